Background: an optimization exercise with open tools, aiming at small area and a short achievable clock period. Do not read the settings as production practice. Only simulation tests tie the RTL to the original design; equivalence was not proved. Order is by start time. A run may have started before the one above it ended, and the first run may already hold edits. Not every run is shown, and edits may drop behaviour that the tests do not exercise. Power and IR drop assume default switching activity.

**flow/design.v**
```verilog
   module B_regFile(Clk, SrcRegA, SrcRegB, DestReg, WriteData, WE, DataA, DataB);
   input Clk;
   input [5-1:0] SrcRegA, SrcRegB;
   input [5-1:0] DestReg;
   input [32-1:0] WriteData;
   input WE;
   output [32-1:0] DataA, DataB;
   reg [32-1:0]    REG_FILE [0:32-1];   
   integer 			i,j;
always @(negedge Clk)
       begin 
	if (WE) 
    	  REG_FILE[DestReg] <=  WriteData;
        end
   assign   DataA = REG_FILE[SrcRegA];
   assign   DataB = REG_FILE[SrcRegB];
endmodule
```
**flow/constraint.sdc**
```tcl
create_clock -name core_clock -period 11.0 [get_ports {Clk}]
set_input_delay 2.2000 -clock core_clock [delete_from_list [all_inputs] [get_ports {Clk}]]
set_output_delay 2.2000 -clock core_clock [all_outputs]
set_load 0.01 [all_outputs]
```
**flow/config.mk**
```make
export PLATFORM = sky130hd
export DESIGN_NAME = B_regFile
export DESIGN_NICKNAME = B_regFile
export VERILOG_FILES = /design/flow/design.v
export SDC_FILE = /design/flow/constraint.sdc
export NUM_CORES = 4
export LEC_CHECK = 0
export CAP_MARGIN = 20
export CORE_MARGIN = 2
export CORE_UTILIZATION = 40
export SLEW_MARGIN = 20
```
**flow/run.sh**
```bash
#!/bin/bash
# synth_recipe.tcl (not shown) runs the flow's synth.tcl, then flattens the netlist and writes it again
# the make line also repeats each setting of config.mk as NAME=value (left out here)
make -C /OpenROAD-flow-scripts/flow DESIGN_CONFIG=/design/flow/config.mk WORK_HOME=/design/flow/orfs CLKGATE_MAP_FILE= SYNTH_SCRIPT=/design/flow/synth_recipe.tcl finish
```
==> run notes, run 1 <==
Clock Tree Root sky130_fd_sc_hd__clkbuf_16; Boundary Pins 113; number of iterations in the first detailed-routing pass 6; TritonCTS buffer count approximately 110; setup TNS after final layout 0 ns; global-route wire length before repair 222200 um; GRT Overall Usage 23.98%; biggest regs REG_FILE x1024; via count of the first global-routing pass roughly 37000; utilization after layout 49.07%; distinct cell type count of the synthesized netlist 24; run status complete, no violations; count of final hold-check violations 0; setup repair bufs after CTS 0; mean cell area of the mapped netlist 14.40 sq um; IO Port Bufs 112; number of synthesized flops with an enable pin around 1000; synthesis-stage register bit count 1024; number of warnings issued by yosys 1; sequential-to-total area share from yosys stat 63.06%; worst path bufs/invs 1; number of max-slew violations in the final report 0; area enclosed by the die boundary 0.1247 sq mm; Worst-Margin Slew 1.100 ns; layout cell share with drive strength beyond 1 7.694%; placed wire-length estimate 79680 um; Crit. End Element primary output; number of antenna violations at the first check in global routing 10; largest net degree at the start of global routing 114; Synth area leaders sky130_fd_sc_hd__edfxtp_1 (63%), sky130_fd_sc_hd__mux2i_1 (21%), sky130_fd_sc_hd__a22oi_1 (3.0%); slowest cell delay on critical path ~0.58 ns; number of gates on the worst path with buffers counted 6; vias after detailed routing 35070; area used by sequential logic in the layout 0.03075 sq mm; post-synth net total ~3400; MaxCap Viol Count 0; Synth Area in Compound Gates 8.046%; sinks on the clock net 1024; adder-cell share of the synthesized area 0%; post-detailed-routing wire length 154000 um; area added between synthesis and finish 22.15%; Max H-tree Level 3; post_cts resized 0; family with the most delay on the worst path compound AO/OA/AOI/OAI gates; Initial Utilization 40.17%; area of the mapped netlist 0.04876 sq mm; number of flip-flops under the largest register name 1024; class of the most critical hold timing path in -> out; nets 4526; tightest slew margin relative to the limit 26.69%; register with the most flip-flops REG_FILE; highest fanout seen on the critical path 2; cells after synthesis 3387; Cell Chain, Critical Path mux2i_1 > a22o_1 > nor3_1 > a31oi_1 > nand3_1 > clkdlybuf4s50_1; mux share of post-synthesis cell area 21.02%; startpoint type of the worst setup path flip-flop; setup repair after global routing missed its margin no; floorplan die height 353.2 um; Die X roughly 350 um; leading register cell type out of synthesis sky130_fd_sc_hd__edfxtp_1; routed wire length per instance 24.83 um; count of nets left with antenna violations after detail routing 0; library cell with the largest summed area after synthesis sky130_fd_sc_hd__edfxtp_1; last weighted congestion value of the routability-driven placer about 0.77; number of buffers inserted for hold repair after clock tree synthesis 0; buffer depth of the longest clock path 3; fraction of synthesized cell area in xor and xnor cells 0%; combinational family with the most area after synthesis multiplexers; hold path depth 6; worst path arrival time 8.32 ns; Slowest cell on crit path sky130_fd_sc_hd__a31oi_1; Site Rows 128; TritonCTS clock tree built; residual DRC count 0; via count normalized by instance count 5.652; fraction of the mapped netlist area in simple logic gates 4.716%; Post-synth ARST share 0%; drt initial violations 3240; total area of multi-input combinational cells 0.01678 sq mm; power density relative to cell area roughly 180 mW/mm^2; core area 0.1214 sq mm; reported leakage power ~0.026 uW; count of filler cells inserted in the layout 10840; total gr overflow 0; Req. time, crit path 8.80 ns; critical path start-end classification reg -> out; final number of setup-violating endpoints 0; Hold WS about 5.8 ns; CTS clk-pin slew, worst paths around 0.030 ns; maximum vdd ir drop 0.1297 mV; fraction of post-synthesis cell area in the top cell type by area a little over three fifths
## cells in the mapped netlist (3+ instances only)
cell type,count
sky130_fd_sc_hd__nand3_1,194
sky130_fd_sc_hd__clkbuf_4,4
sky130_fd_sc_hd__buf_4,52
sky130_fd_sc_hd__buf_1,7
sky130_fd_sc_hd__nor2b_1,4
sky130_fd_sc_hd__a31oi_1,64
sky130_fd_sc_hd__buf_6,37
sky130_fd_sc_hd__clkbuf_1,73
sky130_fd_sc_hd__nand2_1,195
sky130_fd_sc_hd__edfxtp_1,1024
sky130_fd_sc_hd__a22oi_1,192
sky130_fd_sc_hd__or3b_2,3
sky130_fd_sc_hd__nor2_1,35
sky130_fd_sc_hd__nor3_1,64
sky130_fd_sc_hd__mux2i_1,1024
sky130_fd_sc_hd__nand2b_1,4
sky130_fd_sc_hd__nand3b_1,5
sky130_fd_sc_hd__buf_2,80
sky130_fd_sc_hd__a22o_1,128
sky130_fd_sc_hd__a21oi_1,192
## worst min-delay path: cells and delay by family
kind          cells  cell delay, ns
buf+inv           2            0.81
mux               1            0.27
simple gates      3            0.23
## routing by layer
layer	up-vias	global-route usage, %	routed length (um)
met5	-	0	106
met4	16	12.48	5233
met3	303	6.770	12060
met2	1528	38.07	73580
met1	17640	29.86	63030
li1	15580	-	-
## final timing paths
path,from,end
min,SrcRegA[1],DataA[16]
max,REG_FILE[5][7],DataA[7]
## power by group
part | switching, uW | internal (uW)
sequential | 19.9 | 4380
clock | 2570 | 2900
combinational | 523 | 296
total | 3110 | 7580
## logic make-up after synthesis
group                  Yosys count
flip-flops                    1024
multiplexers                  1024
AO/OA/AOI/OAI                  576
AND/OR/NAND/NOR                509
buffers and inverters          254
## metrics by stage
step | worst slack (ns) | instance area (sq um) | cells | total power, uW
2_1_floorplan | 0.8659 | 48760 | 3387 | 5462
3_3_place_gp | 0.8008 | 51830 | 4964 | 5804
3_5_place_dp | 0.7867 | 51840 | 4965 | 5810
4_1_cts | 0.4885 | 59620 | 6200 | 10810
5_1_grt | 0.4242 | 59550 | 6200 | 11290
6_report | 0.4835 | 59560 | 6204 | 10690
## cells in the final DEF (no fill, tap or decap), types with 3 or more instances in the layout
cell type	n
sky130_fd_sc_hd__inv_1	1048
sky130_fd_sc_hd__buf_4	58
sky130_fd_sc_hd__clkinvlp_2	31
sky130_fd_sc_hd__bufinv_16	22
sky130_fd_sc_hd__or3b_2	3
sky130_fd_sc_hd__nand3b_1	5
sky130_fd_sc_hd__clkbuf_16	114
sky130_fd_sc_hd__nand2b_2	4
sky130_fd_sc_hd__nor3_1	64
sky130_fd_sc_hd__a22oi_1	192
sky130_fd_sc_hd__inv_6	3
sky130_fd_sc_hd__inv_4	11
sky130_fd_sc_hd__buf_12	36
sky130_fd_sc_hd__nand2_1	193
sky130_fd_sc_hd__clkdlybuf4s50_1	93
sky130_fd_sc_hd__a21oi_1	192
sky130_fd_sc_hd__nor2b_4	4
sky130_fd_sc_hd__mux2i_1	1024
sky130_fd_sc_hd__nand3_1	194
sky130_fd_sc_hd__edfxtp_1	1024
sky130_fd_sc_hd__a22o_1	128
sky130_fd_sc_hd__nor2_4	34
sky130_fd_sc_hd__clkinv_4	3
sky130_fd_sc_hd__a31oi_1	64
sky130_fd_sc_hd__buf_2	17
sky130_fd_sc_hd__diode_2	4
## final cells by class
class / instances / share of cell area, %
Antenna cell: 4 / 0.01680
Clock buffer: 114 / 4.789
Clock inverter: 1122 / 8.291
Multi-Input combinational cell: 2109 / 28.17
Sequential cell: 1024 / 51.62
Tap cell: 1625 / 3.413
Timing Repair Buffer: 206 / 3.697
==> inputs of run 2 (changes only) <==
==> flow/design.v (replaced) <==
module B_aoi222(a1, a2, b1, b2, c1, c2, y);
   input a1, a2, b1, b2, c1, c2;
   output y;
   assign y = ~((a1 & a2) | (b1 & b2) | (c1 & c2));
endmodule
module B_rdbit(sel, d, y);
   input [32:0] sel;
   input [32:0] d;
   output y;
   wire [10:0] n;
   genvar g;
   generate
      for (g = 0; g < 11; g = g + 1) begin : g_aoi
         B_aoi222 u (.a1(sel[3*g]), .a2(d[3*g]), .b1(sel[3*g+1]), .b2(d[3*g+1]),
                     .c1(sel[3*g+2]), .c2(d[3*g+2]), .y(n[g]));
      end
   endgenerate
   assign y = ~(&n);
endmodule
module B_regFile(Clk, SrcRegA, SrcRegB, DestReg, WriteData, WE, DataA, DataB);
   input Clk;
   input [4:0] SrcRegA, SrcRegB;
   input [4:0] DestReg;
   input [31:0] WriteData;
   input WE;
   output [31:0] DataA, DataB;
   reg [31:0] REG_FILE [0:31];
   wire [31:0] wen = WE ? (32'd1 << DestReg) : 32'd0;
   always @(posedge Clk)
      if (WE) REG_FILE[DestReg] <= WriteData;
   genvar k, b;
   wire [31:0] decA = 32'd1 << SrcRegA;
   wire [31:0] decB = 32'd1 << SrcRegB;
   wire [32:0] selA = {WE & (SrcRegA == DestReg), decA & ~wen};
   wire [32:0] selB = {WE & (SrcRegB == DestReg), decB & ~wen};
   generate
      for (b = 0; b < 32; b = b + 1) begin : g_bit
         wire [32:0] col;
         for (k = 0; k < 32; k = k + 1) begin : g_col
            wire [31:0] word = REG_FILE[k];
            assign col[k] = word[b];
         end
         assign col[32] = WriteData[b];
         B_rdbit ua (.sel(selA), .d(col), .y(DataA[b]));
         B_rdbit ub (.sel(selB), .d(col), .y(DataB[b]));
      end
   endgenerate
endmodule
--- a/flow/config.mk
+++ b/flow/config.mk
@@ -11 +11,2 @@
 export SLEW_MARGIN = 20
+export SYNTH_HIERARCHICAL = 1
==> run 2 against run 1 <==
  * Critical path depth grew 3
  * Wire length shrank 3.6%
  * First-iteration DRC count grew to 2.6 times the previous value
  * Final cell count shrank 38%
  * Sequential share of layout area grew 13 points
  * Hold slack lost 3.7 ns
  * Global-route usage grew 3.9 points
  * Still clean on timing, DRC and antenna
  * Sequential cell count is the same
  * Cell area shrank 20%
  * Core utilization shrank 1.2 points
  * Clock power shrank 37%
==> run notes, run 2 <==
Die X 321.6 um; area used by sequential logic in the layout 0.03075 sq mm; number of max-slew violations in the final report 0; setup repair bufs after CTS 0; timing-limited maximum frequency 110.4 MHz; final number of setup-violating endpoints 0; number of synthesized flops with an enable pin approximately 1000; synthesis-stage register bit count between 1000 and 1500; class of the most critical hold timing path in -> reg; TritonCTS clock tree built; Boundary Pins 113; routed wire length per instance 38.39 um; cell repeated most along the worst path sky130_fd_sc_hd__clkdlybuf4s50_1; number of buffers inserted for hold repair after clock tree synthesis 0; Cell Chain, Critical Path clkdlybuf4s50_1 > nand4b_1 > nor2_4 > nor4_2 > buf_4 > a222oi_1 > nand4_1 > or3_1 > clkdlybuf4s50_1; setup repair after global routing missed its margin no; nets around 2500; worst path bufs/invs 3; Slowest cell on crit path sky130_fd_sc_hd__clkdlybuf4s50_1; Initial Utilization 40.36%; power density relative to cell area between 150 and 200 mW/mm^2; area enclosed by the die boundary 0.1034 sq mm; largest net degree at the start of global routing 35; share of power burned in combinational logic ~6.5%; sequential power share between 50% and 60%; Min Clock Period, post-route 9.055 ns; setup TNS after final layout 0 ns; count of filler cells inserted in the layout approximately 8200; Final Power 8335 uW; maximum vdd ir drop 0.1117 mV; floorplan die height 321.6 um; Crit. End Element primary output; slowest cell delay on critical path 0.99 ns; biggest regs REG_FILE x1024; number of flip-flops under the largest register name 1024; library cell with the largest summed area after synthesis sky130_fd_sc_hd__edfxtp_1; cell-internal power 6518 uW; IO Port Bufs between 100 and 150; sinks on the clock net just over 1000; worst path arrival time 6.86 ns; commonest cells after routing, fill and taps aside sky130_fd_sc_hd__edfxtp_1 (1024), sky130_fd_sc_hd__a222oi_1 (704), sky130_fd_sc_hd__buf_4 (135); CTS clk-pin slew, worst paths 0.06 ns; vias after detailed routing 29740; via count of the first global-routing pass 29320; Synth area leaders sky130_fd_sc_hd__edfxtp_1 (76%), sky130_fd_sc_hd__a222oi_1 (17%), sky130_fd_sc_hd__nand4_1 (2.0%); family with the most delay on the worst path simple AND/OR/NAND/NOR gates; residual DRC count 0; number of iterations in the first detailed-routing pass 13; share of the clock period used by the worst path 82.32%; clock network power share about two fifths; total gr overflow 0; count of nets left with antenna violations after detail routing 0; startpoint type of the worst setup path input port; placed wire-length estimate 85030 um; register with the most flip-flops REG_FILE; reported leakage power around 0.014 uW; global-route wire length before repair 207600 um; buffer depth of the longest clock path 3; drt initial violations ~8400; most common cell after layout, fill and taps aside sky130_fd_sc_hd__edfxtp_1; area added between synthesis and finish 18.61%; diodes inserted 0; GRT Overall Usage 27.92%; Clock Tree Root sky130_fd_sc_hd__clkbuf_16; MaxCap Viol Count 0; mean cell area of the mapped netlist about 19 sq um; number of warnings issued by yosys 7; Net Sw Power approximately 1800 uW; distinct cell type count of the synthesized netlist 27; cells after synthesis 2155; count leader, synth sky130_fd_sc_hd__edfxtp_1; leading register cell type out of synthesis sky130_fd_sc_hd__edfxtp_1; fraction of post-synthesis cell area in the top cell type by area approximately three quarters; Max H-tree Level 3; Worst-Margin Slew 1.187 ns; switching power share of the total 21.80%; highest fanout seen on the critical path 32; run status complete, no violations; Req. time, crit path 8.80 ns; synth cell count leaders sky130_fd_sc_hd__edfxtp_1 (1024), sky130_fd_sc_hd__a222oi_1 (704), sky130_fd_sc_hd__nand4_1 (129), sky130_fd_sc_hd__nand3_1 (66), sky130_fd_sc_hd__or3_1 (66); core area 0.1000 sq mm; post-synth net total between 2000 and 2500; tightest slew margin relative to the limit 20.41%; via count normalized by instance count around 7.7; last weighted congestion value of the routability-driven placer 0.9505; critical path start-end classification in -> out; count of final hold-check violations 0; TritonCTS buffer count 100; layout cell share with drive strength beyond 1 14.88%; Site Rows 116; area of the mapped netlist 0.04036 sq mm; post-detailed-routing wire length 148400 um; post_cts resized 0; sequential-to-total area share from yosys stat 76.19%; number of antenna violations at the first check in global routing 7; total area of multi-input combinational cells 0.01011 sq mm; Post-synth ARST share 0%
==> run 2: cell type report <==
cell class                 instances  area share, %
clock inverter                    54          1.127
tap                             1298          3.393
timing repair buffer             247          4.449
clock buffer                     129          5.677
sequential                      1024          64.24
multi-input combinational       1114          21.12
==> run 2: worst paths after layout <==
check                    startpoint               end  slack, ns  depth (start not counted)
worst min-delay path  WriteData[28]  REG_FILE[21][28]       2.09                          1
worst max-delay path     DestReg[3]          DataA[4]       1.94                          9
==> run 2: Yosys stat by module (local to each module, per instance) <==
module | copies in the design | cells | area (sq um)
B_rdbit | 64 | 4 | 23.77
B_regFile | 1 | 1195 | 31790
B_aoi222 | 704 | 1 | 10.01
==> run 2: power by group through the flow <==
stage	sequential, uW	clock [uW]	combinational [uW]
after floorplan	4440	0	188
after global placement	4440	0	518
after detailed placement	4440	0	524
after CTS	4360	3460	527
after global routing	4370	3600	555
final	4360	3430	542
==> run 2: kinds of logic after synthesis <==
family | count (synthesis) | share of synthesized area (%)
DFF | 1024 | 76.19
buffers and inverters | 17 | 0.2325
xor gates and xnor gates | 10 | 0.2170
and+or+nand+nor | 400 | 5.897
AOI/OAI and AO/OA | 704 | 17.46
==> run 2: metal layers <==
metal	GRT usage (%)	vias up	wire, um
met4	14.43	12	8217
li1	-	11610	-
met3	7.275	473	24000
met1	37.08	14700	50060
met5	0.3310	-	108
met2	42.30	2947	66020
==> run 2: stage by stage <==
step                util, %  cells  worst slack, ns  hold WS, ns  instance area [sq um]
detailed placement    44.59   3682            2.011        3.070                  44600
global route          47.87   3866            1.830        2.083                  47870
finish                47.87   3866            1.945        2.090                  47870
floorplan                 -   2155            2.183        2.299                  40360
global placement      44.59   3682            2.103        3.057                  44600
CTS                   47.85   3865            2.004        2.360                  47850
==> inputs of run 3 (changes only) <==
--- a/flow/config.mk
+++ b/flow/config.mk
@@ -10,2 +10,3 @@
 export CORE_UTILIZATION = 40
+export SETUP_SLACK_MARGIN = 5
 export SLEW_MARGIN = 20
==> run 3 against run 2 <==
  * Sequential power hardly changed
  * Hold slack better by 0.14 ns
  * Sequential cell count stayed put
  * Final cell count is 5.2% higher
  * Synthesized cell count stayed put
  * Non-clock buffer count is 203 higher
  * Via count is 6.3% higher
  * Fmax is 22% higher
  * Die area stayed put
  * Highest routed layer unchanged
==> run notes, run 3 <==
Cell Chain, Critical Path buf_16 > or4b_4 > buf_6 > nor2_4 > buf_12 > buf_12 > nor3_4 > clkbuf_16 > a222oi_1 > nand4_1 > or3_4 > buf_6; area added between synthesis and finish 27.34%; Min Clock Period, post-route 7.405 ns; area of the mapped netlist 0.04036 sq mm; CTS clk-pin slew, worst paths 0.06 ns; number of flip-flops under the largest register name 1024; Max H-tree Level 3; via count of the first global-routing pass 30230; count of final hold-check violations 0; TritonCTS buffer count 100; hold path depth 4; number of max-slew violations in the final report 0; setup TNS after final layout 0 ns; sequential-to-total area share from yosys stat 76.19%; number of warnings issued by yosys 7; residual DRC count 0; met1 layer usage reported by global route 41.25%; count leader, synth sky130_fd_sc_hd__edfxtp_1; library cell with the largest summed area after synthesis sky130_fd_sc_hd__edfxtp_1; most common cell after layout, fill and taps aside sky130_fd_sc_hd__edfxtp_1; Synth area leaders sky130_fd_sc_hd__edfxtp_1 (76%), sky130_fd_sc_hd__a222oi_1 (17%), sky130_fd_sc_hd__nand4_1 (2.0%); Initial Utilization 40.36%; run status complete, no violations; slowest cell delay on critical path 0.59 ns; number of buffers inserted for hold repair after clock tree synthesis 0; core area between 0.1 and 0.15 sq mm; share of the clock period used by the worst path 67.32%; sinks on the clock net 1024; cells after synthesis 2155; post-synth net total 2204; GRT Overall Usage 30.64%; final number of setup-violating endpoints 0; tightest slew margin relative to the limit 31.94%; MaxCap Viol Count 0; IO Port Bufs 112; sequential power share a little over half; synth cell count leaders sky130_fd_sc_hd__edfxtp_1 (1024), sky130_fd_sc_hd__a222oi_1 (704), sky130_fd_sc_hd__nand4_1 (129), sky130_fd_sc_hd__nand3_1 (66), sky130_fd_sc_hd__or3_1 (66); met2 track utilization from global routing 45.01%; Clock Tree Root sky130_fd_sc_hd__clkbuf_16; busiest metal layer after global routing met2; count of nets left with antenna violations after detail routing 0; fraction of post-synthesis cell area in the top cell type by area 76.19%; worst path arrival time 5.21 ns; number of placed instances with taps included 3686; post-detailed-routing wire length approximately 170000 um; met3 GRT Util just under 9%; Crit. End Element primary output; largest net degree at the start of global routing 35; cell-internal power 6427 uW; drt initial violations around 9200; setup repair after global routing missed its margin yes; total gr overflow 0; Site Rows 116; commonest cells after routing, fill and taps aside sky130_fd_sc_hd__edfxtp_1 (1024), sky130_fd_sc_hd__a222oi_1 (704), sky130_fd_sc_hd__buf_4 (203); number of synthesized flops with an enable pin 1024; nets 2740; synthesis-stage register bit count 1024; Post-synth ARST share 0%; number of antenna violations at the first check in global routing 1; layout cell share with drive strength beyond 1 26.40%; Slowest cell on crit path sky130_fd_sc_hd__or4b_4; maximum vdd ir drop 0.1151 mV; placed wire-length estimate 85100 um; Die X 321.6 um; diodes inserted 0; mean cell area of the mapped netlist 18.73 sq um; last weighted congestion value of the routability-driven placer 0.9089; Net Sw Power 1891 uW; number of gates on the worst path with buffers counted 12; Boundary Pins 113; share of power burned in combinational logic 7.6%; biggest regs REG_FILE x1024; area enclosed by the die boundary 0.1034 sq mm; register with the most flip-flops REG_FILE; vias after detailed routing 31620; leading register cell type out of synthesis sky130_fd_sc_hd__edfxtp_1; Hold WS 2.230 ns; routed wire length per instance 40.72 um; family with the most delay on the worst path simple AND/OR/NAND/NOR gates; timing-limited maximum frequency 135.0 MHz; critical path start-end classification in -> out; switching power share of the total between 20% and 30%; utilization after layout 51.39%; count of filler cells inserted in the layout 7853; class of the most critical hold timing path in -> reg; reported leakage power 0.01613 uW; startpoint type of the worst setup path input port; distinct cell type count of the synthesized netlist 27; power density relative to cell area 161.9 mW/mm^2; via count normalized by instance count about 8; Req. time, crit path 8.80 ns; number of iterations in the first detailed-routing pass 14; Final Instance Count excl. Fillers 4067; clock network power share between 30% and 40%; highest fanout seen on the critical path 8; Worst-Margin Slew between 1 and 1.5 ns; global-route wire length before repair 224600 um; worst path bufs/invs 6; buffer depth of the longest clock path 3; TritonCTS clock tree built; floorplan die height between 300 and 400 um
run 3: kinds of logic after synthesis:
logic type      share of synthesized area (%)
compound gates                          17.46
flops                                   76.19
buf+inv                                0.2325
simple gates                            5.897
xor+xnor                               0.2170
run 3: worst paths after layout:
check / start / end
hold / removal: DestReg[1] / REG_FILE[26][1]
setup / recovery: DestReg[3] / DataA[14]
run 3: final cells by class:
class                           instances  area, sq um  share of cell area [%]
Tap cell                             1298         1624                   3.160
Timing Repair Buffer                  450         5223                   10.16
Clock buffer                          124         2656                   5.169
Sequential cell                      1024        30750                   59.83
Clock inverter                         56        432.9                  0.8424
Multi-Input combinational cell       1115        10710                   20.83
run 3: per-module statistics from Yosys (local to each module, per instance):
module | area, sq um | copies in the design
B_aoi222 | 10.01 | 704
B_rdbit | 23.77 | 64
B_regFile | 31790 | 1
run 3: metrics by stage:
stage / total power (uW) / setup WS, ns / cell area [sq um]
4_1_cts: 8283 / 3.752 / 50880
3_5_place_dp: 4994 / 1.850 / 44920
3_3_place_gp: 4985 / 1.880 / 44920
5_1_grt: 8477 / 3.605 / 51390
6_report: 8318 / 3.595 / 51390
2_1_floorplan: 4651 / 3.076 / 40730
run 3: repair_timing:
item / 4_1_cts / 5_1_grt
setup buffers: 124 / 34
setup endpoints to repair: 64 / 64
pin swaps: 271 / 147
gates cloned: 38 / 5
gates resized for setup: 574 / 60
run 3: layer usage:
| layer | up-vias | routed length, um |
|---|---|---|
| li1 | 12040 | - |
| met1 | 15640 | 55690 |
| met2 | 3356 | 70850 |
| met3 | 576 | 28790 |
| met4 | 2 | 10250 |
| met5 | - | 13 |
run 3: power by group through the flow:
stage	Sequential [uW]	Combinational, uW	Clock (uW)
floorplan	4440	211	0
detailed placement	4440	549	0
finish	4360	636	3320
global placement	4440	544	0
global route	4370	645	3470
CTS	4360	603	3320
==> inputs of run 4 (changes only) <==
==> flow/design.v (replaced) <==
module B_aoi222(a1, a2, b1, b2, c1, c2, y);
   input a1, a2, b1, b2, c1, c2;
   output y;
   assign y = ~((a1 & a2) | (b1 & b2) | (c1 & c2));
endmodule
module B_rdbit(sel, d, hit, hitn, wd, y);
   input [31:0] sel;
   input [31:0] d;
   input hit, hitn, wd;
   output y;
   wire [10:0] n;
   genvar g;
   generate
      for (g = 0; g < 10; g = g + 1) begin : g_aoi
         B_aoi222 u (.a1(sel[3*g]), .a2(d[3*g]), .b1(sel[3*g+1]), .b2(d[3*g+1]),
                     .c1(sel[3*g+2]), .c2(d[3*g+2]), .y(n[g]));
      end
   endgenerate
   B_aoi222 u10 (.a1(sel[30]), .a2(d[30]), .b1(sel[31]), .b2(d[31]),
                 .c1(hit), .c2(wd), .y(n[10]));
   wire p0 = ~(&n[3:0]);
   wire p1 = ~(&n[7:4]);
   wire p2 = ~(&n[10:8]);
   assign y = (p0 | p1 | p2) & (hitn | wd);
endmodule
module B_regFile(Clk, SrcRegA, SrcRegB, DestReg, WriteData, WE, DataA, DataB);
   input Clk;
   input [4:0] SrcRegA, SrcRegB;
   input [4:0] DestReg;
   input [31:0] WriteData;
   input WE;
   output [31:0] DataA, DataB;
   reg [31:0] REG_FILE [0:31];
   always @(posedge Clk)
      if (WE) REG_FILE[DestReg] <= WriteData;
   wire [31:0] selA = 32'd1 << SrcRegA;
   wire [31:0] selB = 32'd1 << SrcRegB;
   wire hitA = WE & (SrcRegA == DestReg);
   wire hitB = WE & (SrcRegB == DestReg);
   genvar k, b;
   generate
      for (b = 0; b < 32; b = b + 1) begin : g_bit
         wire [31:0] col;
         for (k = 0; k < 32; k = k + 1) begin : g_col
            wire [31:0] word = REG_FILE[k];
            assign col[k] = word[b];
         end
         B_rdbit ua (.sel(selA), .d(col), .hit(hitA), .hitn(~hitA), .wd(WriteData[b]), .y(DataA[b]));
         B_rdbit ub (.sel(selB), .d(col), .hit(hitB), .hitn(~hitB), .wd(WriteData[b]), .y(DataB[b]));
      end
   endgenerate
endmodule
--- a/flow/config.mk
+++ b/flow/config.mk
@@ -10,2 +10,3 @@
 export CORE_UTILIZATION = 40
+export CTS_BUF_LIST = sky130_fd_sc_hd__clkbuf_4 sky130_fd_sc_hd__clkbuf_8
 export SETUP_SLACK_MARGIN = 5
==> run 4 against run 3 <==
  * Still clean on timing, DRC and antenna
  * Sequential power barely moved
  * Synthesized cell count barely moved
  * Sequential cell count did not move
  * Via count rose by 8.6%
  * Final cell count rose by 4.5%
  * Highest routed layer unchanged
==> run notes, run 4 <==
worst path setup slack after routing roughly 4.3 ns; TritonCTS clock tree built; total gr overflow 0; layout cell share with drive strength beyond 1 29.90%; TritonCTS buffer count 163; area enclosed by the die boundary 0.1036 sq mm; number of warnings issued by yosys 7; GRT Overall Usage between 30% and 40%; nets 2870; maximum vdd ir drop 0.1103 mV; mean cell area of the mapped netlist 18.77 sq um; post-synth net total about 2200; Worst Setup Slack post-DPL approximately 2.8 ns; Req. time, crit path roughly 9 ns; class of the most critical hold timing path in -> reg; core area between 0.1 and 0.15 sq mm; floorplan die height 321.9 um; Slowest cell on crit path sky130_fd_sc_hd__a222oi_1; setup repair after global routing missed its margin yes; number of buffers inserted for hold repair after clock tree synthesis 0; highest fanout seen on the critical path 32; final number of setup-violating endpoints 0; timing-limited maximum frequency 148.2 MHz; run status complete, no violations; critical path start-end classification in -> out; Initial Utilization ~40%; tightest slew margin relative to the limit 27.38%; placed wire-length estimate 93260 um; hold path depth 1; number of antenna violations at the first check in global routing 10; global-route wire length before repair 251000 um; Synth area leaders sky130_fd_sc_hd__edfxtp_1 (76%), sky130_fd_sc_hd__a222oi_1 (17%), sky130_fd_sc_hd__nand4_1 (2.0%); distinct cell type count of the synthesized netlist 21; post-detailed-routing wire length roughly 190000 um; count of nets left with antenna violations after detail routing 0; synthesis-stage register bit count 1024; number of synthesized flops with an enable pin 1024; via count normalized by instance count between 8 and 9; vias after detailed routing 34330; slowest cell delay on critical path 0.53 ns; residual DRC count 0; cells after synthesis approximately 2200; CTS clk-pin slew, worst paths 0.07 ns; Worst-Margin Slew 1.087 ns; Crit. End Element primary output; Hold WS 1.895 ns; area of the mapped netlist 0.04042 sq mm; leading register cell type out of synthesis sky130_fd_sc_hd__edfxtp_1; Min Clock Period, post-route 6.749 ns; IO Port Bufs 112; biggest regs REG_FILE x1024; largest net degree at the start of global routing 37; Site Rows around 120; last weighted congestion value of the routability-driven placer 0.9101; number of max-slew violations in the final report 0; MaxCap Viol Count 0; count of final hold-check violations 0; sinks on the clock net slightly above 1000; buffer depth of the longest clock path 3; Clock Tree Root sky130_fd_sc_hd__clkbuf_8; count leader, synth sky130_fd_sc_hd__edfxtp_1; reported leakage power 0.01669 uW; library cell with the largest summed area after synthesis sky130_fd_sc_hd__edfxtp_1; Post-synth ARST share 0%; via count of the first global-routing pass about 32000; Die X 321.9 um; share of the clock period used by the worst path 61.36%; Max H-tree Level 4; synth cell count leaders sky130_fd_sc_hd__edfxtp_1 (1024), sky130_fd_sc_hd__a222oi_1 (704), sky130_fd_sc_hd__nand4_1 (128), sky130_fd_sc_hd__nor2_1 (98), sky130_fd_sc_hd__nand3_1 (70); fraction of post-synthesis cell area in the top cell type by area 76.07%; power density relative to cell area 156.7 mW/mm^2; most common cell after layout, fill and taps aside sky130_fd_sc_hd__edfxtp_1; number of flip-flops under the largest register name 1024; routed wire length per instance 45.59 um; setup TNS after final layout 0 ns; number of iterations in the first detailed-routing pass 15; Cell Chain, Critical Path buf_12 > buf_4 > nand2b_4 > buf_4 > nor2_4 > buf_8 > a222oi_1 > nand4_1 > o32a_1 > buf_2; startpoint type of the worst setup path input port; worst path arrival time between 4 and 5 ns; cell repeated most along the worst path sky130_fd_sc_hd__buf_4; register with the most flip-flops REG_FILE; drt initial violations 9803; commonest cells after routing, fill and taps aside sky130_fd_sc_hd__edfxtp_1 (1024), sky130_fd_sc_hd__a222oi_1 (704), sky130_fd_sc_hd__buf_4 (172); area added between synthesis and finish 30.09%; utilization after layout 52.51%; sequential-to-total area share from yosys stat between 70% and 80%; Boundary Pins 113
run 4: changes by cell type in the layout (fill, tap and decap cells not counted), sizes merged, moves of 9 or more:
cell	change
buf	+93
o32a	+64
clkdlybuf4s50	-9
nor3	-45
or3	-63
nor4	-21
nor2	+70
bufbuf	-18
clkbuf	+98
run 4: power by group:
| part | switching [uW] | internal (uW) |
|---|---|---|
| sequential | 22.6 | 4340 |
| clock | 1560 | 1650 |
| combinational | 418 | 241 |
| total | 2000 | 6240 |
run 4: stage by stage:
stage,area [sq um],power [uW],instances
floorplan,40890,4657,2154
global placement,44690,4978,3666
detailed placement,44690,4987,3666
CTS,51250,8153,4141
global route,52570,8403,4245
finish,52580,8240,4249
run 4: timing repair:
action | CTS | global route
endpoints found under the setup margin | 64 | 64
buffers inserted | 152 | 85
gates cloned | 36 | 15
resized for setup | 641 | 83
hold endpoints to repair | 0 | 0
pin swaps | 429 | 203
run 4: routing by layer:
layer / global-route usage [%] / vias to the layer above / share of wire, %
li1: - / 12370 / -
met1: 41.98 / 16630 / 31
met2: 50.24 / 4117 / 41
met3: 15.81 / 1188 / 18
met4: 25.47 / 18 / 9.5
met5: 0.2364 / - / 0.15
run 4: per-module statistics from Yosys (local to each module, per instance):
module	cell area, sq um	flops+latches	copies in the design
B_regFile	31610	1024	1
B_rdbit	27.53	0	64
B_aoi222	10.01	0	704
run 4: layout make-up:
cell class,count,area [sq um]
repair buffers,518,6457
clock inverters,69,445.4
flip-flops and latches,1024,30750
clock buffers,218,2669
diodes,8,20.02
multi-input cells,1114,10620
well taps,1298,1624
fillers,7781,47560
run 4: path summary, 6_finish.rpt:
path,startpoint,slack (ns),end
max,SrcRegB[3],4.25,DataB[28]
min,WriteData[25],1.90,REG_FILE[23][25]
run 4: worst max-delay path, delay by kind of cell:
kind	cells	cell delay (ns)
AOI/OAI and AO/OA	2	1.00
and+or+nand+nor	3	0.52
buffers and inverters	5	0.81
run 4: cells by family (layout without fill, tap and decap cells):
kind of cell / Yosys count / in the layout / synth area share (%)
buffers and inverters: 19 / 805 / 0.2848
flip-flops: 1024 / 1024 / 76.07
XOR/XNOR: 10 / 10 / 0.2167
other: 0 / 8 / 0
AND/OR/NAND/NOR: 333 / 336 / 4.408
AO/OA/AOI/OAI: 768 / 768 / 19.02
==> inputs of run 5 (changes only) <==
==> flow/flow/run.sh (new file) <==
#!/bin/bash
# Own layout flow: the standard ORFS flow (standard.sh, unchanged
# synthesis, floorplan, power grid and routing) with three changes:
#  - ports are buffered with buf_2 rather than the resizer's default pick
#  - CTS inserts no dummy loads
#  - CTS uses the buffers from CTS_BUF_LIST in config.mk
set -euo pipefail
cd "$(dirname "$0")/.."
export BUFFER_PORTS_ARGS="-buffer_cell sky130_fd_sc_hd__buf_2"
export CTS_ARGS="-sink_clustering_enable -repair_clock_nets -dont_use_dummy_load -buf_list {sky130_fd_sc_hd__clkbuf_4 sky130_fd_sc_hd__clkbuf_8}"
bash standard.sh finish > flow_make.log 2>&1
==> flow/standard.sh (new file) <==
#!/bin/bash
# synth_recipe.tcl (not shown) runs the flow's synth.tcl, then flattens the netlist and writes it again
# the make line also repeats each setting of config.mk as NAME=value (left out here)
make -C /OpenROAD-flow-scripts/flow DESIGN_CONFIG=/design/flow/config.mk WORK_HOME=/design/flow/orfs CLKGATE_MAP_FILE= SYNTH_SCRIPT=/design/flow/synth_recipe.tcl "${@:-finish}"
removed: flow/run.sh
==> run 5 against run 4 <==
  * Still clean
  * Global-route usage fell by 1.1 points
  * Wire length fell by 3.7%
  * Fmax barely moved
  * Synthesized area did not move
  * Via count fell by 3.1%
  * Sequential power barely moved
  * Count of clock-buffer cells in the layout fell by 55
  * First-iteration DRC count fell by 1.4%
  * Total power fell by 7.1%
  * Critical endpoint is now DataA[3]
==> run notes, run 5 <==
share of the clock period used by the worst path between 60 and 70%; switching power share of the total 23.32%; area added between synthesis and finish 26.20%; MaxCap Viol Count 0; Synth area leaders sky130_fd_sc_hd__edfxtp_1 (76%), sky130_fd_sc_hd__a222oi_1 (17%), sky130_fd_sc_hd__nand4_1 (2.0%); critical path start-end classification in -> out; mux share of post-synthesis cell area 0%; Min Clock Period, post-route around 6.8 ns; via count of the first global-routing pass 31290; power density relative to cell area between 150 and 200 mW/mm^2; Clock Tree Root sky130_fd_sc_hd__clkbuf_8; library cell with the largest summed area after synthesis sky130_fd_sc_hd__edfxtp_1; tightest slew margin relative to the limit 30.53%; post-synth net total about 2200; placed wire-length estimate roughly 97000 um; count of filler cells inserted in the layout 7862; Initial Utilization 40.36%; area of the mapped netlist 0.04042 sq mm; area enclosed by the die boundary around 0.10 sq mm; cell repeated most along the worst path sky130_fd_sc_hd__buf_12; Slowest cell on crit path sky130_fd_sc_hd__a222oi_1; count of final hold-check violations 0; worst path arrival time 4.55 ns; distinct cell type count of the synthesized netlist 21; cells after synthesis 2154; Worst-Margin Slew 1.040 ns; Die X about 320 um; CTS clk-pin slew, worst paths 0.06 ns; number of flip-flops under the largest register name 1024; synth cell count leaders sky130_fd_sc_hd__edfxtp_1 (1024), sky130_fd_sc_hd__a222oi_1 (704), sky130_fd_sc_hd__nand4_1 (128), sky130_fd_sc_hd__nor2_1 (98), sky130_fd_sc_hd__nand3_1 (70); core area 0.1001 sq mm; worst path bufs/invs 4; family with the most delay on the worst path compound AO/OA/AOI/OAI gates; mean cell area of the mapped netlist around 19 sq um; share of power burned in combinational logic between 8 and 9%; timing-limited maximum frequency 148.1 MHz; count of nets left with antenna violations after detail routing 0; fraction of post-synthesis cell area in the top cell type by area 76.07%; slowest cell delay on critical path ~0.64 ns; sequential power share 57.1%; class of the most critical hold timing path in -> reg; sinks on the clock net 1024; count leader, synth sky130_fd_sc_hd__edfxtp_1; reported leakage power between 0.015 and 0.02 uW; Cell Chain, Critical Path buf_12 > nand3b_1 > buf_6 > nor2_4 > buf_12 > a222oi_1 > nand4_1 > o32a_1 > buf_2; adder-cell share of the synthesized area 0%; number of max-slew violations in the final report 0; Req. time, crit path approximately 8.8 ns; setup TNS after final layout 0 ns; highest fanout seen on the critical path 5; Site Rows between 100 and 150; via count normalized by instance count 8.107; cell-internal power 5872 uW; setup repair after global routing missed its margin yes; final number of setup-violating endpoints 0; layout cell share with drive strength beyond 1 28.20%; TritonCTS clock tree built; synthesis-stage register bit count 1024; global-route wire length before repair 243700 um; TritonCTS buffer count 163; fraction of synthesized cell area in xor and xnor cells 0.2167%; Max H-tree Level 4; residual DRC count 0; Worst Setup Slack post-DPL roughly 3.6 ns; Post-synth ARST share 0%; Boundary Pins between 100 and 150; post-detailed-routing wire length 186600 um; last weighted congestion value of the routability-driven placer 0.9135; leading register cell type out of synthesis sky130_fd_sc_hd__edfxtp_1; Synth Area in Compound Gates 19.02%; number of iterations in the first detailed-routing pass 14; total gr overflow 0; commonest cells after routing, fill and taps aside sky130_fd_sc_hd__edfxtp_1 (1024), sky130_fd_sc_hd__a222oi_1 (704), sky130_fd_sc_hd__buf_4 (177); worst path setup slack after routing 4.247 ns; IO Port Bufs 112; fraction of the mapped netlist area in simple logic gates 4.408%; GRT Overall Usage approximately a third; register with the most flip-flops REG_FILE; number of antenna violations at the first check in global routing 12; sequential-to-total area share from yosys stat 76.07%; floorplan die height 321.9 um; buffer depth of the longest clock path 3; drt initial violations 9665; routed wire length per instance between 40 and 50 um; vias after detailed routing 33260; Net Sw Power approximately 1800 uW; combinational family with the most area after synthesis compound AO/OA/AOI/OAI gates; run status complete, no violations; number of synthesized flops with an enable pin 1024; most common cell after layout, fill and taps aside sky130_fd_sc_hd__edfxtp_1; clock network power share 34.8%; Crit. End Element primary output; maximum vdd ir drop 0.1319 mV; number of warnings issued by yosys 7; biggest regs REG_FILE x1024; startpoint type of the worst setup path input port; nets 2845; largest net degree at the start of global routing 37
## run 5: cell counts after synthesis
Identical to the previous run, type by type.
## run 5: kinds of logic after synthesis
kind of cell / after synthesis
AOI/OAI and AO/OA: 768
xor gates and xnor gates: 10
buffers and inverters: 19
DFF: 1024
and+or+nand+nor: 333
## run 5: final cells by class
cell class              instances  area [sq um]  share of cell area, %
diodes                         11         27.53                0.05396
clock buffers                 163          2243                  4.398
multi-input cells            1112         10560                  20.69
flip-flops and latches       1024         30750                  60.28
well taps                    1298          1624                  3.184
repair buffers                495          5812                  11.39
## run 5: power groups by stage
stage / clock network [uW] / registers (uW) / logic, uW
after CTS: 2640 / 4370 / 555
after global routing: 2820 / 4370 / 626
after floorplan: 0 / 4440 / 216
final: 2670 / 4370 / 621
after detailed placement: 0 / 4450 / 478
after global placement: 0 / 4440 / 467
## run 5: timing repair
action                     in CTS  in global routing
cloned                         21                 11
setup buffers                 177                 75
setup endpoints to repair      64                 64
pin swaps                     329                198
hold buffers                    0                  0
gates resized for setup       269                 91
## run 5: layer usage
layer	wire length (um)	track usage [%]	vias to the layer above
met4	15770	21.74	16
met3	34160	12.95	856
met2	77800	49.57	3924
li1	-	-	12180
met5	332	1.324	-
met1	58530	42.67	16290
## run 5: metrics by stage
step	hold slack [ns]	total power, uW	instances	utilization [%]	cell area (sq um)
5_1_grt	1.890	7813	4096	50.92	51000
2_1_floorplan	2.299	4657	2154	-	40890
4_1_cts	1.842	7562	4006	49.56	49630
3_3_place_gp	2.707	4909	3641	43.88	43940
6_report	1.883	7658	4103	50.94	51010
3_5_place_dp	2.731	4924	3645	43.99	44050
## run 5: worst paths after layout
check,start,end,slack [ns],cells after the start
hold / removal,WriteData[1],REG_FILE[21][1],1.88,1
setup / recovery,SrcRegA[2],DataA[3],4.25,9
## run 5: modules after synthesis, one instance, submodules excluded
| module | area, sq um | flops+latches |
|---|---|---|
| B_regFile | 31610 | 1024 |
| B_rdbit | 27.53 | 0 |
| B_aoi222 | 10.01 | 0 |
==> inputs of run 6 (changes only) <==
--- a/flow/config.mk
+++ b/flow/config.mk
@@ -8,2 +8,3 @@
 export CAP_MARGIN = 20
+export CELL_PAD_IN_SITES_DETAIL_PLACEMENT = 1
 export CORE_MARGIN = 2
@@ -11,3 +12,3 @@
 export CTS_BUF_LIST = sky130_fd_sc_hd__clkbuf_4 sky130_fd_sc_hd__clkbuf_8
-export SETUP_SLACK_MARGIN = 5
+export SETUP_SLACK_MARGIN = 4.45
 export SLEW_MARGIN = 20
==> run 6 against run 5 <==
  * Wire length rose by 8.4%
  * Sequential cell count did not move
  * Synthesized area did not move
  * Final cell count fell by 2.5%
  * Combinational power fell by 2%
  * Synthesized cell count did not move
  * Total power rose by 0.28%
  * Core utilization fell by 1.5 points
  * Global-route usage rose by 0.36 points
  * Critical path depth did not move
  * Sequential share of layout area rose by 1.8 points
  * Largest cell class unchanged
  * Highest routed layer unchanged
==> run notes, run 6 <==
adder-cell share of the synthesized area 0%; vias after detailed routing 33750; switching power share of the total roughly 24%; run status complete, no violations; area used by sequential logic in the layout 0.03075 sq mm; mean cell area of the mapped netlist 18.77 sq um; power density relative to cell area roughly 150 mW/mm^2; worst setup path startpoint SrcRegA[2]; worst path arrival time 4.55 ns; global-route wire length before repair 248900 um; post-detailed-routing wire length just over 200000 um; tightest slew margin relative to the limit 28.49%; number of max-slew violations in the final report 0; class of the most critical hold timing path in -> reg; TritonCTS buffer count approximately 160; area added between synthesis and finish 22.56%; worst path setup slack after routing roughly 4.3 ns; Boundary Pins 113; Min Clock Period, post-route 6.748 ns; setup repair after global routing missed its margin yes; DP Area 0.04404 sq mm; fraction of post-synthesis cell area in the top cell type by area between 70% and 80%; cell-internal power 5815 uW; sequential power share 56.9%; Final Instance Count excl. Fillers about 4000; synthesis-stage register bit count 1024; area enclosed by the die boundary between 0.1 and 0.15 sq mm; Worst-Margin Slew 1.070 ns; post-synth net total about 2200; reported leakage power 0.01526 uW; buffer depth of the longest clock path 3; routed wire length per instance 50.53 um; library cell with the largest summed area after synthesis sky130_fd_sc_hd__edfxtp_1; nets 2743; fraction of synthesized cell area in xor and xnor cells less than 1%; most common cell after layout, fill and taps aside sky130_fd_sc_hd__edfxtp_1; Clock Tree Root sky130_fd_sc_hd__clkbuf_8; Site Rows 116; total area of multi-input combinational cells 0.01045 sq mm; share of power burned in combinational logic 7.9%; leading register cell type out of synthesis sky130_fd_sc_hd__edfxtp_1; mux share of post-synthesis cell area 0%; via count of the first global-routing pass 32760; layout cell share with drive strength beyond 1 roughly a quarter; number of warnings issued by yosys 7; biggest regs REG_FILE x1024; critical path start-end classification in -> out; count of nets left with antenna violations after detail routing 0; placed wire-length estimate 97540 um; fraction of the mapped netlist area in simple logic gates 4.408%; floorplan die height 321.9 um; distinct cell type count of the synthesized netlist 21; utilization after layout 49.47%; count of final hold-check violations 0; via count normalized by instance count around 8.4; maximum vdd ir drop 0.1077 mV; number of placed instances with taps included 3647; Worst Setup Slack post-DPL 3.748 ns; last weighted congestion value of the routability-driven placer 0.8821; total gr overflow 0; sequential-to-total area share from yosys stat approximately three quarters; Die X roughly 320 um; sinks on the clock net 1024; Post-synth ARST share 0%; Max H-tree Level 4; highest fanout seen on the critical path 32; synth cell count leaders sky130_fd_sc_hd__edfxtp_1 (1024), sky130_fd_sc_hd__a222oi_1 (704), sky130_fd_sc_hd__nand4_1 (128), sky130_fd_sc_hd__nor2_1 (98), sky130_fd_sc_hd__nand3_1 (70); IO Port Bufs 112; startpoint type of the worst setup path input port; Req. time, crit path 8.80 ns; drt initial violations around 10000; Synth Area in Compound Gates about a fifth; MaxCap Viol Count 0; Net Sw Power 1864 uW; residual DRC count 0; CTS clk-pin slew, worst paths ~0.060 ns; cells after synthesis 2154; Crit. End Element primary output; core area 0.1001 sq mm; Initial Utilization 40.36%; share of the clock period used by the worst path between 60 and 70%; largest net degree at the start of global routing 37; number of synthesized flops with an enable pin 1024; number of flip-flops under the largest register name 1024; TritonCTS clock tree built; setup TNS after final layout 0 ns; Synth area leaders sky130_fd_sc_hd__edfxtp_1 (76%), sky130_fd_sc_hd__a222oi_1 (17%), sky130_fd_sc_hd__nand4_1 (2.0%); number of antenna violations at the first check in global routing 17; commonest cells after routing, fill and taps aside sky130_fd_sc_hd__edfxtp_1 (1024), sky130_fd_sc_hd__a222oi_1 (704), sky130_fd_sc_hd__clkbuf_8 (159); count leader, synth sky130_fd_sc_hd__edfxtp_1; area of all placed cells without fillers slightly below 0.05 sq mm; timing-limited maximum frequency roughly 150 MHz; area of the mapped netlist 0.04042 sq mm; final number of setup-violating endpoints 0; register with the most flip-flops REG_FILE; GRT Overall Usage 34.48%; termination of the worst setup path DataA[24]; number of iterations in the first detailed-routing pass 13; combinational family with the most area after synthesis compound AO/OA/AOI/OAI gates; count of filler cells inserted in the layout around 9300; clock network power share 35.2%
==> run 6: how the worst min path moves through the flow <==
stage	start	to	slack [ns]	depth (start not counted)
after global placement	WriteData[28]	REG_FILE[10][28]	2.72	1
after detailed placement	WriteData[20]	REG_FILE[30][20]	2.74	1
after floorplan	WriteData[0]	REG_FILE[0][0]	2.30	0
after CTS	WriteData[16]	REG_FILE[16][16]	1.83	1
after global routing	WriteData[16]	REG_FILE[0][16]	1.85	1
final	WriteData[16]	REG_FILE[24][16]	1.88	1
==> run 6: metrics by stage <==
step,power [uW],hold slack (ns)
floorplan,4646,2.299
global placement,4916,2.721
detailed placement,4936,2.740
CTS,7526,1.832
global route,7800,1.851
finish,7679,1.875
==> run 6: Yosys stat by module (local to each module, per instance) <==
module | cell area [sq um] | flip-flops and latches | cells
B_aoi222 | 10.01 | 0 | 1
B_regFile | 31610 | 1024 | 1194
B_rdbit | 27.53 | 0 | 4
==> run 6: power groups by stage <==
stage,registers [uW],logic (uW),clock network (uW)
finish,4370,608,2700
CTS,4370,519,2640
global placement,4440,474,0
detailed placement,4450,488,0
floorplan,4440,205,0
global route,4370,609,2820
==> run 6: timing repair <==
item                                    in CTS  in global routing
hold buffers                                 0                  0
setup buffers                               50                100
endpoints found under the setup margin      64                 63
endpoints found under the hold margin        0                  0
gates cloned                                 5                 29
pin swaps                                   69                138
resized for setup                          128                111
==> run 6: layout make-up <==
cell class,instances,share of cell area [%]
multi-input combinational,1112,21.10
tap,1298,3.278
clock buffer,159,4.417
antenna,11,0.05556
sequential,1024,62.07
timing repair buffer,397,9.082
==> run 6: cells by family (layout without fill, tap and decap cells) <==
family                 count (synthesis)  count (layout)
other                                  0              11
AO/OA/AOI/OAI                        768             768
AND/OR/NAND/NOR                      333             334
flip-flops                          1024            1024
XOR/XNOR                              10              10
buffers and inverters                 19             556
==> run 6: critical path, stage by stage <==
cell	delay, ns
sky130_fd_sc_hd__clkbuf_16	0.13
sky130_fd_sc_hd__or3b_4	0.45
sky130_fd_sc_hd__buf_4	0.17
sky130_fd_sc_hd__nor2_4	0.08
sky130_fd_sc_hd__buf_6	0.44
sky130_fd_sc_hd__a222oi_1	0.22
sky130_fd_sc_hd__nand3_1	0.18
sky130_fd_sc_hd__o32a_1	0.31
sky130_fd_sc_hd__buf_2	0.21
==> run 6: per-layer routing <==
layer | vias to the layer above | GRT usage, % | share of wire, %
li1 | 11970 | - | -
met1 | 16550 | 41.91 | 31
met2 | 4121 | 50.65 | 42
met3 | 1101 | 13.00 | 18
met4 | 8 | 24.17 | 9.2
met5 | - | 0 | 0.051
==> inputs of run 7 (changes only) <==
==> flow/flow/run.sh (replaced) <==
#!/bin/bash
# Own layout flow: the standard ORFS flow (standard.sh, unchanged
# synthesis, floorplan, power grid and routing) with three changes:
#  - ports are buffered with buf_2 rather than the resizer's default pick
#  - CTS inserts no dummy loads
#  - CTS uses clkbuf_8/clkbuf_16 and clusters up to 24 flip-flops per leaf buffer
set -euo pipefail
cd "$(dirname "$0")/.."
export BUFFER_PORTS_ARGS="-buffer_cell sky130_fd_sc_hd__buf_2"
export CTS_ARGS="-sink_clustering_enable -repair_clock_nets -dont_use_dummy_load -buf_list {sky130_fd_sc_hd__clkbuf_8 sky130_fd_sc_hd__clkbuf_16} -sink_clustering_size 24 -sink_clustering_max_diameter 60"
bash standard.sh finish > flow_make.log 2>&1
--- a/flow/config.mk
+++ b/flow/config.mk
@@ -11,3 +11,3 @@
 export CORE_UTILIZATION = 40
-export CTS_BUF_LIST = sky130_fd_sc_hd__clkbuf_4 sky130_fd_sc_hd__clkbuf_8
+export CTS_BUF_LIST = sky130_fd_sc_hd__clkbuf_8 sky130_fd_sc_hd__clkbuf_16
 export SETUP_SLACK_MARGIN = 4.45
==> run 7 against run 6 <==
  * Highest routed layer unchanged
  * Setup slack gained 0.032 ns
  * Total power shrank 6.6%
  * Cell area is 2.4% lower
==> run notes, run 7 <==
run status complete, no violations; biggest regs REG_FILE x1024; count of final hold-check violations 0; library cell with the largest summed area after synthesis sky130_fd_sc_hd__edfxtp_1; Die X 321.9 um; class of the most critical hold timing path in -> reg; number of antenna violations at the first check in global routing 23; number of warnings issued by yosys 7; Min Clock Period, post-route approximately 6.7 ns; tightest slew margin relative to the limit around 28%; share of the clock period used by the worst path 61.05%; largest net degree at the start of global routing 37; Req. time, crit path 8.80 ns; worst path arrival time 4.52 ns; GRT Overall Usage between 30 and 40%; Slowest cell on crit path sky130_fd_sc_hd__o32a_1; TritonCTS clock tree built; worst path bufs/invs 5; global-route wire length before repair 246100 um; area added between synthesis and finish 19.61%; post-synth net total 2203; number of flip-flops under the largest register name 1024; Hold WS 2.039 ns; IO Port Bufs 112; buffer depth of the longest clock path 3; mean cell area of the mapped netlist ~19 sq um; last weighted congestion value of the routability-driven placer 0.8821; final number of setup-violating endpoints 0; Boundary Pins about 110; family with the most delay on the worst path compound AO/OA/AOI/OAI gates; CTS clk-pin slew, worst paths 0.10 ns; startpoint type of the worst setup path input port; total gr overflow 0; power density relative to cell area 148.4 mW/mm^2; count of nets left with antenna violations after detail routing 0; fraction of post-synthesis cell area in the top cell type by area 76.07%; sinks on the clock net 1024; setup TNS after final layout 0 ns; cell repeated most along the worst path sky130_fd_sc_hd__buf_12; number of max-slew violations in the final report 0; area of the mapped netlist 0.04042 sq mm; number of synthesized flops with an enable pin a little over 1000; most common cell after layout, fill and taps aside sky130_fd_sc_hd__edfxtp_1; Worst-Margin Slew 1.077 ns; post-detailed-routing wire length ~190000 um; timing-limited maximum frequency about 150 MHz; Crit. End Element primary output; Final Instance Count excl. Fillers 3851; vias after detailed routing 32780; Post-synth ARST share 0%; core area 0.1001 sq mm; count leader, synth sky130_fd_sc_hd__edfxtp_1; maximum vdd ir drop around 0.15 mV; Max H-tree Level 2; TritonCTS buffer count 60; commonest cells after routing, fill and taps aside sky130_fd_sc_hd__edfxtp_1 (1024), sky130_fd_sc_hd__a222oi_1 (704), sky130_fd_sc_hd__nand4_1 (128); Clock Tree Root sky130_fd_sc_hd__clkbuf_16; via count normalized by instance count 8.512; MaxCap Viol Count 0; reported leakage power 0.01452 uW; placed wire-length estimate 97540 um; number of buffers inserted for hold repair after clock tree synthesis 0; highest fanout seen on the critical path 9; distinct cell type count of the synthesized netlist 21; synthesis-stage register bit count 1024; drt initial violations 10320; leading register cell type out of synthesis sky130_fd_sc_hd__edfxtp_1; via count of the first global-routing pass 31670; number of iterations in the first detailed-routing pass 13; number of placed instances with taps included approximately 3600; cells after synthesis 2154; layout cell share with drive strength beyond 1 20.95%; setup repair after global routing missed its margin yes; area enclosed by the die boundary 0.1036 sq mm; critical path start-end classification in -> out; floorplan die height 321.9 um; slowest cell delay on critical path 0.47 ns; sequential-to-total area share from yosys stat 76.07%; Initial Utilization 40.36%; residual DRC count 0; Cell Chain, Critical Path buf_6 > or2_4 > buf_12 > nor2_4 > buf_12 > buf_8 > a222oi_1 > nand4_1 > o32a_1 > buf_2; routed wire length per instance about 50 um; Synth area leaders sky130_fd_sc_hd__edfxtp_1 (76%), sky130_fd_sc_hd__a222oi_1 (17%), sky130_fd_sc_hd__nand4_1 (2.0%); register with the most flip-flops REG_FILE; Final Power 7176 uW; Site Rows 116; nets 2590; synth cell count leaders sky130_fd_sc_hd__edfxtp_1 (1024), sky130_fd_sc_hd__a222oi_1 (704), sky130_fd_sc_hd__nand4_1 (128), sky130_fd_sc_hd__nor2_1 (98), sky130_fd_sc_hd__nand3_1 (70)
[run 7: changes by cell type in the layout (fill, tap and decap cells not counted), sizes merged]
cell and delta:
diode +3, clkbuf -107, nor2 -1, bufbuf -1
buf -44
[run 7: per-module statistics from Yosys (local to each module, per instance)]
module	flops+latches	cells inside
B_regFile	1024	1194
B_aoi222	0	1
B_rdbit	0	4
[run 7: cell type report]
cell class,count,area (sq um)
Timing Repair Buffer,344,3886
Fill cell,9291,51800
Tap cell,1298,1624
Multi-Input combinational cell,1111,10550
Sequential cell,1024,30750
Clock buffer,60,1501
Antenna cell,14,35.03
[run 7: cell families (layout without fill, tap and decap cells)]
family          Yosys count  after routing  share of synthesized area [%]
flops                  1024           1024                          76.07
compound gates          768            768                          19.02
simple gates            333            333                          4.408
buf+inv                  19            404                         0.2848
xor+xnor                 10             10                         0.2167
other cells               0             14                              0
[run 7: layer usage]
| metal | vias up | share of wire, % | global-route usage (%) |
|---|---|---|---|
| li1 | 11670 | - | - |
| met1 | 16220 | 31 | 42.16 |
| met2 | 3896 | 43 | 50.87 |
| met4 | 16 | 8.4 | 21.87 |
| met3 | 984 | 18 | 11.26 |
| met5 | - | 0.060 | 0 |
[run 7: power by group]
group          switching [uW]  internal, uW  total, uW
Combinational             405           193        598
Sequential               24.7          4340       4360
Clock                    1250           962       2220
[run 7: repair_timing]
item / CTS / global route
setup buffers: 44 / 59
gates cloned: 5 / 22
endpoints found under the setup margin: 64 / 62
pin swaps: 62 / 141
gates resized for setup: 120 / 135
[run 7: per-stage QoR]
stage / setup WS [ns] / instance area, sq um / util [%]
floorplan: 4.457 / 40460 / -
global placement: 3.853 / 43960 / 43.89
detailed placement: 3.748 / 44040 / 43.97
CTS: 4.415 / 46630 / 46.57
global route: 4.287 / 48330 / 48.26
finish: 4.284 / 48350 / 48.28
[run 7: worst paths after layout]
check / cells past startpoint / slack (ns) / endpoint / from
worst max-delay path: 10 / 4.28 / DataA[2] / SrcRegA[1]
worst min-delay path: 2 / 2.04 / REG_FILE[27][17] / WriteData[17]
==> inputs of run 8 (changes only) <==
--- a/flow/config.mk
+++ b/flow/config.mk
@@ -12,3 +12,3 @@
 export CTS_BUF_LIST = sky130_fd_sc_hd__clkbuf_8 sky130_fd_sc_hd__clkbuf_16
-export SETUP_SLACK_MARGIN = 4.45
+export SETUP_SLACK_MARGIN = 4.2
 export SLEW_MARGIN = 20
==> run 8 against run 7 <==
  * Still clean on timing, DRC and antenna
  * Sequential cell count stayed put
  * Cell area is 5.2% lower
  * Critical path type unchanged
  * Core utilization is 2.5 points lower
  * Sequential share of layout area is 3.5 points higher
  * Die area stayed put
  * Largest power group unchanged
  * Largest cell class unchanged
==> run notes, run 8 <==
vias after detailed routing 30840; power density relative to cell area 153.8 mW/mm^2; GRT Overall Usage between 30% and 40%; Worst-Margin Slew 1.081 ns; number of max-slew violations in the final report 0; Post-synth ARST share 0%; buffer depth of the longest clock path 3; area of all placed cells without fillers 0.04581 sq mm; number of iterations in the first detailed-routing pass 10; area enclosed by the die boundary 0.1036 sq mm; number of antenna violations at the first check in global routing 14; Max H-tree Level 2; reported leakage power 0.01348 uW; routed wire length per instance 45.22 um; Clock Tree Root sky130_fd_sc_hd__clkbuf_16; largest net degree at the start of global routing 37; Min Clock Period, post-route 6.889 ns; timing-limited maximum frequency 145.2 MHz; highest fanout seen on the critical path 32; class of the most critical hold timing path in -> reg; register with the most flip-flops REG_FILE; floorplan die height 321.9 um; critical path start-end classification in -> out; placed wire-length estimate between 90000 and 100000 um; area of the mapped netlist 0.04042 sq mm; cells after synthesis 2154; last weighted congestion value of the routability-driven placer 0.8714; Site Rows 116; drt initial violations 9027; global-route wire length before repair 232300 um; slowest cell delay on critical path between 0.6 and 0.7 ns; number of synthesized flops with an enable pin slightly above 1000; synth cell count leaders sky130_fd_sc_hd__edfxtp_1 (1024), sky130_fd_sc_hd__a222oi_1 (704), sky130_fd_sc_hd__nand4_1 (128), sky130_fd_sc_hd__nor2_1 (98), sky130_fd_sc_hd__nand3_1 (70); sequential-to-total area share from yosys stat 76.07%; Req. time, crit path 8.80 ns; Worst Setup Slack post-DPL 3.936 ns; hold path depth 1; layout cell share with drive strength beyond 1 17.00%; Slowest cell on crit path sky130_fd_sc_hd__buf_4; share of the clock period used by the worst path 62.63%; count of filler cells inserted in the layout 9485; synthesis-stage register bit count 1024; run status complete, no violations; number of warnings issued by yosys 7; library cell with the largest summed area after synthesis sky130_fd_sc_hd__edfxtp_1; total gr overflow 0; post-detailed-routing wire length ~170000 um; startpoint type of the worst setup path input port; count of nets left with antenna violations after detail routing 0; cell repeated most along the worst path sky130_fd_sc_hd__buf_2; sinks on the clock net 1024; most common cell after layout, fill and taps aside sky130_fd_sc_hd__edfxtp_1; area added between synthesis and finish 13.34%; Hold Path Origin WriteData[2]; post-synth net total around 2200; count of final hold-check violations 0; fraction of post-synthesis cell area in the top cell type by area 76.07%; leading register cell type out of synthesis sky130_fd_sc_hd__edfxtp_1; count leader, synth sky130_fd_sc_hd__edfxtp_1; Hold EP REG_FILE[13][2]; mean cell area of the mapped netlist 18.77 sq um; Initial Utilization 40.36%; distinct cell type count of the synthesized netlist 21; nets 2480; residual DRC count 0; maximum vdd ir drop ~0.13 mV; biggest regs REG_FILE x1024; setup TNS after final layout 0 ns; Boundary Pins ~110; commonest cells after routing, fill and taps aside sky130_fd_sc_hd__edfxtp_1 (1024), sky130_fd_sc_hd__a222oi_1 (704), sky130_fd_sc_hd__nand4_1 (128); tightest slew margin relative to the limit 27.69%; MaxCap Viol Count 0; worst path arrival time approximately 4.7 ns; setup repair after global routing missed its margin yes; worst path setup slack after routing 4.111 ns; CTS clk-pin slew, worst paths roughly 0.090 ns; number of flip-flops under the largest register name 1024; Synth area leaders sky130_fd_sc_hd__edfxtp_1 (76%), sky130_fd_sc_hd__a222oi_1 (17%), sky130_fd_sc_hd__nand4_1 (2.0%); number of buffers inserted for hold repair after clock tree synthesis 0; Die X 321.9 um; Cell Chain, Critical Path buf_2 > or3b_4 > nor2_4 > buf_4 > a222oi_1 > nand3_1 > o32a_1 > buf_2; TritonCTS clock tree built; IO Port Bufs around 110; Crit. End Element primary output; TritonCTS buffer count 59; via count of the first global-routing pass 30800; core area approximately 0.10 sq mm; DP Area 0.04398 sq mm; final number of setup-violating endpoints 0; via count normalized by instance count 8.262
run 8: changes by cell type in the layout (fill, tap and decap cells not counted), moves of 4 or more:
cell                        before  now
sky130_fd_sc_hd__xor2_4          6    0
sky130_fd_sc_hd__buf_4         112  104
sky130_fd_sc_hd__xor2_1          0    8
sky130_fd_sc_hd__clkbuf_16      80   59
sky130_fd_sc_hd__diode_2        14    6
sky130_fd_sc_hd__buf_6          24   16
sky130_fd_sc_hd__bufbuf_16       4    0
sky130_fd_sc_hd__buf_12         66    3
sky130_fd_sc_hd__buf_8          21    0
sky130_fd_sc_hd__buf_2          96  112
run 8: logic make-up after synthesis:
logic type / synth area share, %
XOR/XNOR: 0.2167
AO/OA/AOI/OAI: 19.02
buffers and inverters: 0.2848
flip-flops: 76.07
AND/OR/NAND/NOR: 4.408
run 8: critical path, delay by kind of cell:
| family | cells | cell delay [ns] |
|---|---|---|
| AO/OA/AOI/OAI | 2 | 0.64 |
| AND/OR/NAND/NOR | 3 | 0.79 |
| buffers and inverters | 3 | 1.03 |
run 8: worst max-delay path by stage:
| stage | cells past startpoint | from | to | slack (ns) |
|---|---|---|---|---|
| finish | 8 | SrcRegA[4] | DataA[7] | 4.11 |
| global route | 9 | SrcRegA[4] | DataA[9] | 4.12 |
| CTS | 8 | SrcRegA[3] | DataA[28] | 4.20 |
| detailed placement | 8 | SrcRegA[3] | DataA[28] | 3.94 |
| global placement | 8 | SrcRegA[3] | DataA[9] | 4.06 |
| floorplan | 6 | SrcRegB[0] | DataB[0] | 4.42 |
run 8: timing repair:
item                                   4_1_cts  5_1_grt
pin swaps                                    0       20
setup buffers                                7       15
setup endpoints to repair                   64       38
gates resized for setup                     14       33
endpoints found under the hold margin        0        0
run 8: area by class of cell:
cell class | count | area, sq um | share of cell area [%]
Antenna cell | 6 | 15.01 | 0.03277
Clock buffer | 59 | 1476 | 3.223
Multi-Input combinational cell | 1111 | 10370 | 22.63
Sequential cell | 1024 | 30750 | 67.12
Tap cell | 1298 | 1624 | 3.545
Timing Repair Buffer | 235 | 1582 | 3.452
run 8: modules after synthesis, one instance, submodules excluded:
module	area, sq um	cells inside	flip-flops and latches	copies in the design
B_regFile	31610	1194	1024	1
B_rdbit	27.53	4	0	64
B_aoi222	10.01	1	0	704
run 8: routing by layer:
| metal | routed length, um | track usage, % | up-vias |
|---|---|---|---|
| met5 | 11 | 0 | - |
| met4 | 10780 | 17.55 | 2 |
| met3 | 28640 | 10.18 | 638 |
| met2 | 72150 | 46.24 | 3323 |
| met1 | 57240 | 41.74 | 15430 |
| li1 | - | - | 11450 |
run 8: report_power, final:
group	leakage, uW	switching, uW	total [uW]	internal (uW)
clock network	0.000727	1220	2170	946
registers	0.00922	23.3	4360	4340
logic	0.00353	364	514	150
total	0.0135	1610	7040	5430
run 8: through the flow:
step	total power, uW	hold WS, ns	cells	util [%]
6_report	7044	2.055	3733	45.75
5_1_grt	7165	2.063	3731	45.74
4_1_cts	7005	2.011	3712	45.48
3_5_place_dp	4930	2.727	3646	43.92
3_3_place_gp	4910	2.706	3646	43.92
2_1_floorplan	4645	2.299	2154	-
==> inputs of run 9 (changes only) <==
--- a/flow/config.mk
+++ b/flow/config.mk
@@ -12,3 +12,3 @@
 export CTS_BUF_LIST = sky130_fd_sc_hd__clkbuf_8 sky130_fd_sc_hd__clkbuf_16
-export SETUP_SLACK_MARGIN = 4.2
+export SETUP_SLACK_MARGIN = 3.8
 export SLEW_MARGIN = 20
==> run 9 against run 8 <==
  * Still clean
  * Synthesized area stayed put
  * Final cell count down 0.64%
  * Non-clock buffer count is 22 lower
  * Wire length is 0.36% lower
  * Core utilization shrank 0.34 points
  * Via count decreased by 0.45%
  * Combinational power fell by 2%
  * Cell area shrank 0.75%
  * Highest routed layer unchanged
==> run notes, run 9 <==
Worst Setup Slack post-DPL 3.936 ns; switching power share of the total 22.83%; count of final hold-check violations 0; placed wire-length estimate 91630 um; Synth Area in Compound Gates 19.02%; sequential power share between 60% and 70%; setup TNS after final layout 0 ns; family with the most delay on the worst path simple AND/OR/NAND/NOR gates; count of filler cells inserted in the layout 9495; Final Power 7031 uW; drt initial violations 9024; Net Sw Power 1605 uW; total gr overflow 0; Initial Utilization 40.36%; most common cell after layout, fill and taps aside sky130_fd_sc_hd__edfxtp_1; routed wire length per instance 45.35 um; synth cell count leaders sky130_fd_sc_hd__edfxtp_1 (1024), sky130_fd_sc_hd__a222oi_1 (704), sky130_fd_sc_hd__nand4_1 (128), sky130_fd_sc_hd__nor2_1 (98), sky130_fd_sc_hd__nand3_1 (70); via count of the first global-routing pass 30710; global-route wire length before repair 232100 um; timing-limited maximum frequency 139.8 MHz; commonest cells after routing, fill and taps aside sky130_fd_sc_hd__edfxtp_1 (1024), sky130_fd_sc_hd__a222oi_1 (704), sky130_fd_sc_hd__nand4_1 (128); reported leakage power 0.01332 uW; Boundary Pins 113; combinational family with the most area after synthesis compound AO/OA/AOI/OAI gates; vias after detailed routing 30700; number of flip-flops under the largest register name 1024; Cell Chain, Critical Path buf_2 > nand2b_1 > nor2_4 > buf_4 > a222oi_1 > nand4_1 > o32a_1 > buf_2; CTS clk-pin slew, worst paths 0.10 ns; tightest slew margin relative to the limit 27.70%; post-synth net total 2203; TritonCTS clock tree built; buffer depth of the longest clock path 3; area added between synthesis and finish 12.49%; number of synthesized flops with an enable pin 1024; worst path arrival time 4.95 ns; area enclosed by the die boundary a little over 0.1 sq mm; Slowest cell on crit path sky130_fd_sc_hd__nand2b_1; synthesis-stage register bit count 1024; area of the mapped netlist 0.04042 sq mm; run status complete, no violations; power density relative to cell area roughly 150 mW/mm^2; maximum vdd ir drop 0.1322 mV; mean cell area of the mapped netlist 18.77 sq um; cell repeated most along the worst path sky130_fd_sc_hd__buf_2; Clock Tree Root sky130_fd_sc_hd__clkbuf_16; setup repair bufs after CTS 0; number of placed instances with taps included 3646; Req. time, crit path between 8 and 9 ns; clock network power share 30.8%; via count normalized by instance count 8.278; Synth area leaders sky130_fd_sc_hd__edfxtp_1 (76%), sky130_fd_sc_hd__a222oi_1 (17%), sky130_fd_sc_hd__nand4_1 (2.0%); count leader, synth sky130_fd_sc_hd__edfxtp_1; class of the most critical hold timing path in -> reg; cells after synthesis 2154; setup repair after global routing missed its margin no; residual DRC count 0; share of the clock period used by the worst path 65.03%; critical path start-end classification in -> out; Max H-tree Level 2; layout cell share with drive strength beyond 1 between 10% and 20%; last weighted congestion value of the routability-driven placer 0.8714; Final Instance Count excl. Fillers 3709; highest fanout seen on the critical path 32; core area roughly 0.10 sq mm; number of buffers inserted for hold repair after clock tree synthesis 0; number of warnings issued by yosys 7; TritonCTS buffer count 59; library cell with the largest summed area after synthesis sky130_fd_sc_hd__edfxtp_1; Site Rows 116; MaxCap Viol Count 0; Die X 321.9 um; adder-cell share of the synthesized area 0%; share of power burned in combinational logic 7.1%; cell-internal power 5426 uW; Post-synth ARST share 0%; sinks on the clock net 1024; Crit. End Element primary output; fraction of synthesized cell area in xor and xnor cells 0.2167%; number of antenna violations at the first check in global routing 14; leading register cell type out of synthesis sky130_fd_sc_hd__edfxtp_1; count of nets left with antenna violations after detail routing 0; biggest regs REG_FILE x1024; worst path setup slack after routing 3.847 ns; post-detailed-routing wire length 168200 um; final number of setup-violating endpoints 0; distinct cell type count of the synthesized netlist 21; floorplan die height 321.9 um; Worst-Margin Slew 1.081 ns; slowest cell delay on critical path 0.72 ns; mux share of post-synthesis cell area 0%; GRT Overall Usage 31.61%; Min Clock Period, post-route between 7 and 8 ns; sequential-to-total area share from yosys stat 76.07%; number of max-slew violations in the final report 0; startpoint type of the worst setup path input port; nets 2458; register with the most flip-flops REG_FILE; fraction of the mapped netlist area in simple logic gates 4.408%; largest net degree at the start of global routing 37; number of iterations in the first detailed-routing pass 10; fraction of post-synthesis cell area in the top cell type by area 76.07%; IO Port Bufs 112; worst path bufs/invs 3
[run 9: cell count changes in the layout (fill, tap and decap cells not counted), moves of 3 or more]
cell,previous run,this run
sky130_fd_sc_hd__buf_6,16,0
sky130_fd_sc_hd__or3b_1,3,7
sky130_fd_sc_hd__buf_4,104,101
sky130_fd_sc_hd__nand2_1,1,5
sky130_fd_sc_hd__or3b_4,4,0
sky130_fd_sc_hd__buf_12,3,0
sky130_fd_sc_hd__nand2b_4,4,0
[run 9: final cells by class]
class                   count  area, sq um  area share, %
diodes                      4        10.01        0.02201
clock buffers              59         1476          3.247
multi-input cells        1111        10290          22.64
flip-flops and latches   1024        30750          67.62
well taps                1298         1624          3.572
repair buffers            213         1319          2.900
[run 9: cell families after synthesis]
logic type	count (synthesis)
compound gates	768
flops	1024
buf+inv	19
xor+xnor	10
simple gates	333
[run 9: stage by stage]
step	cell area [sq um]	utilization, %	hold WS, ns
after global placement	43980	43.92	2.706
after floorplan	40420	-	2.299
after CTS	45460	45.39	2.011
final	45470	45.40	2.040
after detailed placement	43980	43.92	2.727
after global routing	45470	45.40	2.059
[run 9: final timing paths]
| path | start | endpoint | cells past startpoint |
|---|---|---|---|
| max | SrcRegB[3] | DataB[28] | 8 |
| min | WriteData[2] | REG_FILE[13][2] | 1 |
[run 9: Yosys stat by module, one instance, submodules excluded]
| module | times used | area (sq um) | flip-flops and latches |
|---|---|---|---|
| B_regFile | 1 | 31610 | 1024 |
| B_rdbit | 64 | 27.53 | 0 |
| B_aoi222 | 704 | 10.01 | 0 |
[run 9: per-layer routing]
| metal | vias to the layer above | wire, um | GRT usage (%) |
|---|---|---|---|
| li1 | 11400 | - | - |
| met1 | 15340 | 57090 | 41.63 |
| met2 | 3343 | 72420 | 46.39 |
| met3 | 623 | 28780 | 10.38 |
| met4 | 4 | 9903 | 16.90 |
| met5 | - | 24 | 0 |
[run 9: power groups by stage]
| stage | combinational (uW) | sequential, uW | clock (uW) |
|---|---|---|---|
| 3_5_place_dp | 482 | 4450 | 0 |
| 6_report | 502 | 4360 | 2170 |
| 2_1_floorplan | 204 | 4440 | 0 |
| 4_1_cts | 484 | 4360 | 2160 |
| 3_3_place_gp | 468 | 4440 | 0 |
| 5_1_grt | 513 | 4360 | 2270 |
[run 9: repair_timing]
action / 4_1_cts / 5_1_grt
resized for setup: 0 / 2
setup endpoints to repair: 0 / 2
hold endpoints to repair: 0 / 0
==> inputs of run 10 (changes only) <==
==> flow/flow/run.sh (replaced) <==
#!/bin/bash
# Own layout flow: the standard ORFS flow (standard.sh, unchanged
# synthesis, floorplan, power grid and routing) with three changes:
#  - ports are buffered with buf_2 rather than the resizer's default pick
#  - CTS inserts no dummy loads
#  - CTS uses clkbuf_8/clkbuf_16 and clusters up to 28 flip-flops per leaf buffer
set -euo pipefail
cd "$(dirname "$0")/.."
export BUFFER_PORTS_ARGS="-buffer_cell sky130_fd_sc_hd__buf_2"
export CTS_ARGS="-sink_clustering_enable -repair_clock_nets -dont_use_dummy_load -buf_list {sky130_fd_sc_hd__clkbuf_8 sky130_fd_sc_hd__clkbuf_16} -sink_clustering_size 28 -sink_clustering_max_diameter 60"
bash standard.sh finish > flow_make.log 2>&1
--- a/flow/config.mk
+++ b/flow/config.mk
@@ -12,3 +12,3 @@
 export CTS_BUF_LIST = sky130_fd_sc_hd__clkbuf_8 sky130_fd_sc_hd__clkbuf_16
-export SETUP_SLACK_MARGIN = 3.8
+export SETUP_SLACK_MARGIN = 4.2
 export SLEW_MARGIN = 20
==> run 10 against run 9 <==
  * Still clean on timing, DRC and antenna
  * Total power rose by 0.22%
  * Core utilization rose by 0.42 points
  * Setup slack improved by 0.31 ns
  * Global-route usage barely moved
  * Critical path type unchanged
  * Critical endpoint is now DataA[7]
  * Largest cell class unchanged
  * Highest routed layer unchanged
==> run notes, run 10 <==
startpoint type of the worst setup path input port; clock network power share 30.8%; number of antenna violations at the first check in global routing 15; floorplan die height 321.9 um; met3 GRT Util 9.997%; cells after synthesis 2154; post-detailed-routing wire length roughly 170000 um; reported leakage power 0.01353 uW; IO Port Bufs 112; post-synth net total approximately 2200; via count of the first global-routing pass 30730; critical path start-end classification in -> out; mux share of post-synthesis cell area 0%; TritonCTS clock tree built; combinational family with the most area after synthesis compound AO/OA/AOI/OAI gates; Slowest cell on crit path sky130_fd_sc_hd__buf_4; Initial Utilization between 40% and 50%; routed wire length per instance ~45 um; register with the most flip-flops REG_FILE; library cell with the largest summed area after synthesis sky130_fd_sc_hd__edfxtp_1; utilization after layout 45.82%; last weighted congestion value of the routability-driven placer 0.8714; sequential power share 61.9%; maximum vdd ir drop 0.1330 mV; sequential-to-total area share from yosys stat ~76%; cell-internal power 5436 uW; largest net degree at the start of global routing 37; share of the clock period used by the worst path 62.18%; Max H-tree Level 2; area enclosed by the die boundary 0.1036 sq mm; distinct cell type count of the synthesized netlist 21; run status complete, no violations; Hold EP REG_FILE[1][2]; TritonCTS buffer count 59; hold path depth 1; mean cell area of the mapped netlist 18.77 sq um; tightest slew margin relative to the limit 28.28%; Clock Tree Root sky130_fd_sc_hd__clkbuf_16; busiest metal layer after global routing met2; met1 layer usage reported by global route between 40% and 50%; Net Sw Power 1610 uW; Site Rows 116; fraction of synthesized cell area in xor and xnor cells less than 1%; GRT Overall Usage 31.61%; number of iterations in the first detailed-routing pass 13; Die X between 300 and 400 um; Final Instance Count excl. Fillers ~3700; cell repeated most along the worst path sky130_fd_sc_hd__buf_2; drt initial violations 9450; worst path arrival time 4.64 ns; number of placed instances with taps included 3646; Boundary Pins roughly 110; most common cell after layout, fill and taps aside sky130_fd_sc_hd__edfxtp_1; setup repair after global routing missed its margin yes; Worst-Margin Slew approximately 1.1 ns; fraction of post-synthesis cell area in the top cell type by area 76.07%; number of flip-flops under the largest register name roughly 1000; leading register cell type out of synthesis sky130_fd_sc_hd__edfxtp_1; commonest cells after routing, fill and taps aside sky130_fd_sc_hd__edfxtp_1 (1024), sky130_fd_sc_hd__a222oi_1 (704), sky130_fd_sc_hd__nand4_1 (128); Crit. End Element primary output; count of final hold-check violations 0; fraction of the mapped netlist area in simple logic gates 4.408%; placed wire-length estimate 91630 um; synthesis-stage register bit count 1024; total gr overflow 0; nets 2489; biggest regs REG_FILE x1024; met2 track utilization from global routing 46.53%; Synth area leaders sky130_fd_sc_hd__edfxtp_1 (76%), sky130_fd_sc_hd__a222oi_1 (17%), sky130_fd_sc_hd__nand4_1 (2.0%); area of all placed cells without fillers 0.04589 sq mm; class of the most critical hold timing path in -> reg; synth cell count leaders sky130_fd_sc_hd__edfxtp_1 (1024), sky130_fd_sc_hd__a222oi_1 (704), sky130_fd_sc_hd__nand4_1 (128), sky130_fd_sc_hd__nor2_1 (98), sky130_fd_sc_hd__nand3_1 (70); area added between synthesis and finish 13.53%; DP Area ~0.044 sq mm; timing-limited maximum frequency 146.2 MHz; number of max-slew violations in the final report 0; setup TNS after final layout 0 ns; vias after detailed routing 30870; via count normalized by instance count 8.253; number of buffers inserted for hold repair after clock tree synthesis 0; Synth Area in Compound Gates 19.02%; Post-synth ARST share 0%; MaxCap Viol Count 0; number of synthesized flops with an enable pin approximately 1000; switching power share of the total 22.85%; residual DRC count 0; core area 0.1001 sq mm; count leader, synth sky130_fd_sc_hd__edfxtp_1; worst path bufs/invs 3; Cell Chain, Critical Path buf_2 > or3b_4 > nor2_4 > buf_4 > a222oi_1 > nand3_1 > o32a_1 > buf_2; area of the mapped netlist 0.04042 sq mm; sinks on the clock net a little over 1000; Req. time, crit path ~8.8 ns; layout cell share with drive strength beyond 1 17.35%; Hold Path Origin WriteData[2]; share of power burned in combinational logic 7.4%; highest fanout seen on the critical path 32; Min Clock Period, post-route 6.840 ns; family with the most delay on the worst path buffers and inverters; global-route wire length before repair 231800 um; CTS clk-pin slew, worst paths roughly 0.10 ns; final number of setup-violating endpoints 0; count of nets left with antenna violations after detail routing 0; adder-cell share of the synthesized area 0%; buffer depth of the longest clock path 3; slowest cell delay on critical path 0.60 ns; power density relative to cell area 153.5 mW/mm^2; number of warnings issued by yosys 7
## run 10: worst max path at each step
stage,start,to,cells past startpoint
6_report,SrcRegA[4],DataA[7],8
5_1_grt,SrcRegA[2],DataA[14],9
4_1_cts,SrcRegA[2],DataA[28],8
3_5_place_dp,SrcRegA[3],DataA[28],8
3_3_place_gp,SrcRegA[3],DataA[9],8
2_1_floorplan,SrcRegB[0],DataB[0],6
## run 10: metal layers
layer,vias up,routed length (um)
met5,-,36
met4,6,10500
met3,634,28690
met2,3285,72540
met1,15480,56960
li1,11460,-
## run 10: final cells by class
| class | instances | area [sq um] |
|---|---|---|
| Antenna cell | 4 | 10.01 |
| Clock buffer | 59 | 1476 |
| Fill cell | 9470 | 54250 |
| Multi-Input combinational cell | 1111 | 10370 |
| Sequential cell | 1024 | 30750 |
| Tap cell | 1298 | 1624 |
| Timing Repair Buffer | 244 | 1659 |
## run 10: kinds of logic (layout without fill, tap and decap cells)
group,count (synthesis),count (layout)
and+or+nand+nor,333,333
DFF,1024,1024
AOI/OAI and AO/OA,768,768
buffers and inverters,19,303
other,0,4
xor gates and xnor gates,10,10
## run 10: power by group through the flow
stage	clock network, uW	registers (uW)	logic (uW)
global route	2280	4360	529
CTS	2160	4360	486
detailed placement	0	4450	482
global placement	0	4440	468
finish	2170	4360	518
floorplan	0	4440	204
## run 10: metrics by stage
stage	worst slack [ns]	power [uW]	hold slack, ns
final	4.160	7046	2.037
after global routing	4.128	7172	2.051
after CTS	4.164	7006	2.004
after detailed placement	3.936	4930	2.727
after global placement	4.058	4910	2.706
after floorplan	4.421	4645	2.299
## run 10: what timing repair did
item | CTS | global route
gates cloned | 0 | 0
setup buffers | 5 | 26
pin swaps | 0 | 16
resized for setup | 14 | 30
endpoints found under the setup margin | 64 | 37
## run 10: per-module statistics from Yosys (local to each module, per instance)
| module | flops+latches | cells | area, sq um | copies in the design |
|---|---|---|---|---|
| B_aoi222 | 0 | 1 | 10.01 | 704 |
| B_regFile | 1024 | 1194 | 31610 | 1 |
| B_rdbit | 0 | 4 | 27.53 | 64 |
==> inputs of run 11 (changes only) <==
==> flow/flow/run.sh (replaced) <==
#!/bin/bash
# Own layout flow: the standard ORFS flow (standard.sh, unchanged
# synthesis, floorplan, power grid and routing) with three changes:
#  - ports are buffered with buf_2 rather than the resizer's default pick
#  - CTS inserts no dummy loads
#  - CTS uses clkbuf_8/clkbuf_16 and clusters up to 24 flip-flops per leaf buffer
set -euo pipefail
cd "$(dirname "$0")/.."
export BUFFER_PORTS_ARGS="-buffer_cell sky130_fd_sc_hd__buf_2"
export CTS_ARGS="-sink_clustering_enable -repair_clock_nets -dont_use_dummy_load -buf_list {sky130_fd_sc_hd__clkbuf_8 sky130_fd_sc_hd__clkbuf_16} -sink_clustering_size 24 -sink_clustering_max_diameter 60"
bash standard.sh finish > flow_make.log 2>&1
--- a/flow/config.mk
+++ b/flow/config.mk
@@ -8,3 +8,2 @@
 export CAP_MARGIN = 20
-export CELL_PAD_IN_SITES_DETAIL_PLACEMENT = 1
 export CORE_MARGIN = 2
==> run 11 against run 10 <==
  * Sequential cell count unchanged
  * Non-clock buffer count down 22
  * Synthesized area unchanged
  * Hold slack better by 0.026 ns
  * Sequential power about the same
  * Setup slack worse by 0.0031 ns
  * Final cell count down 0.67%
  * Sequential share of layout area up 0.38 points
  * Global-route usage down 1.6 points
==> run notes, run 11 <==
MaxCap Viol Count 0; setup repair after global routing missed its margin yes; register with the most flip-flops REG_FILE; number of warnings issued by yosys 7; cell-internal power 5399 uW; Initial Utilization 40.36%; floorplan die height 321.9 um; hold path depth 1; commonest cells after routing, fill and taps aside sky130_fd_sc_hd__edfxtp_1 (1024), sky130_fd_sc_hd__a222oi_1 (704), sky130_fd_sc_hd__nand4_1 (128); synth cell count leaders sky130_fd_sc_hd__edfxtp_1 (1024), sky130_fd_sc_hd__a222oi_1 (704), sky130_fd_sc_hd__nand4_1 (128), sky130_fd_sc_hd__nor2_1 (98), sky130_fd_sc_hd__nand3_1 (70); count of filler cells inserted in the layout ~8600; Hold Path Origin WriteData[11]; clock network power share 30.2%; Hold WS 2.063 ns; Req. time, crit path between 8 and 9 ns; count of final hold-check violations 0; worst path arrival time 4.64 ns; power density relative to cell area roughly 150 mW/mm^2; Slowest cell on crit path sky130_fd_sc_hd__o32a_1; count leader, synth sky130_fd_sc_hd__edfxtp_1; synthesis-stage register bit count 1024; Min Clock Period, post-route 6.843 ns; Boundary Pins 113; maximum vdd ir drop 0.1234 mV; routed wire length per instance about 43 um; sinks on the clock net 1024; Final Power 6968 uW; share of power burned in combinational logic ~7.2%; class of the most critical hold timing path in -> reg; number of antenna violations at the first check in global routing 11; GRT Overall Usage a little under a third; number of synthesized flops with an enable pin 1024; layout cell share with drive strength beyond 1 16.36%; distinct cell type count of the synthesized netlist 21; drt initial violations ~8800; post-synth net total ~2200; total gr overflow 0; number of flip-flops under the largest register name between 1000 and 1500; number of iterations in the first detailed-routing pass 13; IO Port Bufs 112; timing-limited maximum frequency 146.1 MHz; area enclosed by the die boundary roughly 0.10 sq mm; mean cell area of the mapped netlist 18.77 sq um; nets about 2500; largest net degree at the start of global routing 37; highest fanout seen on the critical path 32; Die X 321.9 um; slowest cell delay on critical path about 0.5 ns; global-route wire length before repair 219600 um; Hold EP REG_FILE[26][11]; Clock Tree Root sky130_fd_sc_hd__clkbuf_16; sequential power share 62.5%; Max H-tree Level 2; Cell Chain, Critical Path buf_2 > or3b_1 > nor2_4 > buf_4 > a222oi_1 > nand4_1 > o32a_1 > buf_2; sequential-to-total area share from yosys stat 76.07%; switching power share of the total 22.51%; core area 0.1001 sq mm; count of nets left with antenna violations after detail routing 0; critical path start-end classification in -> out; leading register cell type out of synthesis sky130_fd_sc_hd__edfxtp_1; area added between synthesis and finish 12.89%; TritonCTS clock tree built; buffer depth of the longest clock path 3; tightest slew margin relative to the limit 27.18%; Site Rows 116; run status complete, no violations; number of placed instances with taps included around 3600; Post-synth ARST share 0%; Net Sw Power 1569 uW; setup TNS after final layout 0 ns; area of all placed cells without fillers 0.04563 sq mm; biggest regs REG_FILE x1024; via count of the first global-routing pass 29320; cells after synthesis 2154; area of the mapped netlist 0.04042 sq mm; reported leakage power 0.01339 uW; CTS clk-pin slew, worst paths 0.09 ns; number of buffers inserted for hold repair after clock tree synthesis 0; startpoint type of the worst setup path input port; via count normalized by instance count roughly 8; library cell with the largest summed area after synthesis sky130_fd_sc_hd__edfxtp_1; placed wire-length estimate about 86000 um; Worst-Margin Slew 1.089 ns; TritonCTS buffer count 57; most common cell after layout, fill and taps aside sky130_fd_sc_hd__edfxtp_1; cell repeated most along the worst path sky130_fd_sc_hd__buf_2; fraction of post-synthesis cell area in the top cell type by area 76.07%; Synth area leaders sky130_fd_sc_hd__edfxtp_1 (76%), sky130_fd_sc_hd__a222oi_1 (17%), sky130_fd_sc_hd__nand4_1 (2.0%); residual DRC count 0; last weighted congestion value of the routability-driven placer 0.8714; DP Area 0.04398 sq mm; Final Instance Count excl. Fillers around 3700; Crit. End Element primary output; vias after detailed routing between 30000 and 40000; share of the clock period used by the worst path 62.21%; post-detailed-routing wire length 160300 um; number of max-slew violations in the final report 0; final number of setup-violating endpoints 0
==> run 11: changes by cell type in the layout (fill, tap and decap cells not counted), sizes merged <==
cell,delta
clkbuf,-2
buf,-22
diode,-1
==> run 11: repair_timing <==
item,4_1_cts,5_1_grt
pin swaps,0,10
setup buffers,1,8
resized for setup,9,27
setup endpoints to repair,62,25
==> run 11: layout make-up <==
class / instances / area, sq um / area share (%)
well taps: 1298 / 1624 / 3.559
multi-input cells: 1111 / 10350 / 22.69
repair buffers: 222 / 1470 / 3.222
clock buffers: 57 / 1426 / 3.126
flip-flops and latches: 1024 / 30750 / 67.39
diodes: 3 / 7.507 / 0.01645
==> run 11: power by group through the flow <==
| stage | Combinational, uW | Clock (uW) | Sequential [uW] |
|---|---|---|---|
| after floorplan | 204 | 0 | 4440 |
| after global placement | 468 | 0 | 4440 |
| after detailed placement | 478 | 0 | 4450 |
| after CTS | 480 | 2110 | 4360 |
| after global routing | 514 | 2240 | 4360 |
| final | 503 | 2110 | 4360 |
==> run 11: worst max-delay path by stage <==
stage                     from        end  slack, ns
finish              SrcRegB[0]  DataB[28]       4.16
global route        SrcRegB[4]  DataB[28]       4.14
CTS                 SrcRegB[4]  DataB[28]       4.14
detailed placement  SrcRegB[3]  DataB[28]       3.91
global placement    SrcRegA[3]   DataA[9]       4.06
floorplan           SrcRegB[0]   DataB[0]       4.42
==> run 11: layer usage <==
| metal | up-vias | wire length, um | global-route usage (%) |
|---|---|---|---|
| li1 | 11400 | - | - |
| met1 | 14990 | 54490 | 40.06 |
| met2 | 3372 | 67400 | 43.72 |
| met3 | 569 | 29070 | 10.44 |
| met4 | 2 | 9290 | 14.82 |
| met5 | - | 13 | 0 |
==> run 11: Yosys stat by module, one instance, submodules excluded <==
module | cell area [sq um] | cells
B_regFile | 31610 | 1194
B_rdbit | 27.53 | 4
B_aoi222 | 10.01 | 1
==> run 11: metrics by stage <==
step | utilization, % | setup slack (ns)
3_3_place_gp | 43.92 | 4.058
4_1_cts | 45.39 | 4.142
5_1_grt | 45.56 | 4.137
2_1_floorplan | - | 4.421
6_report | 45.56 | 4.157
3_5_place_dp | 43.92 | 3.906
==> run 11: critical path: cells and delay by family <==
kind	cells	cell delay, ns
buf+inv	3	0.64
simple gates	3	0.82
compound gates	2	0.96
==> run 11: logic make-up after synthesis <==
logic type,synth area share [%]
xor+xnor,0.2167
simple gates,4.408
buf+inv,0.2848
flops,76.07
compound gates,19.02

## separate check: timing with driven ports
How much do the figures lean on ideal ports? The routed layouts below were timed once more, with nothing changed but the port constraints.
Step 1, drivers: a clkbuf_16 drives Clk and a buf_2 each remaining input, both assumed.
Step 2 adds t to the input delays and takes it off the output delays; t is the mean of the earliest and latest rising clock arrival at the registers after step 1. Input paths then give back, and output paths get back, about the clock's delay inside the block.
Slacks: ideal / step 1 / step 2; pairs: ideal / step 1.
| run | t (ns) | setup slack, ns | worst hold slack (ns) | worst setup path after step 2 | worst register clock-pin slew, ns |
|---|---|---|---|---|---|
| run 2 | 0.724 | 1.945 / 1.917 / 1.917 | 2.090 / 2.043 / 2.766 | input to output | 0.07 / 0.07 |
| run 3 | 0.736 | 3.595 / 3.534 / 3.534 | 2.230 / 2.196 / 2.885 | input to output | 0.07 / 0.07 |
| run 4 | 0.910 | 4.251 / 4.000 / 4.000 | 1.895 / 1.856 / 2.766 | input to output | 0.08 / 0.08 |
| run 5 | 0.885 | 4.247 / 4.038 / 4.038 | 1.883 / 1.866 / 2.751 | input to output | 0.07 / 0.07 |
| run 6 | 0.917 | 4.252 / 4.113 / 4.113 | 1.875 / 1.835 / 2.752 | input to output | 0.08 / 0.08 |
| run 7 | 0.758 | 4.284 / 4.149 / 4.149 | 2.039 / 1.991 / 2.749 | input to output | 0.10 / 0.10 |
| run 8 | 0.729 | 4.111 / 4.078 / 4.078 | 2.055 / 2.000 / 2.729 | input to output | 0.10 / 0.10 |
| run 9 | 0.730 | 3.847 / 3.729 / 3.729 | 2.040 / 1.985 / 2.715 | input to output | 0.10 / 0.10 |
| run 10 | 0.738 | 4.160 / 4.095 / 4.095 | 2.037 / 1.985 / 2.723 | input to output | 0.11 / 0.11 |
| run 11 | 0.708 | 4.157 / 4.128 / 4.128 | 2.063 / 2.015 / 2.723 | input to output | 0.10 / 0.10 |
After both steps every run listed still meets setup and hold. The setup slack of run 4, which loses most, moves by -0.251 ns with the drivers and by -0.251 ns with both steps.
